Source: an optimization exercise on an open RTL-to-GDS flow (aim: small area). Production flows keep margins and buffers that such runs may drop. At most, simulation tests tie the RTL to the original design; equivalence was not proved. Runs are listed by start time; runs that overlapped did not see each other's results, and the first one shown may already differ from the original design. Not every run is shown, and edits may drop behaviour that the tests do not exercise. The RTL of runs 3 to 6 was laid out without a check of its function. The flow treats the clock pin as an ideal source, which a real chip does not have. Power and IR drop assume default switching activity.

<file path="design/flow/design.v">
`timescale 1ns/100ps
module UART_echo(
	input wire CLK100MHZ,
	input wire SW0, SW1, SW2, 
	input wire RXD,
	output wire TXD
);
wire empty, full;
wire [4:0] depth;
wire isRX, isTX, reset;
assign reset = SW0;
assign isRX = SW1;
assign isTX = SW2;
wire [7:0] tx_data, rx_data;
wire done1, done2;
UART_Receiver U1 (.CLK100MHZ(CLK100MHZ), .reset(reset), .isRx(isRX), .RXD(RXD), .data(rx_data), .done(done1));
fifo_reg_array_sc U2 (.clk(CLK100MHZ), .reset(reset), .data_in(rx_data), .wen(done1), .ren(done2), .data_out(tx_data), .depth(depth), .empty(empty), .full(full));
UART_Trans #(8) M1 (.CLK100MHZ(CLK100MHZ), .reset(reset), .isTX(isTX&!empty), .data(tx_data), .TXD(TXD), .done(done2));
endmodule
module pulse_generator #(
	parameter CLEAR_IDLE = 0
) (
	input CLK100MHZ,
	input reset,
	input enable,
	output reg pulse
);
reg [9:0] counter;
parameter baudCount = 868;  
always @ (posedge CLK100MHZ, posedge reset) 
begin
	if (reset)
		begin
			pulse <= 0;
			counter <= 0;
		end
	else if (enable)	
		begin
			if (counter == baudCount - 1)
				begin
					pulse <= 1;
					counter <= 0;
				end
			else
				begin
					pulse <= 0;
					counter <= counter + 1;
				end
		end
	else if (CLEAR_IDLE)
		begin
			pulse <= 0;
			counter <= 0;
		end
end
endmodule
`timescale 1ns/100ps
module UART_Receiver #(
	parameter DATA_WIDTH = 8
)(
	input wire CLK100MHZ,
	input wire reset, 
	input wire isRx, 
	input wire RXD,
	output wire [DATA_WIDTH-1:0] data,
	output reg done
);
wire en;
reg [4:0] state;
reg pulse_enable;
reg [7:0] counter;
reg [4:0] i;
reg [DATA_WIDTH-1:0] D,Dout;
localparam
	Qini 	= 5'b00001,
	Qstart	= 5'b00010,
	Qrx		= 5'b00100,
	Qstop	= 5'b01000,
	Qdone 	= 5'b10000;
pulse_generator #(.CLEAR_IDLE(1)) Mp(.CLK100MHZ(CLK100MHZ), .reset(reset), .enable(pulse_enable), .pulse(en));
assign data = Dout;
always @ (posedge CLK100MHZ, posedge reset)
begin
	if (reset)
		begin
			state <= Qini;
			done <= 0;
			pulse_enable <= 0;
			D <= 0;
		end
	else if (isRx)
		case (state)
			Qini:
			begin
				if (RXD == 1'b0)
					begin
						state <= Qstart;
						pulse_enable <= 1;
						i <= 0;
						counter <= 0;
						D <= 0;
					end
			end
			Qstart:
			begin
				if (en)
					state <= Qrx;
			end
			Qrx:
			begin
				if (en)
					begin
						if (i == DATA_WIDTH-1)
							state <= Qstop;
						else 
							begin
								i <= i + 1;
								counter <= 0;
							end
					end
				else 
					begin
						counter <= counter + 1;
						if (counter == 217)
							begin
								D[i] <= RXD;
							end
					end
			end
			Qstop:
			begin
				if (en)
					begin
						state <= Qdone;
						done <= 1'b1;
						Dout <= D;
					end
			end
			Qdone:
			begin
				state<= Qini;
				done <= 1'b0;
				pulse_enable <= 1'b0;
			end
		endcase
end
endmodule
`timescale 1ns/100ps
module UART_Trans #(
	parameter DATA_WIDTH = 8
)(
	input wire CLK100MHZ,
	input wire reset, 
	input wire isTX, 
	input wire [DATA_WIDTH-1:0] data,
	output reg TXD,
	output reg done
);
wire en;
reg [4:0] i;
reg [DATA_WIDTH+1:0] dout;
reg [2:0] state;
localparam
	Qini 	= 3'b001,
	Qtrans	= 3'b010,
	Qend	= 3'b100;
pulse_generator Mp(.CLK100MHZ(CLK100MHZ), .reset(reset), .enable(isTX), .pulse(en));
always @ (posedge CLK100MHZ, posedge reset)
begin
	if (reset)
		begin
			state <= Qini;
			TXD <= 1;
			done <= 0;
		end
	else if (isTX) 
		begin		
			case(state)
				Qini:
				begin
					state <= Qtrans;
					i <= 0;
					dout <= {1'b1, data, 1'b0};  
				end
				Qtrans:
				begin
					if (en)
					begin
						if (i == DATA_WIDTH+2)
						begin
							i <= 0;
							state <= Qend;
							done <= 1'b1;
						end
						else
						begin
							TXD <= dout[i]; 
							i <= i + 1;
						end
					end
				end
				Qend:
				begin
					done <= 1'b0;
					state <= Qini;
				end
			endcase	
		end
end
endmodule
`timescale 1ns/100ps
module fifo_reg_array_sc (clk, reset, data_in, wen, ren, data_out, depth, empty, full);
parameter DATA_WIDTH = 8;
parameter ADDR_WIDTH = 4;
input clk, reset;
input wen, ren;  
input [DATA_WIDTH-1:0] data_in;
output [ADDR_WIDTH:0] depth;
output [DATA_WIDTH-1:0] data_out;
output empty, full;
reg [ADDR_WIDTH:0] rdptr, wrptr;  
wire [ADDR_WIDTH:0] depth;
wire wenq, renq; 
reg full, empty;
reg [DATA_WIDTH-1:0] Reg_Array [(2**ADDR_WIDTH)-1:0]; 
wire [ADDR_WIDTH:0] N_Plus_1_zeros = {(ADDR_WIDTH+1){1'b0}};
wire [ADDR_WIDTH-1:0] N_zeros = {(ADDR_WIDTH){1'b0}};
wire [ADDR_WIDTH:0] A_1_and_N_zeros = {1'b1, N_zeros}; 
assign depth = wrptr - rdptr;
always@(*)
begin
	empty  = 1'b0;
	full   = 1'b0;
	if (depth == N_Plus_1_zeros)
		empty  = 1'b1;
	if (depth ==  A_1_and_N_zeros) 
		full  = 1'b1;
end
assign wenq = (~full) & wen; 
assign renq = (~empty)& ren; 
assign data_out = Reg_Array[rdptr[ADDR_WIDTH-1:0]];  
always@(posedge clk, posedge reset)
begin
    if (reset)
		begin
			wrptr <= N_Plus_1_zeros;
			rdptr <= N_Plus_1_zeros;
		end
	else
		begin
			if (wenq) 
				begin
					Reg_Array[wrptr[ADDR_WIDTH-1:0]] <= data_in;   
					wrptr <= wrptr + 1;
				end
			if (renq)
					rdptr <= rdptr + 1;
		end
end
endmodule
</file>
<file path="design/flow/run.sh">
#!/bin/bash
# synth_recipe.tcl (not shown) runs the flow's synth.tcl, then flattens the netlist and writes it again
# the make line also repeats each setting of config.mk as NAME=value (left out here)
make -C /OpenROAD-flow-scripts/flow DESIGN_CONFIG=/design/flow/config.mk WORK_HOME=/design/flow/orfs CLKGATE_MAP_FILE= SYNTH_SCRIPT=/design/flow/synth_recipe.tcl finish
</file>
<file path="design/flow/config.mk">
export PLATFORM = sky130hd
export DESIGN_NAME = UART_echo
export DESIGN_NICKNAME = UART_echo
export VERILOG_FILES = /design/flow/design.v
export SDC_FILE = /design/flow/constraint.sdc
export NUM_CORES = 4
export LEC_CHECK = 0
export CAP_MARGIN = 20
export CORE_MARGIN = 2
export CORE_UTILIZATION = 40
export SLEW_MARGIN = 20
</file>
<file path="design/flow/constraint.sdc">
create_clock -name core_clock -period 10.0 [get_ports {CLK100MHZ}]
set_input_delay 2.0000 -clock core_clock [delete_from_list [all_inputs] [get_ports {CLK100MHZ}]]
set_output_delay 2.0000 -clock core_clock [all_outputs]
set_load 0.01 [all_outputs]
</file>
==> results.txt, run 1 <==
The sort of element at the start of the critical path was a flip-flop. For the via count, the log shows 5,888. For this run, the slowest stage of the critical path takes 1.02 ns.

The endpoint identified for the worst register-to-register timing path is U2.Reg_Array[2][2]. Data on the critical path is required at its endpoint by 10.12 ns. The worst-case reg-to-reg path depth is 7. Among all cell types in the netlist, the one instantiated most often is sky130_fd_sc_hd__edfxtp_1. Once detailed placement completed, the half-perimeter wirelength came to 13,300 um. The logs give 53 for the pin count of the biggest net entering global routing and 56 for the row count. Worst reg2reg path startpoint: U2.rdptr[3]. For the pin with the worst max-slew slack, the measured transition is 1.07 ns. Static timing analysis puts the maximum clock frequency at 230 MHz.

The worst hold path begins at U1.D[4]. The worst-case IR drop observed on VDD is 0.136 mV. The tools report the root cell of the clock tree as sky130_fd_sc_hd__clkbuf_16. For the total setup violations reported at the end of the flow, the log shows 0. Using the TritonRoute via totals, the vias-per-cell ratio works out to 5.56. The total global routing overflow was 0; the average detailed-routed wire length per instance was 19.2 um. Clock latency on the worst-skew pair, taken at its later pin, is 0.51 ns. Sorting the synthesized cells by how often they occur yields sky130_fd_sc_hd__edfxtp_1 (162), sky130_fd_sc_hd__nor2_1 (74), sky130_fd_sc_hd__dfrtp_1 (49), sky130_fd_sc_hd__nand2_1 (37), sky130_fd_sc_hd__o21ai_0 (36). The final worst clock skew came out at 0.0201 ns. The run gives 66 as the count of different cell masters after synthesis. The synthesized design spends more area on one cell type than any other, namely sky130_fd_sc_hd__edfxtp_1. The path class of the tightest hold or removal check is reg -> reg. After synthesis the netlist holds a flip-flop and latch count of 214.

The core region is 0.0233 mm2. Maximum level of the CTS H-tree: 1. For the total cell area at the placement stage, the log shows 0.00975 mm2.

After clock tree synthesis, the setup repair step added 0 buffers. Pin placement for this block handled 6 I/O pins. Synthesis produced a netlist with a net count of 745. The total routing usage reported by global routing was 17.0%; the fraction of final layout cells sized beyond drive strength 1 was 10.7%.

The congestion estimate from routability-driven global placement came to 0.824. The internal power contribution came out at 1.54 mW. At the end of the flow, the number of nets in the layout was 751.

The setup check on the worst reg-to-reg path leaves a slack of 5.65 ns. The routed design has 20,400 um of wire. Per report_power, the combinational group accounts for 5.7% of the total.

The finished layout holds 1,059 standard cells, fillers aside. The signal on the critical path passes through inv_1 > ha_1 > a21oi_1 > and3_1 > o41a_1 > nand3_1 > nor3_1. Clock-pin slew was measured on the worst setup and hold paths at 0.06 ns. The floorplan step defined a die boundary enclosing 0.0247 mm2. After clock tree synthesis, the repair step resized 0 gates. The final critical path takes up 43.5% of the cycle.

Counting along the longest clock path gives a buffer depth of 3. For this design the total switching power over the nets is 0.432 mW. Net switching is 21.8% of the power. TritonCTS built the clock tree.

Before antenna repair, the detailed router went through 6 iterations. The synthesized design devotes to its leading area cell type 51.8% of total area. The count of inserted antenna diode cells was 0; the leakage power total was 3.57 nW. The sequential share of power is 50.3%.

The critical path is of the reg -> reg type. The clock buffer count from CTS is 23, and the area growth from synthesis to final layout is 12.6%. For this configuration, the core starts out at a cell density of 40.3%. The Yosys step of the flow raised 6 warnings. Clock tree synthesis found a total of 214 sinks. The initial antenna violation count is 0. The synthesized area divided by synthesized cell count is 13.1 um2. On the critical path, the stage with the largest delay is an instance of sky130_fd_sc_hd__dfrtp_1.

Setup repair after global routing left no endpoint under its margin. Sequential cells were found to cover 65.8% of the synthesized design area. The clock period minus final worst setup slack is 4.35 ns.

Input and output buffers added on the ports amount to 5. Among all flip-flop cells after synthesis, the most frequent one is sky130_fd_sc_hd__edfxtp_1. The worst setup path is captured at a flip-flop. Chip height: 157 um. By area the synthesized netlist is led by sky130_fd_sc_hd__edfxtp_1 (52%), sky130_fd_sc_hd__dfrtp_1 (13%), sky130_fd_sc_hd__nor2_1 (3.0%), sky130_fd_sc_hd__ha_1 (2.9%), sky130_fd_sc_hd__xnor2_1 (2.2%).

Hold repair after CTS inserted 0 buffers. The iteration-0 DRC count of the detailed router came out at 578. The first global-routing pass estimated 32,700 um of wire.

Hold path endpoint: U1.Dout[4]. The flow ran to the end and the layout has no timing, DRC or antenna violations. The synthesized design contains 162 enable-type register cells. After synthesis, the share of flip-flops with an asynchronous set or reset is 24.3%. In the routed design, unresolved DRC markers number 0. The power density of the placed cells was 187 mW/mm2; the final-report max-slew violation count was 0. Measured along the x axis, the die boundary spans 157 um. The number of global-route vias before repair came out at 5,917. The antenna violation net count after detailed routing is 0.

Summing every instance area after synthesis gives 0.00938 mm2. Data arrives at the worst endpoint at 4.47 ns. For the worst slew margin relative to its limit, the log shows 27.9%.

For the finished layout cell area, the log shows 0.0106 mm2. The cell count after synthesis came out at 718. The worst hold path cell count was 0; the final total negative setup slack was 0 ns.

The number of failing hold endpoints at the final stage is 0, and the max-cap check violation count is 0. The post-placement cell count was 1,017; the largest driver fanout on the critical path was 32. The clock network accounts for 44.0% of the total power.
## critical path, delay by kind of cell, from the launching register on
family	cells	cell delay (ns)
flops	1	1.02
buf+inv	1	0.48
fa+ha+maj	1	0.47
compound gates	2	0.63
simple gates	3	1.35
## flip-flops by register name, indices dropped and copies added, names as in the netlist
register         cells
M1.Mp.counter       10
U2.wrptr             5
U1.D                 8
M1.i                 5
U1.Dout              8
U1.pulse_enable      1
U1.done              1
U2.rdptr             5
M1.Mp.pulse          1
U1.Mp.pulse          1
M1.state             3
U2.Reg_Array       128
M1.dout              8
U1.Mp.counter       10
U1.counter           8
M1.done              1
M1.TXD               1
U1.i                 5
U1.state             5
## through the flow
step | total power [mW] | worst slack [ns] | util, % | hold slack (ns)
2_1_floorplan | 1.09 | 5.48 | - | 0.419
3_3_place_gp | 1.11 | 5.78 | 41.9 | 0.430
3_5_place_dp | 1.12 | 5.59 | 41.9 | 0.434
4_1_cts | 1.99 | 5.57 | 45.3 | 0.447
5_1_grt | 2.05 | 5.26 | 45.4 | 0.471
6_report | 1.98 | 5.65 | 45.4 | 0.443
## layout by cell type, fill, tap and decap left out, drive strengths merged, types with 4 or more instances in the layout
master and n:
a21oi 24, a221oi 9, a222oi 10, a22oi 27
a311oi 6, a31oi 13, and3 7, buf 7
bufinv 4, clkbuf 26, clkdlybuf4s50 5, clkinv 10
dfrtp 49, edfxtp 162, ha 22, inv 22
mux2 7, mux2i 4, nand2 37, nand2b 11
nand3 36, nand4 6, nor2 74, nor2b 5
nor3 13, nor4 4, o21ai 37, o31ai 8
o41ai 4, or2 6, or3 5, xnor2 24
xor2 13
## layer usage
layer,part of all wire [%],vias up,global-route usage [%]
met5,0,-,0
met4,2.5,0,5.15
met3,6.7,36,2.75
li1,-,2741,-
met1,44,2905,23.9
met2,47,206,27.1
## power groups by stage
stage / Clock, mW / Sequential, mW / Combinational (mW)
global route: 0.922 / 0.997 / 0.129
global placement: 0 / 1.01 / 0.105
CTS: 0.885 / 0.993 / 0.112
floorplan: 0 / 0.999 / 0.0952
detailed placement: 0 / 1.01 / 0.112
finish: 0.870 / 0.993 / 0.113
## how the worst max path moves through the flow
| stage | from | slack (ns) | end | cells past startpoint |
|---|---|---|---|---|
| after floorplan | SW0 | 5.48 | U2.Reg_Array[1][0] | 3 |
| after global placement | SW0 | 5.78 | U2.Reg_Array[0][0] | 4 |
| after detailed placement | U2.rdptr[3] | 5.59 | U2.Reg_Array[0][0] | 6 |
| after CTS | U2.rdptr[3] | 5.57 | U2.Reg_Array[0][6] | 7 |
| after global routing | U2.rdptr[3] | 5.26 | U2.Reg_Array[3][0] | 7 |
| final | U2.rdptr[3] | 5.65 | U2.Reg_Array[2][2] | 7 |
## kinds of logic (layout without fill, tap and decap cells)
| logic type | count (synthesis) | count (layout) | share of synthesized area, % |
|---|---|---|---|
| flops | 214 | 214 | 65.8 |
| mux | 13 | 13 | 1.75 |
| simple gates | 224 | 224 | 12.1 |
| buf+inv | 53 | 75 | 2.20 |
| compound gates | 155 | 155 | 11.8 |
| fa+ha+maj | 22 | 22 | 2.93 |
| xor+xnor | 37 | 37 | 3.45 |
## area by class of cell
cell class              instances  area [um2]
clock buffers                  26         597
clock inverters                15         179
fillers                      2119       12700
inverters                      22        82.6
multi-input cells             451        3030
flip-flops and latches        214        6170
well taps                     319         399
repair buffers                 12         106
==> run 2, diff against run 1 <==
==> design/flow/design.v (replaced) <==
`timescale 1ns/100ps
module UART_echo(
	input wire CLK100MHZ,
	input wire SW0, SW1, SW2,
	input wire RXD,
	output wire TXD
);
wire clk = CLK100MHZ;
wire reset = SW0;
wire isRx = SW1;
localparam [3:0]
	R_INI   = 4'd0,
	R_START = 4'd1,
	R_RX0   = 4'd2,    
	R_STOP  = 4'd10,
	R_DONE  = 4'd11;
reg [3:0] rs;
reg [9:0] rc;        
reg [7:0] cnt;       
reg [7:0] D;
wire r_ini   = (rs == R_INI);
wire r_start = (rs == R_START);
wire r_rx    = (rs >= R_RX0) && (rs < R_STOP);
wire r_stop  = (rs == R_STOP);
wire r_done  = (rs == R_DONE);
wire [2:0] r_k = rs - R_RX0;
wire ren_p   = (rc == 10'd868);
always @(posedge clk, posedge reset)
	if (reset)
		rs <= R_INI;
	else if (isRx) begin
		if (r_ini) begin
			if (!RXD) rs <= R_START;
		end else if (r_done)
			rs <= R_INI;
		else if (ren_p)
			rs <= rs + 4'd1;
	end
always @(posedge clk)
	if (r_ini)
		rc <= 10'd0;
	else if (ren_p)
		rc <= 10'd1;
	else
		rc <= rc + 10'd1;
always @(posedge clk)
	if (isRx)
		cnt <= ren_p ? 8'd0 : cnt + 8'd1;
wire sample = isRx && r_rx && !ren_p && (cnt == 8'd217);
always @(posedge clk)
	if (isRx && r_start && ren_p)
		D <= 8'd0;
	else if (sample)
		D[r_k] <= RXD;
reg [4:0] wrptr, rdptr, w0;
reg [3:0] ph;
wire [4:0] depth = wrptr - rdptr;
wire empty = (depth == 5'd0);
wire full  = (depth == 5'd16);
localparam [3:0]
	T_INI = 4'd0,
	T_B0  = 4'd1,     
	T_END = 4'd12;
reg [3:0] ts;
wire t_end = (ts == T_END);
wire wenq = r_done && !full;
wire renq = t_end && !empty;
always @(posedge clk, posedge reset)
	if (reset) begin
		wrptr <= 5'd0;
		rdptr <= 5'd0;
		ph <= 4'd0;
	end else begin
		if (wenq) wrptr <= wrptr + 5'd1;
		if (renq) rdptr <= rdptr + 5'd1;
		ph <= ph + 4'd1;
	end
always @(posedge clk)
	if (isRx && r_stop && ren_p)
		w0 <= wrptr;
wire [4:0] nwr = wrptr - w0;
wire [3:0] off = ph - w0[3:0];
wire we = (r_done || r_ini || r_start) && ({1'b0, off} < nwr);
reg [15:0] ring [0:7];
integer b;
always @(posedge clk)
	for (b = 0; b < 8; b = b + 1)
		ring[b] <= {ring[b][14:0], we ? D[b] : ring[b][15]};
wire isTX = SW2 && !empty;
reg [9:0] tc;
wire ten = (tc == 10'd868);
always @(posedge clk, posedge reset)
	if (reset)
		tc <= 10'd0;
	else if (isTX)
		tc <= ten ? 10'd1 : tc + 10'd1;
always @(posedge clk, posedge reset)
	if (reset)
		ts <= T_INI;
	else if (isTX) begin
		if (ts == T_INI)
			ts <= T_B0;
		else if (t_end)
			ts <= T_INI;
		else if (ten)
			ts <= (ts == T_B0 + 4'd10) ? T_END : ts + 4'd1;
	end
wire [3:0] t_i = ts - T_B0;
wire [2:0] t_k = t_i - 4'd1;
wire t_data_next = (ts >= T_B0 + 4'd1) && (ts <= T_B0 + 4'd8);
wire t_data_now  = (ts >= T_B0 + 4'd2) && (ts <= T_B0 + 4'd9);
reg nextbit, databit;
reg [7:0] tap;
always @* for (b = 0; b < 8; b = b + 1) tap[b] = ring[b][15];
always @(posedge clk)
	if (t_data_next && ph == rdptr[3:0])
		nextbit <= tap[t_k];
always @(posedge clk)
	if (isTX && ten && t_data_next)
		databit <= nextbit;
assign TXD = (ts == T_B0 + 4'd1) ? 1'b0 : t_data_now ? databit : 1'b1;
endmodule
`timescale 1ns/100ps
`timescale 1ns/100ps
`timescale 1ns/100ps
==> results.txt, run 2 <==
The flow ran to the end and the layout has no timing, DRC or antenna violations. Counting instances in the post-synthesis netlist gives the leading cell types as sky130_fd_sc_hd__dfxtp_1 (146), sky130_fd_sc_hd__nor2_1 (43), sky130_fd_sc_hd__ha_1 (37), sky130_fd_sc_hd__dfrtp_1 (32), sky130_fd_sc_hd__nand3_1 (27). Summed over all cells, the static leakage comes to 3.17 nW. For this design the ratio of total power to cell area is 215 mW/mm2. The mapped netlist covers 0.00661 mm2. The congestion estimate from routability-driven global placement came to 0.822. The pin count of the biggest net entering global routing was 33; the maximum level of the CTS H-tree was 4.

Derived from the worst setup path, the maximum achievable clock frequency is 233 MHz. At the placement stage, the worst setup path has a slack of 5.67 ns. For this run, the register share of the synthesized area comes to 63.1%. The first routing iteration left 130 violations.

In this run the critical register-to-register path is captured at ring[7][0]. The worst vdd rail ir drop is 0.161 mV, and the ratio of final minimum period to clock period is 43.0%. The run gives 10,000 um as the total wirelength of the detailed-routed design.

The worst register-to-register path has a setup slack of 6.87 ns. For this design the top-level I/O count stands at 6. The critical path start-end classification is reg -> out.

The die is 133 um tall. The data arrival time of the critical path was 2.30 ns; the clock-pin transition on the worst setup and hold timing paths was 0.07 ns. The slowest stage of the critical path belongs to the cell sky130_fd_sc_hd__clkdlybuf4s50_1. The number of flops mapped to enable cells by yosys was 15.

The post-route netlist has 10.8% of its cells at a drive strength greater than 1. The starting density of the core came out at 40.4%. Setup repair after global routing left no endpoint under its margin. The clock period minus final worst setup slack is 4.30 ns, and the number of warnings reported in the yosys synthesis log is 2.

The run gives 3,570 as the number of global-route vias before repair. The worst setup path startpoint was ts[2]. The sort of element at the start of the critical path was a flip-flop. In the synthesized netlist the dominant register cell turns out to be sky130_fd_sc_hd__dfxtp_1. After synthesis, the netlist uses 61 different library cells.

The area growth from synthesis to final layout was 13.5%; the post-CTS repair timing setup buffer count was 0. The TritonCTS sink count is 193, and the row count is 47. The antenna violation net count after detailed routing came out at 0. For the number of buffers on the longest clock path, the log shows 2. For the number of filler cells placed in the layout, the log shows 1,523. The die is 133 um wide.

The startpoint identified for the worst register-to-register timing path is wrptr[0]. Share of flip-flops with an asynchronous set or reset after synthesis: 16.6%. The run gives 4 as the count of TritonRoute iterations in the first routing pass. The logs give 0 ns for the final total negative setup slack and 0.00750 mm2 for the finished layout cell area.

The worst hold path belongs to the class reg -> reg. The register with the most flip-flops in the layout has 128 of them. After floorplanning, the core was sized to cover 0.0163 mm2. The worst slew margin relative to its limit was 36.2%. The clock insertion delay at the later pin of the skew report is 0.43 ns, and the max-cap check violation count is 0. After synthesis, the largest area contributor takes up 44.2% of total cell area.

At the end of the flow, the number of nets in the layout was 596. The run gives 17,400 um as the global-route wire length before repair. Traced cell by cell, the critical path runs through inv_1 > ha_1 > a221oi_1 > nor3_1 > a21oi_1 > clkdlybuf4s50_1. In this run, synthesis produced a sequential element count of 193. The detailed placer's ending HPWL is 6680 um. After synthesis, the mean cell area works out to 12.4 um2. The post-detailed-route via-to-cell ratio is 4.71. Along the worst hold path, the cell count comes to 0. The routed layout has 3,697 vias. At the pin with the least slew margin, the transition time is 0.954 ns. The synthesized design spends more area on one cell type than any other, namely sky130_fd_sc_hd__dfxtp_1. The path with the worst hold slack has its endpoint at ring[6][10].

Hold buffer count at cts: 0. Data on the critical path is required at its endpoint by 8.00 ns. The clock arrives with 0.00762 ns of skew. The total global routing overflow was 0. TritonCTS built the clock tree. By area the synthesized netlist is led by sky130_fd_sc_hd__dfxtp_1 (44%), sky130_fd_sc_hd__dfrtp_1 (12%), sky130_fd_sc_hd__ha_1 (7.0%), sky130_fd_sc_hd__edfxtp_1 (6.8%), sky130_fd_sc_hd__xor2_1 (2.8%). The category of the worst setup path capture point was a primary output.

Across every metal layer, demand over resource in global routing totals 12.5%. Summing internal, switching and leakage power gives 1.62 mW. Counting every net in the synthesized netlist gives 577.

The launch instance of the worst min-delay path was ring[6][9]. The top cell types in the final layout, fill and taps aside, are sky130_fd_sc_hd__dfxtp_1 (146), sky130_fd_sc_hd__nor2_1 (43), sky130_fd_sc_hd__ha_1 (37). Setup violations remaining at the end of the flow were counted as 0.

The library cell used most frequently in the layout, excluding fill and tap cells, is sky130_fd_sc_hd__dfxtp_1. The setup slack after layout was 5.70 ns. Number of I/O port buffers: 5. The largest driver fanout on the critical path was 7; the total cell area at the placement stage was 0.00690 mm2. Count of inserted antenna diode cells: 0. Clock buffer count from CTS: 17.

The initial antenna violation count was 0. CTS placed an instance of sky130_fd_sc_hd__clkbuf_16 at the clock tree root. The instance count of the mapped netlist was 533.

The worst-case reg-to-reg path depth is 11. The final-report max-slew violation count was 0. The tools report the number of gates resized after CTS as 0. Dividing the detail-routed wire length by the instance count gives 12.8 um. In the post-synthesis netlist, the cell with the most instances is sky130_fd_sc_hd__dfxtp_1.

For this run, design rule violations remaining after detail routing come to 0. On the worst path, the slowest cell contributes a delay of 0.58 ns. The die covers 0.0176 mm2. The number of failing hold endpoints at the final stage is 0.
[run 2: cell types whose count changed in the layout (fill, tap and decap cells not counted), sizes merged, moves of 9 or more]
cell	change
a222oi	-10
o21ai	-18
ha	+15
inv	+15
dfrtp	-17
nor2	-31
nand2	-15
nand3	-9
a31oi	-10
a21oi	-9
edfxtp	-147
dfxtp	+146
a22oi	-25
[run 2: layout make-up]
| class | count | area [um2] | share of cell area [%] |
|---|---|---|---|
| multi-input combinational | 306 | 2290 | 30.5 |
| sequential | 193 | 4170 | 55.6 |
| timing repair buffer | 6 | 57.6 | 0.767 |
| tap | 220 | 275 | 3.67 |
| inverter | 28 | 105 | 1.40 |
| clock buffer | 18 | 439 | 5.85 |
| clock inverter | 14 | 161 | 2.15 |
[run 2: cell families (layout without fill, tap and decap cells)]
| family | Yosys count | count (layout) | synth area share [%] |
|---|---|---|---|
| buffers and inverters | 34 | 66 | 2.20 |
| adder cells (fa/ha/maj) | 39 | 39 | 7.61 |
| flip-flops | 193 | 193 | 63.1 |
| XOR/XNOR | 41 | 41 | 5.43 |
| AO/OA/AOI/OAI | 61 | 61 | 6.11 |
| AND/OR/NAND/NOR | 146 | 146 | 11.9 |
| multiplexers | 19 | 19 | 3.58 |
[run 2: how the worst max path moves through the flow]
stage,endpoint,slack [ns],cells after the start
global placement,D[0],5.76,7
CTS,TXD,5.67,6
detailed placement,D[0],5.67,7
global route,TXD,5.55,6
floorplan,D[0],6.80,6
finish,TXD,5.70,6
[run 2: power breakdown]
| part | switching (mW) | internal (mW) |
|---|---|---|
| Clock | 0.320 | 0.345 |
| Sequential | 0.0331 | 0.806 |
| Combinational | 0.0622 | 0.0495 |
| Total | 0.415 | 1.20 |
[run 2: worst max-delay path, delay by kind of cell (launching register included)]
kind	cells	cell delay (ns)
buffers and inverters	2	0.71
AND/OR/NAND/NOR	1	0.08
AO/OA/AOI/OAI	2	0.42
flip-flops	1	0.46
adder cells (fa/ha/maj)	1	0.20
[run 2: per-layer routing]
| metal | share of wire (%) | vias to the layer above | global-route usage [%] | wire, um |
|---|---|---|---|---|
| met4 | 2.2 | 0 | 5.97 | 221 |
| met2 | 44 | 36 | 18.8 | 4410 |
| met3 | 3.1 | 17 | 3.72 | 312 |
| met1 | 51 | 1772 | 16.5 | 5070 |
| met5 | 0 | - | 0 | 0 |
| li1 | - | 1872 | - | - |
[run 2: stage by stage]
step / cells / hold WS (ns) / utilization [%]
floorplan: 533 / 0.310 / -
CTS: 785 / 0.325 / 45.9
detailed placement: 753 / 0.312 / 42.2
finish: 785 / 0.326 / 45.9
global route: 785 / 0.332 / 45.9
global placement: 753 / 0.311 / 42.2
==> run 3, diff against run 2 <==
==> design/flow/design.v (replaced) <==
`timescale 1ns/100ps
module UART_echo(
	input wire CLK100MHZ,
	input wire SW0, SW1, SW2,
	input wire RXD,
	output reg TXD
);
wire clk = CLK100MHZ;
wire reset = SW0;
wire isRx = SW1;
localparam [9:0] BT_P = 10'd737;
function [9:0] bt_next(input [9:0] s, input p);
	bt_next = {s[8:3], s[2] ^ p, s[1:0], s[9] ^ s[6]};
endfunction
function bt_pulse(input [9:0] s);    
	bt_pulse = s[9] & s[6] & s[5] & !s[4] & !s[3] & s[2] & !s[1] & s[0];
endfunction
localparam [3:0]
	R_INI   = 4'd4,
	R_START = 4'd5,
	R_RX0   = 4'd6,
	R_RX6   = 4'd12,
	R_STOP  = 4'd14,
	R_DONE  = 4'd15;
reg [3:0] rs;
reg [9:0] rc;
reg [7:0] cnt;
reg [7:0] D;
wire r_ini   = (rs == R_INI);
wire r_start = (rs == R_START);
wire r_rx    = (rs >= R_RX0) && (rs < R_STOP);
wire r_stop  = (rs == R_STOP);
wire r_done  = (rs == R_DONE);
wire ren_p   = bt_pulse(rc);
wire r_adv   = isRx && (r_ini ? !RXD : (r_done || ren_p));
wire [4:0] rs_inc = {1'b0, rs} + 5'd1;
always @(posedge clk, posedge reset)
	if (reset)
		rs <= R_INI;
	else if (r_adv)
		rs <= rs_inc[3:0] | {1'b0, rs_inc[4], 2'b00};
always @(posedge clk)
	if (r_ini)
		rc <= BT_P;
	else
		rc <= bt_next(rc, ren_p);
always @(posedge clk)
	if (isRx)
		cnt <= ren_p ? 8'd0 : {cnt[6:0], cnt[7] ^ cnt[5] ^ cnt[4] ^ cnt[3] ^ (cnt[6:0] == 7'd0)};
wire sample = isRx && r_rx && !ren_p && (cnt == 8'd202);
wire shift = isRx && ren_p && (rs >= R_START) && (rs <= R_RX6);
always @(posedge clk)
	if (shift)
		D <= {1'b0, D[7:1]};
	else if (sample)
		D[7] <= RXD;
reg [4:0] wrptr, rdptr, w0;
reg [3:0] ph;
wire lo_eq = (wrptr[3:0] == rdptr[3:0]);
wire empty = lo_eq && (wrptr[4] == rdptr[4]);
wire full  = lo_eq && (wrptr[4] != rdptr[4]);
localparam [3:0]
	T_B9  = 4'd3,
	T_END = 4'd5,
	T_INI = 4'd6;
reg [3:0] ts;
wire t_end = (ts == T_END);
wire t_ini = (ts == T_INI);
wire wenq = r_done && !full;
wire renq = t_end && !empty;
always @(posedge clk, posedge reset)
	if (reset) begin
		wrptr <= 5'd0;
		rdptr <= 5'd0;
		ph <= 4'd0;
	end else begin
		if (wenq) wrptr <= wrptr + 5'd1;
		if (renq) rdptr <= rdptr + 5'd1;
		ph <= ph + 4'd1;
	end
always @(posedge clk)
	if (isRx && r_stop && ren_p)
		w0 <= wrptr;
wire [4:0] nwr = wrptr - w0;
wire [3:0] off = ph - w0[3:0];
wire we = (r_done || r_ini || r_start) && ({1'b0, off} < nwr);
reg [15:0] ring [0:7];
integer b;
always @(posedge clk)
	for (b = 0; b < 8; b = b + 1)
		ring[b] <= {ring[b][14:0], we ? D[b] : ring[b][15]};
wire isTX = SW2 && !empty;
reg [9:0] tc;
wire ten = bt_pulse(tc);
always @(posedge clk, posedge reset)
	if (reset)
		tc <= BT_P;
	else if (isTX)
		tc <= bt_next(tc, ten);
wire t_adv = isTX && (t_ini || t_end || ten);
wire [4:0] ts_inc = {1'b0, ts} + 5'd1;
always @(posedge clk, posedge reset)
	if (reset)
		ts <= T_INI;
	else if (t_adv)
		ts <= ts_inc[3:0] | {2'b00, ts_inc[4], ts_inc[4]};
reg nextbit;
reg [7:0] tap;
always @* for (b = 0; b < 8; b = b + 1) tap[b] = ring[b][15];
always @(posedge clk)
	if (t_ini)
		nextbit <= 1'b0;
	else if (ts == T_B9)
		nextbit <= 1'b1;
	else if (ts[3] && ph == rdptr[3:0])
		nextbit <= tap[ts[2:0]];
always @(posedge clk, posedge reset)
	if (reset)
		TXD <= 1'b1;
	else if (isTX && ten && !t_ini && !t_end)
		TXD <= nextbit;
endmodule
`timescale 1ns/100ps
`timescale 1ns/100ps
`timescale 1ns/100ps
--- a/design/flow/config.mk
+++ b/design/flow/config.mk
@@ -9,3 +9,4 @@
 export CORE_MARGIN = 2
 export CORE_UTILIZATION = 40
+export CTS_BUF_LIST = sky130_fd_sc_hd__clkbuf_8
 export SLEW_MARGIN = 20
==> results.txt, run 3 <==
In the final layout, the share of cells above drive strength 1 is 15.7%. For the iteration-0 DRC count of the detailed router, the log shows 108. Post-CTS repair timing setup buffer count: 0. For this design, the slowest cell found on the critical path is sky130_fd_sc_hd__a2111oi_2. The tools report the number of nets produced by synthesis as 433. The area growth from synthesis to final layout came out at 9.74%. The most used flip-flop cell after synthesis is sky130_fd_sc_hd__dfxtp_1. The floorplan step defined a core boundary enclosing 0.0145 mm2.

0 antenna diodes ended up in the layout. Synthesis instantiated 47 different standard cells from the library. Once placement finished, the instance area stood at 0.00619 mm2. After layout, the worst path uses 36.1% of the clock period. The post-detailed-route via-to-cell ratio is 4.50, and the worst vdd rail ir drop is 0.115 mV. The floorplan step defined a die boundary enclosing 0.0159 mm2. Measured along the x axis, the die boundary spans 126 um. Global routing used 10.9% of the available tracks. Setup repair after global routing left no endpoint under its margin.

Most common cell in the netlist: sky130_fd_sc_hd__dfxtp_1. The clock insertion delay at the later pin of the skew report is 0.44 ns, and the clock period minus final worst setup slack is 3.61 ns. The number of hold buffers added after CTS was 0.

After clock tree synthesis, the clock-pin slew on the worst setup and hold paths is 0.09 ns. Measured along the y axis, the die boundary spans 126 um. The first global-routing pass estimated 13,500 um of wire. Detailed routing inserted a total of 2,771 vias. Timing would allow up to 277 MHz. The register with the most flip-flops in the layout has 128 of them. Max-cap violations in this run came to 0. The multi-input combinational cells in the finished layout cover a total of 0.00159 mm2. STA puts the critical path data required time at 10.07 ns. The number of buffers on the longest clock path was 2.

Once detail routing completed, the nets flagged for antenna violations numbered 0. In the final design database the tool counted 450 nets. For this block, the routed nets add up to 7790 um of wire. The sequential cell area is 0.00424 mm2, and the average detailed-routed wire length per instance is 12.6 um. Once the floorplan was initialized, standard cells occupied 40.9% of the core. The post-route DRC violation count is 0, and the number of warnings reported in the yosys synthesis log is 2. By area the synthesized netlist is led by sky130_fd_sc_hd__dfxtp_1 (47%), sky130_fd_sc_hd__dfrtp_1 (10%), sky130_fd_sc_hd__edfxtp_1 (10%), sky130_fd_sc_hd__ha_1 (4.8%), sky130_fd_sc_hd__dfstp_2 (4.0%). Initial antenna violation count: 0. For the number of global-route vias before repair, the log shows 2,744. Yosys mapped a number of flops with a built-in enable equal to 20.

The sequential element share of the synthesized area is 71.3%, and the synthesis-stage register bit count is 193. The logs give 0 for the number of failing hold endpoints at the final stage and 193 for the TritonCTS sink count. For this design the ratio of total power to cell area is 258 mW/mm2. The run gives 0 as the number of gates resized after CTS.

Leaving out fill and tap cells, the most frequent cell in the layout is sky130_fd_sc_hd__dfxtp_1. The pin count of the biggest net entering global routing was 34; the number of filler cells placed in the layout was 1,314. Data on the critical path arrives at its endpoint at 3.68 ns.

On the final layout, the worst hold slack is 0.319 ns. The run gives 36.7% as the worst slew margin relative to its limit. The synthesized area divided by synthesized cell count came out at 14.8 um2.

The flow ran to the end and the layout has no timing, DRC or antenna violations. The floorplan has 44 rows. For the clock buffer count from CTS, the log shows 17.

The H-tree was split into 4 levels. The synthesized design devotes to its leading area cell type 47.1% of total area. STA classifies the critical path startpoint as an input pin. TritonCTS built the clock tree.

The placer congestion estimate came out at 0.740. The top cell types in the final layout, fill and taps aside, are sky130_fd_sc_hd__dfxtp_1 (140), sky130_fd_sc_hd__dfrtp_1 (24), sky130_fd_sc_hd__inv_1 (23), sky130_fd_sc_hd__ha_1 (23), sky130_fd_sc_hd__edfxtp_1 (20). The boundary pin count is 6. The delay of the slowest critical-path stage came out at 0.80 ns. Of all nets on the critical path, the largest fanout is 12. Of all cell types, the one taking the most synthesized area is sky130_fd_sc_hd__dfxtp_1.

Type of the tightest min-delay check: reg -> reg. Counting both buffers and inverters, the worst setup path holds a total of 2. Walking the worst path, the cells encountered are clkdlybuf4s50_1 > inv_1 > a2111oi_2. Among cell families on the critical path, the largest total delay comes from buffers and inverters.

The final total negative setup slack is 0 ns. CTS placed an instance of sky130_fd_sc_hd__clkbuf_8 at the clock tree root. After synthesis, the most frequently instantiated cells are sky130_fd_sc_hd__dfxtp_1 (140), sky130_fd_sc_hd__dfrtp_1 (24), sky130_fd_sc_hd__ha_1 (23), sky130_fd_sc_hd__edfxtp_1 (20), sky130_fd_sc_hd__inv_1 (19). Finished layout cell area: 0.00653 mm2. The worst setup path is of the in -> reg kind. After technology mapping, the gate count stands at 403. The transition time at the pin with the least slew margin was 0.941 ns.

The share of flip-flops with an asynchronous set or reset after synthesis came out at 17.1%. For the final worst clock skew, the log shows 0.0141 ns. The worst setup path is captured at a flip-flop.

In this run the tool buffered the top-level ports with 5 buffer cells. The logs give 0 for the total setup violations reported at the end of the flow and 0 for the total global routing overflow. For the detailed placer's ending HPWL, the log shows 4950 um. The count of TritonRoute iterations in the first routing pass was 4; the final-report max-slew violation count was 0.

The analysis attributes to cell leakage a power of 2.79 nW. Combined area of all synthesized cells: 0.00595 mm2.
## run 3: report_power, final
part           total (mW)  switching [mW]  internal [mW]
clock               0.429           0.252          0.177
combinational       0.226           0.104          0.122
sequential           1.03          0.0789          0.949
## run 3: worst paths after layout
| kind | start | slack, ns | endpoint | cells past startpoint |
|---|---|---|---|---|
| hold / removal | ring[0][2] | 0.32 | ring[0][3] | 0 |
| max in group asynchronous | SW0 | 7.71 | TXD | 3 |
| setup / recovery | SW1 | 6.39 | D[1] | 3 |
| min in group asynchronous | SW0 | 1.96 | wrptr[3] | 3 |
| setup reg to reg | wrptr[0] | 7.05 | ring[6][0] | 10 |
| hold reg to reg | ring[0][2] | 0.32 | ring[0][3] | 0 |
## run 3: cells by family (layout without fill, tap and decap cells)
logic type	Yosys count	count (layout)	synth area share, %
adders and majority gates	25	25	5.51
and+or+nand+nor	70	70	6.92
DFF	193	193	71.3
xor gates and xnor gates	33	33	4.86
buffers and inverters	27	56	2.06
AOI/OAI and AO/OA	28	28	3.30
muxes	27	27	6.02
## run 3: area by class of cell
cell class	count	area share [%]
flip-flops and latches	193	65.0
repair buffers	6	0.882
well taps	184	3.53
multi-input cells	183	24.4
clock inverters	13	1.36
inverters	19	1.09
clock buffers	18	3.80
## run 3: stage by stage
step	utilization, %	setup WS [ns]	power, mW	std cells
finish	44.9	6.39	1.68	616
detailed placement	42.6	5.88	1.27	585
floorplan	-	6.18	1.22	403
global route	44.9	6.23	1.78	616
CTS	44.9	6.39	1.71	616
global placement	42.6	5.98	1.26	585
## run 3: per-layer routing
layer | global-route usage [%] | up-vias | part of all wire, %
li1 | - | 1394 | -
met1 | 14.9 | 1345 | 52
met2 | 15.2 | 21 | 43
met3 | 4.16 | 11 | 3.0
met4 | 5.43 | 0 | 1.6
met5 | 0 | - | 0
==> run 4, diff against run 3 <==
--- a/design/flow/config.mk
+++ b/design/flow/config.mk
@@ -9,4 +9,3 @@
 export CORE_MARGIN = 2
 export CORE_UTILIZATION = 40
-export CTS_BUF_LIST = sky130_fd_sc_hd__clkbuf_8
 export SLEW_MARGIN = 20
==> results.txt, run 4 <==
Of the cells placed in the final design, the portion with a size suffix greater than 1 is 15.7%. The synthesized area divided by synthesized cell count works out to 14.8 um2. The flow ran to the end and the layout has no timing, DRC or antenna violations. For the number of warnings reported in the yosys synthesis log, the log shows 2. In this design, the largest share of critical-path delay is due to buffers and inverters. The total global routing overflow is 0, and the mux cell area share after synthesis is 6.02%. The run gives 13,500 um as the global-route wire length before repair. The average detailed-routed wire length per instance is 12.7 um. Of the total synthesized cell area, the portion taken by full adders, half adders and majority gates is 5.51%. TritonCTS built the clock tree. The width of the die was 126 um; the number of flip-flops in the largest register was 128.

Worst vdd rail ir drop: 0.132 mV. The initial antenna violation count came out at 0. In the synthesized netlist the dominant register cell turns out to be sky130_fd_sc_hd__dfxtp_1. The synthesis-stage register bit count works out to 193. The total wirelength of the detailed-routed design was 7800 um.

STA puts the critical path data required time at 10.04 ns. The tools report the data arrival time of the critical path as 3.67 ns. STA classifies the critical path startpoint as an input pin. Summed over its instances, the top area cell type makes up 47.1% of the synthesized netlist area. The tools report the sequential element share of the synthesized area as 71.3%. Dividing the detail-routed via count by the number of cells gives 4.52. The top cell types in the final layout, fill and taps aside, are sky130_fd_sc_hd__dfxtp_1 (140), sky130_fd_sc_hd__dfrtp_1 (24), sky130_fd_sc_hd__ha_1 (23). The synthesized netlist occupies a cell area of 0.00595 mm2. Of the total synthesized cell area, the portion taken by XOR and XNOR cells is 4.86%. For the antenna violation net count after detailed routing, the log shows 0.

The number of global-route vias before repair came out at 2,744. Setup violations remaining at the end of the flow were counted as 0. The most common cell in the synthesized netlist is sky130_fd_sc_hd__dfxtp_1. The run gives 1.85 mW as the total chip power. In the finished design, the share of the clock period the worst path needs comes to 36.3%. Type of the tightest min-delay check: reg -> reg. The critical path runs through a total of 3 cells. The run gives 36.6% as the worst slew margin relative to its limit. Delay of the slowest critical-path stage: 0.80 ns. The dominant cell type by area after synthesis was sky130_fd_sc_hd__dfxtp_1. The clock period minus final worst setup slack came out at 3.63 ns. Setup repair after global routing left no endpoint under its margin. Counting flops with a built-in enable in the synthesized netlist gives 20.

The compound-cell area share of the yosys netlist was 3.30%. Yosys mapped the design onto 47 distinct sky130hd cell types. The transition time at the pin with the least slew margin works out to 0.943 ns. The tools report the final-report max-slew violation count as 0. Counting along the longest clock path gives a buffer depth of 2. Yosys attributes the largest share of cell area to sky130_fd_sc_hd__dfxtp_1 (47%), sky130_fd_sc_hd__dfrtp_1 (10%), sky130_fd_sc_hd__edfxtp_1 (10%), sky130_fd_sc_hd__ha_1 (4.8%), sky130_fd_sc_hd__dfstp_2 (4.0%). Synthesis produced a netlist with a net count of 433. Most common cell after layout, fill and taps aside: sky130_fd_sc_hd__dfxtp_1. Routability-driven placement finished with a final weighted congestion of 0.740. The power density of the placed cells is 276 mW/mm2, and the number of gates resized after CTS is 0. Traced cell by cell, the critical path runs through clkdlybuf4s50_1 > inv_1 > a2111oi_2. The worst hold path cell count was 0.

The wire-length estimate of the detail-placed layout is 4950 um. Along the worst path, the maximum fanout reaches 12. The run gives 0 as the max-cap check violation count. Final total negative setup slack: 0 ns. In the synthesized netlist the async set-or-reset flop fraction comes to 17.1%.

The logs give 193 for the TritonCTS sink count and 0 for the hold buffer count at cts. The H-tree generated during clock tree synthesis spans 4 levels. The worst-case reg-to-reg path depth came out at 10.

The simple-gate area share of the yosys netlist is 6.92%. Clock insertion delay at the later pin of the skew report: 0.42 ns. The post-placement setup slack came out at 5.88 ns.

The number of buffer and inverter stages on the critical path is 2, and the post-route DRC violation count is 0. The area growth from synthesis to final layout works out to 13.0%. STA classifies the critical path endpoint as a flip-flop. The number of I/O port buffers is 5. The core area was 0.0145 mm2. The final-stage net count is 450. Summed over all cells, the static leakage comes to 2.86 nW. The row count was 44; the instance count of the mapped netlist was 403.

The root cell of the clock tree was sky130_fd_sc_hd__clkbuf_16. The logs give 10.9% for the total routing usage reported by global routing and 4 for the count of TritonRoute iterations in the first routing pass. The clock-pin transition on the worst setup and hold timing paths came out at 0.06 ns.

The critical path start-end classification is in -> reg. In this run the post-CTS setup repair buffer count came out at 0. Entering global routing, the biggest net connects 34 pins.

Ranked by instance count, the synthesized netlist is headed by sky130_fd_sc_hd__dfxtp_1 (140), sky130_fd_sc_hd__dfrtp_1 (24), sky130_fd_sc_hd__ha_1 (23), sky130_fd_sc_hd__edfxtp_1 (20), sky130_fd_sc_hd__inv_1 (19). For this configuration, the core starts out at a cell density of 40.9%. The clock buffer count from CTS was 17. The largest individual stage delay along the critical path comes from the cell sky130_fd_sc_hd__a2111oi_2.

The die covers 0.0159 mm2. Setup slack on the critical path of the routed design comes to 6.37 ns. For this run, the top clock speed supported by timing is 275 MHz. The chip height was 126 um. The run gives 0.0133 ns as the final worst clock skew.

The boundary pin count came out at 6. The run gives 0 as the number of failing hold endpoints at the final stage. Cells fill 46.2% of the core in the end.

The repair_antennas step left the layout with diodes totalling 0. The detailed router placed 2,786 vias in this run. The combinational family with the most area after synthesis is simple AND/OR/NAND/NOR gates.

The iteration-0 DRC count of the detailed router was 141.
-- run 4: cell count changes in the layout (fill, tap and decap cells not counted) --
cell,change
sky130_fd_sc_hd__clkbuf_8,-17
sky130_fd_sc_hd__clkbuf_16,+17
sky130_fd_sc_hd__inv_1,-4
sky130_fd_sc_hd__clkbuf_1,+4
-- run 4: per-stage QoR --
step | cells | instance area [um2] | hold WS [ns]
finish | 616 | 6720 | 0.320
global route | 616 | 6720 | 0.328
CTS | 616 | 6720 | 0.323
detailed placement | 585 | 6190 | 0.312
global placement | 585 | 6190 | 0.310
floorplan | 403 | 5950 | 0.310
-- run 4: worst paths after layout --
| kind | from | to | slack [ns] |
|---|---|---|---|
| max in group asynchronous | SW0 | TXD | 7.67 |
| max | SW1 | D[1] | 6.37 |
| min in group asynchronous | SW0 | wrptr[3] | 1.99 |
| min reg2reg | ring[0][2] | ring[0][3] | 0.32 |
| max reg2reg | wrptr[0] | ring[7][0] | 7.04 |
| min | ring[0][2] | ring[0][3] | 0.32 |
-- run 4: routing by layer --
layer	track usage [%]	part of all wire, %	vias to the layer above
met3	4.67	3.6	10
li1	-	-	1395
met5	0	0	-
met1	14.9	52	1351
met4	4.85	1.3	0
met2	15.2	43	30
-- run 4: layout make-up --
class,count,area [um2]
clock inverter,9,73.8
inverter,19,71.3
fill,1294,7820
clock buffer,22,454
sequential,193,4240
multi-input combinational,183,1590
tap,184,230
timing repair buffer,6,57.6
-- run 4: kinds of logic after synthesis --
| logic type | after synthesis |
|---|---|
| compound gates | 28 |
| flops | 193 |
| buf+inv | 27 |
| mux | 27 |
| xor+xnor | 33 |
| fa+ha+maj | 25 |
| simple gates | 70 |
-- run 4: power by group --
part | switching, mW | internal, mW | leakage (nW)
logic | 0.104 | 0.122 | 0.865
registers | 0.0789 | 0.950 | 1.74
clock network | 0.271 | 0.327 | 0.256
total | 0.454 | 1.40 | 2.86
==> run 5, diff against run 4 <==
--- a/design/flow/config.mk
+++ b/design/flow/config.mk
@@ -9,3 +9,7 @@
 export CORE_MARGIN = 2
 export CORE_UTILIZATION = 40
+export CTS_BUF_LIST = sky130_fd_sc_hd__clkbuf_8
+export CTS_CLUSTER_DIAMETER = 80
+export CTS_CLUSTER_SIZE = 25
+export HOLD_SLACK_MARGIN = 0
 export SLEW_MARGIN = 20
==> results.txt, run 5 <==
The number of gates resized after CTS was 0. After routing, the total negative slack on setup checks comes to 0 ns. Measured in cells, the most critical reg-to-reg path has a length of 10.

In this run the worst hold path is classified as reg -> reg. The synthesized netlist devotes 5.51% of its cell area to adder and majority cells. For this run, the detailed router's first-pass iteration total came to 4. The clock period minus final worst setup slack is 3.61 ns. In this run the post-CTS setup repair buffer count came out at 0.

The compound-cell area share of the yosys netlist is 3.30%. The area share of xor/xnor cells in the synthesized design was 4.86%. Number of flops mapped to enable cells by yosys: 20. The run gives 0.00653 mm2 as the finished layout cell area. Measured along the x axis, the die boundary spans 126 um. After detailed routing, the number of vias per cell comes to 4.50.

Registers take 0.00424 mm2. The number of I/O port buffers is 5. The tools report the worst reg2reg path startpoint as wrptr[0]. The run gives 2,771 as the via count. The initial antenna violation count is 0, and the number of failing hold endpoints at the final stage is 0.

The antenna violation net count after detailed routing was 0. Setup violations remaining at the end of the flow were counted as 0. met2 is the most crowded layer. Synthesis produced 403 cells.

Entering global routing, the biggest net connects 34 pins. The fraction of final layout cells sized beyond drive strength 1 is 15.7%. Between clock sinks in the finished design, the worst skew comes to 0.0141 ns. Sequential cells were found to cover 71.3% of the synthesized design area. Global routing used 15.2% of the available met2 tracks. The tools report the number of global-route vias before repair as 2,744. Global routing used 10.9% of the available tracks.

The iteration-0 DRC count of the detailed router is 108, and the setup slack after layout is 6.39 ns. For the leakage power total, the log shows 2.79 nW. STA classifies the critical path endpoint as a flip-flop. sky130_fd_sc_hd__dfxtp_1 takes more of the synthesized area than any other cell. The filler cells instantiated in the layout total 1,314. In this run the count of I/O pins placed on the die edge is 6. The run gives 7790 um as the total wirelength of the detailed-routed design. The number of antenna diodes in the final layout is 0. For the clock insertion delay at the later pin of the skew report, the log shows 0.44 ns.

Clock tree synthesis inserted a total of 17 buffers. The required time at the worst-slack endpoint is 10.07 ns. Of all flip-flops after synthesis, the portion carrying an async set or reset was 17.1%.

Detailed placement finished with a half-perimeter wire length of 4950 um. TritonCTS built the clock tree. After clock tree synthesis, the clock-pin slew on the worst setup and hold paths is 0.09 ns. The transition time at the pin with the least slew margin is 0.941 ns.

The worst setup path startpoint is SW1. The library cells used most frequently in the layout, excluding fill and tap cells, are sky130_fd_sc_hd__dfxtp_1 (140), sky130_fd_sc_hd__dfrtp_1 (24), sky130_fd_sc_hd__inv_1 (23), sky130_fd_sc_hd__ha_1 (23), sky130_fd_sc_hd__edfxtp_1 (20). Dividing the final minimum period by the clock period gives 36.1%.

In this run the critical register-to-register path is captured at ring[6][0]. Prior to clock tree synthesis, the placed netlist has a worst setup slack of 5.88 ns. Synthesized area divided by synthesized cell count: 14.8 um2. VDD sags by at most 0.115 mV.

Dividing the detail-routed wire length by the instance count gives 12.6 um. Root cell of the clock tree: sky130_fd_sc_hd__clkbuf_8. The tools report the total global routing overflow as 0. Across all register-to-register paths, the minimum setup slack is 7.05 ns. The post-route DRC violation count was 0. The most common cell in the netlist is sky130_fd_sc_hd__dfxtp_1.

The combinational family with the most area after synthesis was simple AND/OR/NAND/NOR gates. The number of nets produced by synthesis was 433; the chip height was 126 um. Of the post-synthesis cell area, the part taken by muxes is 6.02%. After clock tree synthesis, the flow added hold-fix buffers numbering 0.

The logs give 0 for the final-report max-slew violation count and 450 for the final-stage net count. In the synthesized netlist, the cells that appear most often are sky130_fd_sc_hd__dfxtp_1 (140), sky130_fd_sc_hd__dfrtp_1 (24), sky130_fd_sc_hd__ha_1 (23), sky130_fd_sc_hd__edfxtp_1 (20), sky130_fd_sc_hd__inv_1 (19). Max-cap violations in this run came to 0.

The routing usage on met1 came out at 14.9%. The die covers 0.0159 mm2. The proportion of netlist area held by the largest area contributor works out to 47.1%. By area the synthesized netlist is led by sky130_fd_sc_hd__dfxtp_1 (47%), sky130_fd_sc_hd__dfrtp_1 (10%), sky130_fd_sc_hd__edfxtp_1 (10%), sky130_fd_sc_hd__ha_1 (4.8%), sky130_fd_sc_hd__dfstp_2 (4.0%). The TritonCTS sink count is 193. By startpoint and endpoint, the worst setup path is classified as in -> reg. In the synthesized netlist the dominant register cell turns out to be sky130_fd_sc_hd__dfxtp_1.

After detailed placement, the total cell area comes to 0.00619 mm2. Largest driver fanout on the critical path: 12. The tools report the combined area of all synthesized cells as 0.00595 mm2. Based on the critical path, the design can be clocked at up to 277 MHz. The H-tree was split into 4 levels. Row generation in the floorplan step produced 44 rows. Capturing instance or port of the critical path: D[1]. The run gives 36.7% as the worst slew margin relative to its limit. STA puts the critical path data arrival time at 3.68 ns. Sort of element at the start of the critical path: an input pin. The first global-routing pass estimated 13,500 um of wire.

For this configuration, the core starts out at a cell density of 40.9%. The power density of the placed cells works out to 258 mW/mm2. During synthesis, Yosys emitted a total of 2 warnings. The run finished with no timing, DRC or antenna violations.

The congestion estimate from routability-driven global placement came to 0.740. The synthesized design contains 193 register bits. In this run the standard cell core region covers 0.0145 mm2. The register with the most flip-flops in the layout has 128 of them.

Routing usage on met3: 4.16%. The most common cell after layout, fill and taps aside was sky130_fd_sc_hd__dfxtp_1. From synthesis to final layout, the design area changed by 9.74%. The netlist uses 47 different library cells. For the number of buffers on the longest clock path, the log shows 2. The simple-gate area share of the yosys netlist is 6.92%, and the combined area of the multi-input logic cells is 0.00159 mm2. Setup repair after global routing left no endpoint under its margin.
[run 5: cell count changes in the layout (fill, tap and decap cells not counted)]
cell	change
sky130_fd_sc_hd__clkbuf_1	-4
sky130_fd_sc_hd__clkbuf_8	+17
sky130_fd_sc_hd__clkbuf_16	-17
sky130_fd_sc_hd__inv_1	+4
[run 5: per-stage QoR]
stage | hold WS, ns | total power [mW] | utilization (%) | instances
final | 0.319 | 1.68 | 44.9 | 616
after global routing | 0.333 | 1.78 | 44.9 | 616
after CTS | 0.323 | 1.71 | 44.9 | 616
after detailed placement | 0.312 | 1.27 | 42.6 | 585
after global placement | 0.310 | 1.26 | 42.6 | 585
after floorplan | 0.310 | 1.22 | - | 403
[run 5: logic make-up (layout without fill, tap and decap cells)]
group	Yosys count	in the layout
flip-flops	193	193
AND/OR/NAND/NOR	70	70
XOR/XNOR	33	33
AO/OA/AOI/OAI	28	28
multiplexers	27	27
buffers and inverters	27	56
adder cells (fa/ha/maj)	25	25
[run 5: worst min-delay path by stage]
stage	slack (ns)	cells after the start	endpoint	from
2_1_floorplan	0.31	0	ring[0][10]	ring[0][9]
3_3_place_gp	0.31	0	ring[0][2]	ring[0][1]
3_5_place_dp	0.31	0	ring[0][1]	ring[0][0]
4_1_cts	0.32	0	ring[3][11]	ring[3][10]
5_1_grt	0.33	0	ring[0][3]	ring[0][2]
6_report	0.32	0	ring[0][3]	ring[0][2]
[run 5: layer usage]
layer  part of all wire (%)  wire [um]  up-vias
met5                      0          0        -
met4                    1.6        123        0
met3                    3.0        235       11
met2                     43       3360       21
met1                     52       4060     1345
li1                       -          -     1394
[run 5: critical path, stage by stage]
cell	delay (ns)
sky130_fd_sc_hd__clkdlybuf4s50_1	0.77
sky130_fd_sc_hd__inv_1	0.10
sky130_fd_sc_hd__a2111oi_2	0.80
[run 5: power by group]
| group | switching [mW] | leakage [nW] | internal, mW |
|---|---|---|---|
| Sequential | 0.0789 | 1.74 | 0.949 |
| Clock | 0.252 | 0.185 | 0.177 |
| Combinational | 0.104 | 0.865 | 0.122 |
[run 5: layout make-up]
class / instances / share of cell area (%)
flip-flops and latches: 193 / 65.0
clock inverters: 13 / 1.36
multi-input cells: 183 / 24.4
clock buffers: 18 / 3.80
repair buffers: 6 / 0.882
well taps: 184 / 3.53
inverters: 19 / 1.09
==> run 6, diff against run 5 <==
--- a/design/flow/config.mk
+++ b/design/flow/config.mk
@@ -10,6 +10,6 @@
 export CORE_UTILIZATION = 40
 export CTS_BUF_LIST = sky130_fd_sc_hd__clkbuf_8
-export CTS_CLUSTER_DIAMETER = 80
-export CTS_CLUSTER_SIZE = 25
+export CTS_CLUSTER_DIAMETER = 200
+export CTS_CLUSTER_SIZE = 40
 export HOLD_SLACK_MARGIN = 0
 export SLEW_MARGIN = 20
==> results.txt, run 6 <==
The clock-pin transition on the worst setup and hold timing paths was 0.09 ns; the worst vdd rail ir drop was 0.115 mV. The most common cell after layout, fill and taps aside was sky130_fd_sc_hd__dfxtp_1. The run gives 0.00595 mm2 as the combined area of all synthesized cells. The share of synthesized area in the top cell type comes to 47.1%. The routing usage on met3 is 4.16%.

After clock tree synthesis, the setup repair step added 0 buffers. The clock passes through at most 2 buffers. The share of flip-flops with an asynchronous set or reset after synthesis works out to 17.1%. The chip height is 126 um. At the end of routability-driven placement, the weighted congestion stood at 0.740. For the leakage power total, the log shows 2.79 nW. Count of different cell masters after synthesis: 47. The synthesis-stage register bit count was 193.

The run gives 0.44 ns as the clock insertion delay at the later pin of the skew report. The average detailed-routed wire length per instance works out to 12.6 um. Setup repair after global routing left no endpoint under its margin. The starting density of the core came out at 40.9%.

TritonCTS built the clock tree. After routing the design area is 0.00653 mm2. The number of I/O port buffers came out at 5. Sorting the synthesized cells by how often they occur yields sky130_fd_sc_hd__dfxtp_1 (140), sky130_fd_sc_hd__dfrtp_1 (24), sky130_fd_sc_hd__ha_1 (23), sky130_fd_sc_hd__edfxtp_1 (20), sky130_fd_sc_hd__inv_1 (19). The instance count of the mapped netlist is 403, and the core area is 0.0145 mm2. The largest driver fanout on the critical path is 12, and the antenna violation net count after detailed routing is 0. The run gives 0 as the post-route DRC violation count. In the global route stage, met1 resource usage came out at 14.9%.

Among all cell types in the netlist, the one instantiated most often is sky130_fd_sc_hd__dfxtp_1. The sort of element at the start of the critical path was an input pin. The repair_antennas step left the layout with diodes totalling 0.

Before antenna repair, the detailed router went through 4 iterations. The total overflow left after global routing is 0. The transition time at the pin with the least slew margin came out at 0.941 ns. Setup violations remaining at the end of the flow were counted as 0. The row count was 44; the area growth from synthesis to final layout was 9.74%.

The tree is rooted in a sky130_fd_sc_hd__clkbuf_8. Prevailing post-synth register cell: sky130_fd_sc_hd__dfxtp_1. The worst setup path is captured at a flip-flop. Ranked by total cell area, the synthesized netlist is headed by sky130_fd_sc_hd__dfxtp_1 (47%), sky130_fd_sc_hd__dfrtp_1 (10%), sky130_fd_sc_hd__edfxtp_1 (10%), sky130_fd_sc_hd__ha_1 (4.8%), sky130_fd_sc_hd__dfstp_2 (4.0%). The ratio of final minimum period to clock period is 36.1%, and the number of gates resized after CTS is 0.

The initial antenna violation count is 0. For the total wirelength of the detailed-routed design, the log shows 7790 um. The worst setup path is of the in -> reg kind.

The final total negative setup slack came out at 0 ns. The logs give 2,744 for the number of global-route vias before repair and 13,500 um for the global-route wire length before repair. Width of the die: 126 um.

For the worst setup path, the data arrival time is 3.68 ns. The number of warnings reported in the yosys synthesis log is 2. When the netlist entered floorplanning its net count stood at 433.

The via count is 2,771. For this design the top-level I/O count stands at 6. In this run, the number of DRC markers left after iteration 0 of detailed routing was 108. Summed over all nets, the half-perimeter wirelength after detailed placement is 4950 um. The total chip power came out at 1.68 mW. The synthesized area divided by synthesized cell count came out at 14.8 um2. The final core area utilization is 44.9%, and the pin count of the biggest net entering global routing is 34. The logs give 0 for the hold buffer count at cts and 10.9% for the total routing usage reported by global routing. The power density of the placed cells works out to 258 mW/mm2. Buffers inserted during clock tree synthesis total 17.

The worst pin sits at a relative slew slack of 36.7%. The type of the tightest min-delay check is reg -> reg. In the layout the commonest cells are sky130_fd_sc_hd__dfxtp_1 (140), sky130_fd_sc_hd__dfrtp_1 (24), sky130_fd_sc_hd__inv_1 (23), sky130_fd_sc_hd__ha_1 (23), sky130_fd_sc_hd__edfxtp_1 (20). The tool flagged a number of max-cap violations equal to 0.

Of the cells placed in the final design, the portion with a size suffix greater than 1 is 15.7%. The global routing stage identified its most utilized layer as met2. The sequential element share of the synthesized area was 71.3%; the TritonCTS sink count was 193. The final-stage net count was 450. Using the TritonRoute via totals, the vias-per-cell ratio works out to 4.50. Yosys mapped a number of flops with a built-in enable equal to 20.

The flow ran to the end and the layout has no timing, DRC or antenna violations. The global-route track usage on met2 was 15.2%; the die footprint was 0.0159 mm2. The register with the most flip-flops in the layout has 128 of them. For this run, the top clock speed supported by timing is 277 MHz. For the maximum level of the CTS H-tree, the log shows 4. The biggest area contributor in the post-synthesis netlist is sky130_fd_sc_hd__dfxtp_1. The required time at the worst-slack endpoint was 10.07 ns; the clock period minus final worst setup slack was 3.61 ns.

The number of failing hold endpoints at the final stage is 0. The final-report max-slew violation count came out at 0. On the final layout, the worst clock skew is 0.0141 ns. Summing all placed instances gives a cell area of 0.00619 mm2.
run 6: cell counts in the layout (fill, tap and decap cells not counted):
No cell type changed its count.
run 6: critical path, stage by stage:
cell,delay (ns)
sky130_fd_sc_hd__clkdlybuf4s50_1,0.77
sky130_fd_sc_hd__inv_1,0.10
sky130_fd_sc_hd__a2111oi_2,0.80
run 6: through the flow:
stage                     hold WS [ns]  std cells  setup slack, ns
after floorplan                  0.310        403             6.18
after global placement           0.310        585             5.98
after detailed placement         0.312        585             5.88
after CTS                        0.323        616             6.39
after global routing             0.333        616             6.23
final                            0.319        616             6.39
run 6: per-layer routing:
metal / share of wire (%) / up-vias
met3: 3.0 / 11
met1: 52 / 1345
met5: 0 / -
met2: 43 / 21
met4: 1.6 / 0
li1: - / 1394
run 6: path summary, 6_finish.rpt:
path	slack [ns]	to	startpoint	cells past startpoint
max	6.39	D[1]	SW1	3
min	0.32	ring[0][3]	ring[0][2]	0
max reg2reg	7.05	ring[6][0]	wrptr[0]	10
min reg2reg	0.32	ring[0][3]	ring[0][2]	0
max in group asynchronous	7.71	TXD	SW0	3
min in group asynchronous	1.96	wrptr[3]	SW0	3
run 6: kinds of logic after synthesis:
logic type | synth area share, %
compound gates | 3.30
xor+xnor | 4.86
fa+ha+maj | 5.51
buf+inv | 2.06
flops | 71.3
mux | 6.02
simple gates | 6.92
run 6: area by class of cell:
class / instances / area, um2
multi-input combinational: 183 / 1590
inverter: 19 / 71.3
sequential: 193 / 4240
clock inverter: 13 / 88.8
clock buffer: 18 / 248
fill: 1314 / 8010
tap: 184 / 230
timing repair buffer: 6 / 57.6
run 6: power by group:
group | leakage (nW) | switching, mW | internal (mW)
clock | 0.185 | 0.252 | 0.177
combinational | 0.865 | 0.104 | 0.122
sequential | 1.74 | 0.0789 | 0.949
total | 2.79 | 0.435 | 1.25
==> run 7, diff against run 6 <==
--- a/design/flow/design.v
+++ b/design/flow/design.v
@@ -55,9 +55,8 @@
 	else if (sample)
 		D[7] <= RXD;
-reg [4:0] wrptr, rdptr, w0;
-reg [3:0] ph;
-wire lo_eq = (wrptr[3:0] == rdptr[3:0]);
-wire empty = lo_eq && (wrptr[4] == rdptr[4]);
-wire full  = lo_eq && (wrptr[4] != rdptr[4]);
+reg [4:0] depth, m;
+reg [3:0] j;
+wire empty = (depth == 5'd0);
+wire full  = depth[4];
 localparam [3:0]
 	T_B9  = 4'd3,
@@ -71,18 +70,14 @@
 always @(posedge clk, posedge reset)
 	if (reset) begin
-		wrptr <= 5'd0;
-		rdptr <= 5'd0;
-		ph <= 4'd0;
+		depth <= 5'd0;
+		j <= 4'd0;
 	end else begin
-		if (wenq) wrptr <= wrptr + 5'd1;
-		if (renq) rdptr <= rdptr + 5'd1;
-		ph <= ph + 4'd1;
+		depth <= depth + {4'd0, wenq} - {4'd0, renq};
+		j <= j + {3'd0, !renq};
 	end
+wire [4:0] m_base = (isRx && r_stop && ren_p) ? depth : m;
 always @(posedge clk)
-	if (isRx && r_stop && ren_p)
-		w0 <= wrptr;
-wire [4:0] nwr = wrptr - w0;
-wire [3:0] off = ph - w0[3:0];
-wire we = (r_done || r_ini || r_start) && ({1'b0, off} < nwr);
+	m <= m_base - {4'd0, renq && (m_base != 5'd0)};
+wire we = (r_done || r_ini || r_start) && ({1'b0, j} >= m);
 reg [15:0] ring [0:7];
 integer b;
@@ -113,5 +108,5 @@
 	else if (ts == T_B9)
 		nextbit <= 1'b1;
-	else if (ts[3] && ph == rdptr[3:0])
+	else if (ts[3] && j == 4'd0)
 		nextbit <= tap[ts[2:0]];
 always @(posedge clk, posedge reset)
--- a/design/flow/config.mk
+++ b/design/flow/config.mk
@@ -10,6 +10,3 @@
 export CORE_UTILIZATION = 40
 export CTS_BUF_LIST = sky130_fd_sc_hd__clkbuf_8
-export CTS_CLUSTER_DIAMETER = 200
-export CTS_CLUSTER_SIZE = 40
-export HOLD_SLACK_MARGIN = 0
 export SLEW_MARGIN = 20
==> results.txt, run 7 <==
The flow ran to the end and the layout has no timing, DRC or antenna violations. The combinational power share is 10.0%. The floorplan step defined a die boundary enclosing 0.0150 mm2.

Counting flops with an async set or reset pin after synthesis yields a share of 14.9%. Counting the buffers created by CTS gives 17. The tools report the sequential cell area as 0.00407 mm2. Data on the critical path is required at its endpoint by 10.34 ns. The final-report max-slew violation count was 0. The tools report the post-placement cell count as 566. In this run the top signal layer used is met4. Once the floorplan was initialized, standard cells occupied 40.7% of the core. Clock tree synthesis found a total of 188 sinks. The antenna violation net count after detailed routing was 0; the simple-gate area share of the yosys netlist was 8.29%. The commonest cells after synthesis are sky130_fd_sc_hd__dfxtp_1 (145), sky130_fd_sc_hd__ha_1 (23), sky130_fd_sc_hd__inv_1 (23), sky130_fd_sc_hd__dfrtp_1 (19), sky130_fd_sc_hd__mux2_1 (18). The global-route wire length before repair came out at 12,800 um. TritonCTS built the clock tree. The average detailed-routed wire length per instance was 12.1 um.

For the pin with the worst max-slew slack, the measured transition is 0.550 ns. The synthesized netlist devotes 2.80% of its cell area to XOR and XNOR gates. The sort of element at the start of the critical path is an input pin. Sequential elements use 72.2% of the synthesized area. The most critical setup path has its startpoint at SW1. The tools report the category of the worst setup path capture point as a flip-flop. At the end of routability-driven placement, the weighted congestion stood at 0.769.

In this run, flip-flops and latches consume 61.2% of the power. For this design the total switching power over the nets is 0.390 mW. In this run the critical register-to-register path is captured at depth[4]. Counting along the longest clock path gives a buffer depth of 2.

The pre-antenna-repair detailed-routing pass consisted of 4 iterations. Leaving out filler cells and counting taps, the final layout contains 598. The run gives 0.00145 mm2 as the combined area of the multi-input logic cells. The clock-pin transition on the worst setup and hold timing paths works out to 0.08 ns.

Setup repair after global routing left no endpoint under its margin. Dividing the detail-routed via count by the number of cells gives 4.40. The switching power share of the total is 24.8%, and the number of nets produced by synthesis is 414. Hold buffer count at cts: 0.

The run gives 105 as the iteration-0 DRC count of the detailed router. Setup slack on the worst reg-to-reg path comes out at 7.04 ns. The max-cap check violation count came out at 0.

By area the synthesized netlist is led by sky130_fd_sc_hd__dfxtp_1 (52%), sky130_fd_sc_hd__dfrtp_1 (8.4%), sky130_fd_sc_hd__edfxtp_1 (8.0%), sky130_fd_sc_hd__ha_1 (5.1%), sky130_fd_sc_hd__dfstp_2 (4.2%). The routed layout has 2,633 vias. Gates resized during post-CTS repair numbered 0. The chip height came out at 123 um.

The tools report the worst reg2reg path startpoint as depth[3]. The number of flops mapped to enable cells by yosys works out to 15. The run gives 0 as the initial antenna violation count.

The type of the tightest min-delay check was reg -> reg. The power density of the placed cells was 252 mW/mm2. The number of global-route vias before repair came out at 2,722. The critical path is of the in -> reg type. The boundary pin count is 6.

The tools report the clock insertion delay at the later pin of the skew report as 0.45 ns. After global routing the overflow that remains totals 0. The mapped netlist covers 0.00563 mm2.

The share of synthesized area in the top cell type comes to 51.6%. Synthesis inferred 188 register bits. The pin count of the biggest net entering global routing came out at 29. After layout, the design draws a total of 1.58 mW. Of all nets on the critical path, the largest fanout is 12. Derived from the worst setup path, the maximum achievable clock frequency is 257 MHz. The tools report the core area as 0.0138 mm2. The logs give 1,205 for the number of filler cells placed in the layout and 3030 um for the routed wire length on met2. After technology mapping, the gate count stands at 385.

Of the available clock period, the critical path in the final layout requires 39.0%. The clock period minus final worst setup slack was 3.90 ns. The path with the worst hold slack has its endpoint at ring[0][7]. The internal power contribution was 1.19 mW. The number of I/O port buffers works out to 5.

After legalization and detailed placement, the total HPWL measured 4700 um. The dominant cell type by area after synthesis was sky130_fd_sc_hd__dfxtp_1. For the final worst clock skew, the log shows 0.0137 ns. The library cells used most frequently in the layout, excluding fill and tap cells, are sky130_fd_sc_hd__dfxtp_1 (145), sky130_fd_sc_hd__inv_1 (25), sky130_fd_sc_hd__ha_1 (23). The row count was 43.

For this design the static power due to leakage is 2.65 nW. Among all cell types in the netlist, the one instantiated most often is sky130_fd_sc_hd__dfxtp_1. By area, the combinational part of the netlist is dominated by simple AND/OR/NAND/NOR gates.

The mux cell area share after synthesis was 5.58%. For the final routed database, the setup TNS stands at 0 ns. Once the clock tree was built, the setup fixing pass inserted 0 buffers.

Setup violations remaining at the end of the flow were counted as 0. After detailed routing, the wire length on met1 is 3800 um. The count of inserted antenna diode cells is 0, and the number of failing hold endpoints at the final stage is 0. The run gives 0 as the post-route DRC violation count.

For the worst slew margin relative to its limit, the log shows 63.2%. The clock tree synthesis step divided the H-tree into 4 levels. The data arrival time of the critical path was 4.23 ns; the synthesized area divided by synthesized cell count was 14.6 um2. The number of warnings reported in the yosys synthesis log was 2.

Global routing used 11.4% of the available tracks. In this run the horizontal extent of the chip is 123 um. Counting cells, the worst reg-to-reg path comes to 15.

The routed length on met3 is 280 um, and the arithmetic-cell share of the synthesized area counting full adders, half adders and majority gates is 5.47%. The most used flip-flop cell after synthesis is sky130_fd_sc_hd__dfxtp_1. The clock network burns 28.8% of the power. The startpoint identified for the worst hold timing path is ring[0][6]. Area growth from synthesis to final layout: 11.0%. For the count of different cell masters after synthesis, the log shows 54.

The root cell of the clock tree is sky130_fd_sc_hd__clkbuf_8. The total wirelength of the detailed-routed design came out at 7250 um. The run gives 434 as the final-stage net count.

The most common cell after layout, fill and taps aside is sky130_fd_sc_hd__dfxtp_1. The register with the most flip-flops in the layout has 128 of them. The run gives 0.122 mV as the worst vdd rail ir drop. Compound-cell area share of the yosys netlist: 3.56%. The fraction of final layout cells sized beyond drive strength 1 is 12.7%, and the worst hold path cell count is 0.
run 7: cell count changes after synthesis, sizes merged, moves of 4 or more:
cell	change
nor3	-5
inv	+4
xor2	-12
o21ai	-6
dfxtp	+5
dfrtp	-5
edfxtp	-5
nor2	+10
run 7: per-layer routing:
metal,GRT usage [%],vias to the layer above
li1,-,1337
met1,15.1,1257
met2,15.6,28
met3,4.93,11
met4,6.47,0
met5,0,-
run 7: critical path, stage by stage:
cell and delay, ns:
sky130_fd_sc_hd__clkdlybuf4s50_1 0.82, sky130_fd_sc_hd__nand3_4 0.24, sky130_fd_sc_hd__a311oi_1 0.32, sky130_fd_sc_hd__ha_1 0.26, sky130_fd_sc_hd__ha_1 0.21, sky130_fd_sc_hd__nand3_1 0.11
sky130_fd_sc_hd__xnor2_1 0.14, sky130_fd_sc_hd__nor2_1 0.09, sky130_fd_sc_hd__a21oi_1 0.05
run 7: worst max path at each step:
stage | to | slack (ns) | depth (start not counted)
2_1_floorplan | m[4] | 6.76 | 9
3_3_place_gp | m[4] | 5.75 | 9
3_5_place_dp | m[4] | 5.62 | 9
4_1_cts | m[4] | 6.12 | 9
5_1_grt | m[4] | 5.92 | 9
6_report | m[4] | 6.10 | 9
run 7: logic make-up (layout without fill, tap and decap cells):
family | Yosys count | after routing
xor gates and xnor gates | 18 | 18
AOI/OAI and AO/OA | 27 | 27
muxes | 26 | 26
DFF | 188 | 188
adders and majority gates | 24 | 24
buffers and inverters | 28 | 61
and+or+nand+nor | 74 | 74
run 7: stage by stage:
stage / setup WS [ns] / util [%] / area (um2) / hold WS [ns]
6_report: 6.10 / 45.2 / 6250 / 0.329
5_1_grt: 5.92 / 45.2 / 6250 / 0.332
4_1_cts: 6.12 / 45.2 / 6250 / 0.326
3_5_place_dp: 5.62 / 42.5 / 5880 / 0.312
3_3_place_gp: 5.75 / 42.5 / 5880 / 0.310
2_1_floorplan: 6.76 / - / 5630 / 0.310
run 7: layout make-up:
cell class,instances,share of cell area (%)
timing repair buffer,6,0.921
multi-input combinational,169,23.2
sequential,188,65.1
clock buffer,18,3.97
tap,180,3.61
clock inverter,14,1.88
inverter,23,1.38
run 7: power by group through the flow:
stage                     Combinational [mW]  Clock [mW]  Sequential (mW)
final                                  0.158       0.454            0.965
after global routing                   0.182       0.505            0.983
after CTS                              0.161       0.475            0.969
after detailed placement               0.160           0            0.982
after global placement                 0.155           0            0.980
after floorplan                        0.148           0            0.954
==> run 8, diff against run 7 <==
==> design/flow/flow/run.sh (new file) <==
#!/bin/bash
# The standard layout (bash standard.sh, standard synthesis included) with two
# changes passed to ORFS through its own variables:
#  - clock tree synthesis without dummy loads (ORFS's arguments otherwise);
#  - port buffers made with buf_1.
set -euo pipefail
export CTS_ARGS="-sink_clustering_enable -repair_clock_nets -dont_use_dummy_load -buf_list sky130_fd_sc_hd__clkbuf_8"
export BUFFER_PORTS_ARGS="-buffer_cell sky130_fd_sc_hd__buf_1"
bash standard.sh > standard_flow.log 2>&1
==> design/flow/standard.sh (new file) <==
#!/bin/bash
# synth_recipe.tcl (not shown) runs the flow's synth.tcl, then flattens the netlist and writes it again
# the make line also repeats each setting of config.mk as NAME=value (left out here)
make -C /OpenROAD-flow-scripts/flow DESIGN_CONFIG=/design/flow/config.mk WORK_HOME=/design/flow/orfs CLKGATE_MAP_FILE= SYNTH_SCRIPT=/design/flow/synth_recipe.tcl "${@:-finish}"
removed: design/flow/run.sh
==> results.txt, run 8 <==
The flow ran to the end and the layout has no timing, DRC or antenna violations. The most common cell in the netlist was sky130_fd_sc_hd__dfxtp_1. The completed layout was analyzed and its total power is 1.49 mW.

After synthesis, the share of flip-flops with an asynchronous set or reset is 14.9%. In the layout the commonest cells are sky130_fd_sc_hd__dfxtp_1 (145), sky130_fd_sc_hd__ha_1 (23), sky130_fd_sc_hd__inv_1 (22). The worst path meets setup with 6.38 ns of slack. For this run, the post-layout net count is 433. The cell sitting at the root of the clock tree is a sky130_fd_sc_hd__clkbuf_8.

For the sequential element share of the synthesized area, the log shows 72.2%. The antenna violation net count after detailed routing is 0. For this configuration, the core starts out at a cell density of 40.7%.

The final-report max-slew violation count is 0, and the detailed placer's ending HPWL is 4700 um. The number of clock buffers added by TritonCTS is 17. The worst vdd rail ir drop was 0.100 mV; the ratio of final minimum period to clock period was 36.2%. Initial antenna violation count: 0. TritonCTS built the clock tree. The final layout contains routed wiring with a total length of 7200 um. The die covers 0.0150 mm2. The slowest stage of the critical path is the sky130_fd_sc_hd__buf_1 cell. Clock-pin slew was measured on the worst setup and hold paths at 0.09 ns. The floorplan step set the die height to 123 um. Grouping stages by cell kind, the critical path spends the most delay in buffers and inverters.

For this design, the sink count on the clock tree is 188. The number of nets in the synthesized netlist is 414. In this run the core area contains 43 standard-cell rows. Averaged over all synthesized cells, the footprint is 14.6 um2.

The proportion of netlist area held by the largest area contributor works out to 51.6%. Timing would allow up to 276 MHz. By area the synthesized netlist is led by sky130_fd_sc_hd__dfxtp_1 (52%), sky130_fd_sc_hd__dfrtp_1 (8.4%), sky130_fd_sc_hd__edfxtp_1 (8.0%), sky130_fd_sc_hd__ha_1 (5.1%), sky130_fd_sc_hd__dfstp_2 (4.2%).

At the pin with the least slew margin, the transition time is 0.650 ns. For this run, the number of Yosys warnings is 2. Headroom to the max-slew limit came out at 56.7%. The number of global-route vias before repair was 2,666; the count of TritonRoute iterations in the first routing pass was 6. The category of the worst setup path capture point was a flip-flop.

Prevailing post-synth register cell: sky130_fd_sc_hd__dfxtp_1. The worst setup path is launched from an input pin. The leakage power total was 2.56 nW; the average detailed-routed wire length per instance was 12.4 um. At the worst endpoint, the required time is 10.32 ns. After global routing the overflow that remains totals 0. Clock insertion delay at the later pin of the skew report: 0.44 ns.

The repair_antennas step left the layout with diodes totalling 0. Routability-driven placement finished with a final weighted congestion of 0.769. For the combined area of all synthesized cells, the log shows 0.00563 mm2. The critical path start-end classification was in -> reg. The maximum level of the CTS H-tree was 4. The post-detailed-route via-to-cell ratio works out to 4.47. Summed over all instances, the cell type with the most area after synthesis is sky130_fd_sc_hd__dfxtp_1. Relative to the synthesized area, the layout overhead comes to 7.94%. After synthesis, the most frequently instantiated cells are sky130_fd_sc_hd__dfxtp_1 (145), sky130_fd_sc_hd__ha_1 (23), sky130_fd_sc_hd__inv_1 (23), sky130_fd_sc_hd__dfrtp_1 (19), sky130_fd_sc_hd__mux2_1 (18). After synthesis the netlist holds a flip-flop and latch count of 188.

The run gives 0 as the post-route DRC violation count. Counting flops with a built-in enable in the synthesized netlist gives 15. For the final routed database, the setup TNS stands at 0 ns. For this design the ratio of total power to cell area is 244 mW/mm2. The first global-routing pass estimated 12,500 um of wire. The fraction of final layout cells sized beyond drive strength 1 is 9.95%.

The library cell used most frequently in the layout, excluding fill and tap cells, is sky130_fd_sc_hd__dfxtp_1. The number of flip-flops in the largest register was 128; the count of different cell masters after synthesis was 54. Traced cell by cell, the critical path runs through buf_1 > nand3_4 > a311oi_1 > ha_1 > ha_1 > nand3_1 > xnor2_1 > nor2_1 > a21oi_1. The final route contains 2,600 vias. The final worst clock skew is 0.0334 ns.

Number of gates resized after CTS: 0. The boundary pin count came out at 6. The run gives 0 as the number of failing hold endpoints at the final stage.

The hold slack came out at 0.318 ns. The run gives 385 as the instance count of the mapped netlist. The number of buffers on the longest clock path is 2. Prior to clock tree synthesis, the placed netlist has a worst setup slack of 5.93 ns. The number of buffer and inverter stages on the critical path was 1; the pin count of the biggest net entering global routing was 29.

The delay of the slowest critical-path stage works out to 0.48 ns. Global routing used 11.1% of the available tracks. The data arrival time of the critical path is 3.94 ns, and the largest driver fanout on the critical path is 12.

The number of I/O port buffers is 5, and the iteration-0 DRC count of the detailed router is 126. Max-cap violations in this run came to 0. The floorplan step defined a core boundary enclosing 0.0138 mm2.

The hold buffer count at cts is 0. The smallest clock period supported by the final layout is computed as 3.62 ns. The post-CTS repair timing setup buffer count was 0.

The width of the die works out to 123 um. Setup repair after global routing left no endpoint under its margin. The type of the tightest min-delay check is reg -> reg. The total setup violations reported at the end of the flow is 0. The most common cell type on the critical path is sky130_fd_sc_hd__ha_1.
## run 8: cell counts after synthesis
No cell type changed its count.
## run 8: cell type report
cell class | instances | area [um2]
timing repair buffer | 5 | 18.8
sequential | 188 | 4070
tap | 180 | 225
multi-input combinational | 169 | 1450
clock buffer | 17 | 234
fill | 1229 | 7750
inverter | 23 | 86.3
## run 8: final timing paths
kind / from / endpoint / slack [ns] / depth (start not counted)
setup / recovery: SW1 / m[4] / 6.38 / 9
hold / removal: ring[2][2] / ring[2][3] / 0.32 / 0
setup reg to reg: depth[2] / depth[4] / 7.06 / 15
hold reg to reg: ring[2][2] / ring[2][3] / 0.32 / 0
max in group asynchronous: SW0 / j[3] / 7.96 / 2
min in group asynchronous: SW0 / tc[1] / 1.63 / 2
## run 8: worst register-to-register path: stages (launching register included)
cell and delay, ns:
sky130_fd_sc_hd__dfrtp_1 0.43, sky130_fd_sc_hd__inv_1 0.15, sky130_fd_sc_hd__ha_1 0.18, sky130_fd_sc_hd__or4b_1 0.49, sky130_fd_sc_hd__nand3_1 0.19, sky130_fd_sc_hd__inv_1 0.06
sky130_fd_sc_hd__ha_1 0.28, sky130_fd_sc_hd__inv_1 0.05, sky130_fd_sc_hd__ha_1 0.15, sky130_fd_sc_hd__inv_1 0.05, sky130_fd_sc_hd__fa_1 0.40, sky130_fd_sc_hd__inv_1 0.07
sky130_fd_sc_hd__a21oi_1 0.06, sky130_fd_sc_hd__nor2_1 0.09, sky130_fd_sc_hd__nor2_1 0.05, sky130_fd_sc_hd__xnor2_1 0.12
## run 8: logic make-up (layout without fill, tap and decap cells)
logic type / after synthesis / in the layout / synth area share [%]
AOI/OAI and AO/OA: 27 / 27 / 3.56
xor gates and xnor gates: 18 / 18 / 2.80
adders and majority gates: 24 / 24 / 5.47
buffers and inverters: 28 / 45 / 2.09
DFF: 188 / 188 / 72.2
muxes: 26 / 26 / 5.58
and+or+nand+nor: 74 / 74 / 8.29
## run 8: per-stage QoR
| step | utilization (%) | area, um2 | std cells |
|---|---|---|---|
| 4_1_cts | 43.9 | 6080 | 582 |
| 5_1_grt | 43.9 | 6080 | 582 |
| 6_report | 43.9 | 6080 | 582 |
| 3_3_place_gp | 42.2 | 5840 | 565 |
| 3_5_place_dp | 42.2 | 5840 | 565 |
| 2_1_floorplan | - | 5630 | 385 |
## run 8: per-layer routing
metal	part of all wire, %	vias to the layer above	track usage, %
li1	-	1316	-
met2	42	20	15.3
met5	0	-	0
met3	3.1	7	4.79
met4	1.3	0	4.96
met1	53	1257	15.1
## run 8: power breakdown
part	leakage (nW)	switching (mW)	internal [mW]
registers	1.67	0.0659	0.900
logic	0.761	0.0766	0.0817
clock network	0.122	0.210	0.151
total	2.56	0.352	1.13
==> run 9, diff against run 8 <==
--- a/design/flow/design.v
+++ b/design/flow/design.v
@@ -4,5 +4,5 @@
 	input wire SW0, SW1, SW2,
 	input wire RXD,
-	output reg TXD
+	output wire TXD
 );
 wire clk = CLK100MHZ;
@@ -60,7 +60,6 @@
 wire full  = depth[4];
 localparam [3:0]
-	T_B9  = 4'd3,
-	T_END = 4'd5,
-	T_INI = 4'd6;
+	T_END = 4'd4,
+	T_INI = 4'd5;
 reg [3:0] ts;
 wire t_end = (ts == T_END);
@@ -100,19 +99,15 @@
 	else if (t_adv)
 		ts <= ts_inc[3:0] | {2'b00, ts_inc[4], ts_inc[4]};
-reg nextbit;
+reg nextbit, databit;
 reg [7:0] tap;
-always @* for (b = 0; b < 8; b = b + 1) tap[b] = ring[b][15];
+always @* for (b = 0; b < 8; b = b + 1) tap[b] = ring[(b + 1) % 8][15];
+wire t_data_next = (ts >= 4'd7) && (ts != 4'd15);    
 always @(posedge clk)
-	if (t_ini)
-		nextbit <= 1'b0;
-	else if (ts == T_B9)
-		nextbit <= 1'b1;
-	else if (ts[3] && j == 4'd0)
+	if (t_data_next && j == 4'd0)
 		nextbit <= tap[ts[2:0]];
-always @(posedge clk, posedge reset)
-	if (reset)
-		TXD <= 1'b1;
-	else if (isTX && ten && !t_ini && !t_end)
-		TXD <= nextbit;
+always @(posedge clk)
+	if (isTX && ten && t_data_next)
+		databit <= nextbit;
+assign TXD = (ts == 4'd7) ? 1'b0 : (ts[3] ? databit : 1'b1);
 endmodule
 `timescale 1ns/100ps
==> results.txt, run 9 <==
The flow ran to the end and the layout has no timing, DRC or antenna violations. 6 I/O pins were placed. Final-stage net count: 435. The sort of element at the start of the critical path was an input pin. For this run, design rule violations remaining after detail routing come to 0. Across all hold checks on the routed design, the worst slack comes to 0.313 ns. In this run the worst setup path begins at SW1. The width of the die was 122 um. The most used flip-flop cell after synthesis is sky130_fd_sc_hd__dfxtp_1. STA puts the critical path data arrival time at 4.50 ns.

The average detailed-routed wire length per instance is 12.4 um. The tools report the category of the worst setup path capture point as a flip-flop. Sequential element share of the synthesized area: 72.9%. The library cells used most frequently in the layout, excluding fill and tap cells, are sky130_fd_sc_hd__dfxtp_1 (144), sky130_fd_sc_hd__ha_1 (23), sky130_fd_sc_hd__inv_1 (22). For the pin with the worst max-slew slack, the measured transition is 0.823 ns. The critical path is of the in -> reg type. The logs give 0.0149 mm2 for the die footprint and 10.9% for the total routing usage reported by global routing.

Counting flops and latches in the post-synthesis netlist gives 188. VDD sags by at most 0.0945 mV. The power density of the placed cells came out at 246 mW/mm2. The register-to-register setup slack is 6.95 ns, and the total wirelength of the detailed-routed design is 7260 um.

Fraction of final layout cells sized beyond drive strength 1: 13.9%. Hold repair after CTS inserted 0 buffers. The final core area utilization came out at 43.8%.

The repair_antennas step left the layout with diodes totalling 0. The worst slew margin relative to its limit was 44.9%; the worst hold path cell count was 0. The startpoint identified for the worst register-to-register timing path is depth[2].

The clock period minus final worst setup slack was 4.22 ns. The iteration-0 DRC count of the detailed router is 148. The most common cell in the netlist is sky130_fd_sc_hd__dfxtp_1. The first global-routing pass estimated 12,200 um of wire.

The largest driver fanout on the critical path works out to 15. Clock-pin slew was measured on the worst setup and hold paths at 0.08 ns. Synthesis handed over a netlist of 388 instances. During synthesis, Yosys emitted a total of 2 warnings. The detailed placer's ending HPWL was 4790 um; the leakage power total was 2.48 nW.

For the combined area of all synthesized cells, the log shows 0.00559 mm2. The number of filler cells placed in the layout was 1,284. The number of flops mapped to enable cells by yosys came out at 17. The share of flip-flops with an asynchronous set or reset after synthesis works out to 14.4%. TritonCTS built the clock tree.

The register with the most flip-flops in the layout has 128 of them. Measured in cells, the most critical reg-to-reg path has a length of 15. The maximum level of the CTS H-tree is 4, and the highest achievable clock rate is 237 MHz.

The cell sitting at the root of the clock tree is a sky130_fd_sc_hd__clkbuf_8. Buffers inserted during clock tree synthesis total 17. The tools report the number of buffers on the longest clock path as 2. Setup repair after global routing left no endpoint under its margin. The final total negative setup slack was 0 ns; the proportion of netlist area held by the largest area contributor was 51.6%. For this run the aggregate overflow at the end of global routing stands at 0. The biggest area contributor in the post-synthesis netlist is sky130_fd_sc_hd__dfxtp_1. Ratio of final minimum period to clock period: 42.2%. At the later pin of the worst-skew pair, clock insertion delay measures 0.43 ns. The run gives 43 as the row count. The routed layout has 2,643 vias. The chip height is 122 um. After detailed routing, the number of vias per cell comes to 4.53. The initial antenna violation count was 0.

Sorting the synthesized cells by how often they occur yields sky130_fd_sc_hd__dfxtp_1 (144), sky130_fd_sc_hd__ha_1 (23), sky130_fd_sc_hd__inv_1 (23), sky130_fd_sc_hd__mux2_2 (20), sky130_fd_sc_hd__dfrtp_1 (19). The run gives 0 as the number of failing hold endpoints at the final stage. The max-cap check violation count is 0.

The tools report the launch instance of the worst min-delay path as ring[0][5]. Required time at the worst-slack endpoint: 10.27 ns. When the netlist entered floorplanning its net count stood at 417. Core area: 0.0138 mm2. The synthesized area divided by synthesized cell count is 14.4 um2. The number of different library cells used by synthesis comes to 47. The post-CTS repair timing setup buffer count is 0.

Clock skew on the completed layout was measured at 0.0212 ns. The number of I/O port buffers came out at 5. The count of TritonRoute iterations in the first routing pass is 4, and the number of global-route vias before repair is 2,580. The starting density of the core came out at 40.6%. By area the synthesized netlist is led by sky130_fd_sc_hd__dfxtp_1 (52%), sky130_fd_sc_hd__edfxtp_1 (9.1%), sky130_fd_sc_hd__dfrtp_1 (8.5%), sky130_fd_sc_hd__ha_1 (5.1%), sky130_fd_sc_hd__mux2_2 (4.0%). Final-report max-slew violation count: 0. The most common cell after layout, fill and taps aside was sky130_fd_sc_hd__dfxtp_1. The TritonCTS sink count came out at 188. Entering global routing, the biggest net connects 28 pins.

The tools report the finished layout cell area as 0.00604 mm2. Total cell area at the placement stage: 0.00580 mm2. The area growth from synthesis to layout is 7.97%.

The logs give 0 for the number of gates resized after CTS and 0 for the total setup violations reported at the end of the flow. The type of the tightest min-delay check is reg -> reg. In this run the remaining antenna-violating nets after routing total 0. Routability-driven placement finished with a final weighted congestion of 0.756.
==> run 9: cells by family after synthesis <==
logic type / Yosys count / synth area share, %
AO/OA/AOI/OAI: 29 / 3.45
XOR/XNOR: 17 / 2.66
adder cells (fa/ha/maj): 24 / 5.50
buffers and inverters: 29 / 2.13
flip-flops: 188 / 72.9
multiplexers: 24 / 5.19
AND/OR/NAND/NOR: 77 / 8.12
==> run 9: cell type report <==
cell class                      instances  area, um2  share of cell area, %
Clock buffer                           17        234                   3.88
Inverter                               23       86.3                   1.43
Multi-Input combinational cell        171       1390                   23.1
Sequential cell                       188       4080                   67.6
Tap cell                              180        225                   3.73
Timing Repair Buffer                    5       18.8                  0.311
==> run 9: path summary, 6_finish.rpt <==
check                              to
hold / removal             ring[0][6]
setup / recovery                 m[4]
max in group asynchronous       tc[6]
setup reg to reg             depth[4]
hold reg to reg            ring[0][6]
min in group asynchronous        j[1]
==> run 9: worst max-delay path, cell delays in order <==
cell	delay [ns]
sky130_fd_sc_hd__buf_1	0.43
sky130_fd_sc_hd__nand2b_1	0.18
sky130_fd_sc_hd__nor4_4	0.63
sky130_fd_sc_hd__nor2_2	0.06
sky130_fd_sc_hd__a311oi_2	0.28
sky130_fd_sc_hd__ha_1	0.28
sky130_fd_sc_hd__ha_1	0.24
sky130_fd_sc_hd__nand3_1	0.11
sky130_fd_sc_hd__xnor2_1	0.13
sky130_fd_sc_hd__nor2_1	0.09
sky130_fd_sc_hd__a21oi_1	0.05
==> run 9: power by group <==
| part | total, mW | internal [mW] | switching (mW) | leakage, nW |
|---|---|---|---|---|
| clock | 0.359 | 0.150 | 0.208 | 0.122 |
| sequential | 0.967 | 0.907 | 0.0607 | 1.67 |
| combinational | 0.161 | 0.0795 | 0.0817 | 0.688 |
| total | 1.49 | 1.14 | 0.351 | 2.48 |
==> run 9: layer usage <==
layer	wire (um)	track usage, %	vias up
li1	-	-	1325
met1	3770	14.6	1284
met2	3120	14.8	30
met3	284	4.60	4
met4	83	6.32	0
met5	0	0	-
==> run 9: per-stage QoR <==
step / power (mW) / std cells / setup WS [ns]
after global routing: 1.57 / 584 / 5.46
after global placement: 1.14 / 567 / 5.56
after CTS: 1.51 / 584 / 5.81
after floorplan: 1.10 / 388 / 6.36
after detailed placement: 1.15 / 567 / 5.33
final: 1.49 / 584 / 5.78
==> run 10, diff against run 9 <==
==> design/flow/flow/run.sh (replaced) <==
#!/bin/bash
# The standard layout (bash standard.sh, standard synthesis included) with
# changes passed to ORFS through its own variables and step hooks:
#  - clock tree synthesis without dummy loads (ORFS's arguments otherwise);
#  - port buffers made with buf_1;
#  - after floorplan, combinational cells downsized (flow/downsize.tcl);
#  - after CTS, clock buffers downsized where slew allows (flow/clk_downsize.tcl).
set -euo pipefail
here=$(pwd)
export CTS_ARGS="-sink_clustering_enable -repair_clock_nets -dont_use_dummy_load -buf_list sky130_fd_sc_hd__clkbuf_8"
export BUFFER_PORTS_ARGS="-buffer_cell sky130_fd_sc_hd__buf_1"
export POST_FLOORPLAN_TCL="$here/flow/downsize.tcl"
export POST_CTS_TCL="$here/flow/clk_downsize.tcl"
bash standard.sh > standard_flow.log 2>&1
==> design/flow/flow/clk_downsize.tcl (new file) <==
proc clk_sink_slew_max { inst } {
  set worst 0.0
  foreach opin [get_pins -of_objects $inst -filter "direction == output"] {
    set net [get_nets -of_objects $opin]
    foreach p [get_pins -of_objects $net -filter "direction == input"] {
      set s [get_property $p slew_max]
      if { $s > $worst } { set worst $s }
    }
  }
  return $worst
}
set clk_limit 0.110
estimate_parasitics -placement
set swapped 0
foreach inst [get_cells clkbuf_*] {
  if { [get_property $inst ref_name] != "sky130_fd_sc_hd__clkbuf_8" } { continue }
  set name [get_name $inst]
  replace_cell $name sky130_fd_sc_hd__clkbuf_4
  estimate_parasitics -placement
  if { [clk_sink_slew_max $inst] > $clk_limit } {
    replace_cell $name sky130_fd_sc_hd__clkbuf_8
    estimate_parasitics -placement
  } else {
    incr swapped
  }
}
puts "clk_downsize: $swapped clock buffers now clkbuf_4"
==> design/flow/flow/downsize.tcl (new file) <==
# POST_FLOORPLAN hook: the design has several ns of setup slack, so give every
# combinational cell the smallest-area cell of its family (same function and
# pins). Later steps (repair_design, repair_timing) size up what needs it.
# Flip-flops, clock cells and physical cells are left alone.
set ds_dont_use [split $::env(DONT_USE_CELLS)]
set ds_count 0
set ds_saved 0.0
foreach inst [get_cells *] {
  set ref [get_property $inst ref_name]
  if { ![regexp {^(sky130_fd_sc_hd__([a-z0-9]+))_([0-9]+)$} $ref -> base fam drv] } { continue }
  if { [regexp {^(df|dl|sdf|edf|clk|tap|fill|decap|conb|diode|lpflow|probe)} $fam] } { continue }
  set cur [lindex [get_lib_cells */$ref] 0]
  set best $ref
  set best_area [get_property $cur area]
  foreach c [get_lib_cells */${base}_*] {
    set cname [get_name $c]
    if { ![regexp "^${base}_\[0-9\]+\$" $cname] } { continue }
    if { [lsearch -exact $ds_dont_use $cname] >= 0 } { continue }
    set a [get_property $c area]
    if { $a < $best_area } {
      set best $cname
      set best_area $a
    }
  }
  if { $best ne $ref } {
    set ds_saved [expr { $ds_saved + [get_property $cur area] - $best_area }]
    replace_cell [get_name $inst] $best
    incr ds_count
  }
}
puts "downsize: $ds_count cells resized, [format %.1f $ds_saved] um2 less"
==> results.txt, run 10 <==
Of the total power, the share spent switching nets is 23.6%. Power density of the placed cells: 243 mW/mm2. Timing would allow up to 240 MHz. The sequential cell area is 0.00408 mm2, and the count of different cell masters after synthesis is 47. For this run, the post-layout net count is 435. The tools report the max-cap check violation count as 0. Counting flops with a built-in enable in the synthesized netlist gives 17. The setup path with the least slack is of type in -> reg. In this run, synthesis produced a sequential element count of 188. The clock period minus final worst setup slack works out to 4.17 ns. Fill cells in the final layout number 1,275. Type of the tightest min-delay check: reg -> reg. After detailed routing, no signal wire sits above met4. The number of I/O port buffers is 5, and the instance count of the mapped netlist is 388. Setup violations remaining at the end of the flow were counted as 0.

The initial antenna violation count is 0. Along the worst path, the maximum fanout reaches 15. From synthesis to final layout, the design area changed by 6.87%. For the routed wire length on met2, the log shows 3090 um. The register with the most flip-flops in the layout has 128 of them.

sky130_fd_sc_hd__dfxtp_1 takes more of the synthesized area than any other cell. After detailed routing, the number of remaining DRC violations is 0. The first global-routing pass estimated 12,500 um of wire. The total wirelength of the detailed-routed design is 7250 um.

The most common cell after layout, fill and taps aside was sky130_fd_sc_hd__dfxtp_1. Counting flops with an async set or reset pin after synthesis yields a share of 14.4%. By instance count, the leading cell after synthesis is sky130_fd_sc_hd__dfxtp_1. The run finished with no timing, DRC or antenna violations. In the finished design, the share of the clock period the worst path needs comes to 41.7%.

The met1 wire length was 3790 um; the hold slack was 0.306 ns. Total global routing overflow: 0. The internal power contribution was 1.11 mW; the clock-pin transition on the worst setup and hold timing paths was 0.10 ns. After Yosys synthesis, XOR and XNOR cells account for 2.66% of the synthesized area.

For the final worst clock skew, the log shows 0.0288 ns. Routability-driven placement finished with a final weighted congestion of 0.746. Prior to clock tree synthesis, the placed netlist has a worst setup slack of 5.07 ns.

The tools report the combined area of all synthesized cells as 0.00559 mm2. From bottom edge to top edge, the die measures 122 um. For this configuration, the core starts out at a cell density of 40.6%. The simple-gate area share of the yosys netlist came out at 8.12%.

The tools report the die footprint as 0.0149 mm2. The post-route netlist has 12.9% of its cells at a drive strength greater than 1. Detailed routing placed a total of 255 um of wire on met3. 0 antenna diodes ended up in the layout. IR analysis of the VDD net gives a maximum drop of 0.0917 mV. At the worst endpoint, the arrival time is 4.47 ns.

Combinational cells account for 10.6% of the total power. The final-report max-slew violation count is 0, and the antenna violation net count after detailed routing is 0. The proportion of netlist area held by the largest area contributor was 51.6%. Of the post-synthesis cell area, the part taken by muxes is 5.19%. The prevailing post-synth register cell is sky130_fd_sc_hd__dfxtp_1.

The total routing usage reported by global routing is 11.1%. The transition time at the pin with the least slew margin works out to 0.848 ns. Iteration-0 DRC count of the detailed router: 133. During synthesis, Yosys emitted a total of 2 warnings.

TritonCTS built the clock tree. The via count was 2,611. After floorplanning, the core was sized to cover 0.0138 mm2. The run gives 66.7% as the sequential share of power. The run gives 2.46 nW as the leakage power total. After routing, the total negative slack on setup checks comes to 0 ns. Summing the areas of all compound-gate instances in the mapped netlist gives 3.45% of the synthesized area.

The pin count of the biggest net entering global routing is 28. Counting every sink on the clock net gives 188. Per report_power, the clock group accounts for 22.6% of the total. The setup slack after layout is 5.83 ns, and the total net switching power is 0.342 mW. By area, the combinational part of the netlist is dominated by simple AND/OR/NAND/NOR gates.

Setup repair after global routing left no endpoint under its margin. Row generation in the floorplan step produced 43 rows. In the layout the commonest cells are sky130_fd_sc_hd__dfxtp_1 (144), sky130_fd_sc_hd__ha_1 (23), sky130_fd_sc_hd__inv_1 (22). For this run, the register share of the synthesized area comes to 72.9%.

The worst setup path is captured at a flip-flop. At the worst endpoint, the required time is 10.29 ns. The detailed placer's ending HPWL came out at 4730 um.

Dividing the detail-routed wire length by the instance count gives 12.4 um. When the netlist entered floorplanning its net count stood at 417. The completed layout was analyzed and its total power is 1.45 mW. The synthesized area divided by synthesized cell count came out at 14.4 um2. Measured against its own limit, the worst slew margin works out to 43.2%. Using the TritonRoute via totals, the vias-per-cell ratio works out to 4.47.

By count the netlist is led by sky130_fd_sc_hd__dfxtp_1 (144), sky130_fd_sc_hd__ha_1 (23), sky130_fd_sc_hd__inv_1 (23), sky130_fd_sc_hd__mux2_2 (20), sky130_fd_sc_hd__dfrtp_1 (19). The clock insertion delay at the later pin of the skew report is 0.43 ns. The number of global-route vias before repair is 2,654, and the boundary pin count is 6. Summing all multi-input logic gate instances after layout gives 0.00137 mm2.

The pre-antenna-repair detailed-routing pass consisted of 4 iterations. The arithmetic-cell share of the synthesized area counting full adders, half adders and majority gates came out at 5.50%. The width of the die is 122 um. By area the synthesized netlist is led by sky130_fd_sc_hd__dfxtp_1 (52%), sky130_fd_sc_hd__edfxtp_1 (9.1%), sky130_fd_sc_hd__dfrtp_1 (8.5%), sky130_fd_sc_hd__ha_1 (5.1%), sky130_fd_sc_hd__mux2_2 (4.0%). STA classifies the critical path startpoint as an input pin. Number of failing hold endpoints at the final stage: 0.
-- run 10: cell counts after synthesis --
No cell type changed its count.
-- run 10: final cells by class --
class / instances / share of cell area, %
multi-input combinational: 171 / 22.9
clock buffer: 17 / 3.29
tap: 180 / 3.77
sequential: 188 / 68.3
inverter: 23 / 1.44
timing repair buffer: 5 / 0.314
-- run 10: kinds of logic (layout without fill, tap and decap cells) --
kind of cell	after synthesis	count (layout)
compound gates	29	29
xor+xnor	17	17
simple gates	77	77
mux	24	24
fa+ha+maj	24	24
buf+inv	29	45
flops	188	188
-- run 10: worst paths after layout --
| kind | to | depth (start not counted) | slack [ns] | start |
|---|---|---|---|---|
| min reg2reg | ring[5][1] | 0 | 0.31 | ring[5][0] |
| max | m[4] | 11 | 5.83 | SW1 |
| max reg2reg | depth[4] | 15 | 6.94 | depth[2] |
| min | ring[5][1] | 0 | 0.31 | ring[5][0] |
| min in group asynchronous | tc[8] | 2 | 1.60 | SW0 |
| max in group asynchronous | ts[3] | 2 | 7.99 | SW0 |
-- run 10: metal layers --
| metal | GRT usage, % | vias to the layer above |
|---|---|---|
| li1 | - | 1328 |
| met5 | 0 | - |
| met4 | 4.96 | 0 |
| met3 | 4.51 | 8 |
| met1 | 14.8 | 1252 |
| met2 | 15.8 | 23 |
-- run 10: power by group through the flow --
stage	Sequential [mW]	Combinational (mW)	Clock, mW
final	0.968	0.154	0.328
after global routing	0.985	0.178	0.374
after floorplan	0.957	0.142	0
after global placement	0.984	0.150	0
after detailed placement	0.985	0.153	0
-- run 10: critical path, cell delays in order --
cell and delay, ns:
sky130_fd_sc_hd__buf_1 0.43, sky130_fd_sc_hd__nand2b_1 0.18, sky130_fd_sc_hd__nor4_4 0.57, sky130_fd_sc_hd__nor2_1 0.10, sky130_fd_sc_hd__a311oi_1 0.29, sky130_fd_sc_hd__ha_1 0.28
sky130_fd_sc_hd__ha_1 0.24, sky130_fd_sc_hd__nand3_1 0.11, sky130_fd_sc_hd__xnor2_1 0.13, sky130_fd_sc_hd__nor2_1 0.09, sky130_fd_sc_hd__a21oi_1 0.05
-- run 10: stage by stage --
stage / utilization, % / instances / instance area (um2)
2_1_floorplan: - / 388 / 5590
6_report: 43.4 / 584 / 5980
5_1_grt: 43.4 / 584 / 5980
3_5_place_dp: 41.9 / 567 / 5770
3_3_place_gp: 41.9 / 567 / 5770
==> run 11, diff against run 10 <==
--- a/design/flow/flow/clk_downsize.tcl
+++ b/design/flow/flow/clk_downsize.tcl
@@ -10,5 +10,5 @@
   return $worst
 }
-set clk_limit 0.110
+set clk_limit 0.120
 estimate_parasitics -placement
 set swapped 0
==> results.txt, run 11 <==
The flow ran to the end and the layout has no timing, DRC or antenna violations. The clock-pin transition on the worst setup and hold timing paths is 0.11 ns, and the share of flip-flops with an asynchronous set or reset after synthesis is 14.4%. The post-detailed-route via-to-cell ratio works out to 4.48. Sorting the synthesized cells by area gives the leading types as sky130_fd_sc_hd__dfxtp_1 (52%), sky130_fd_sc_hd__edfxtp_1 (9.1%), sky130_fd_sc_hd__dfrtp_1 (8.5%), sky130_fd_sc_hd__ha_1 (5.1%), sky130_fd_sc_hd__mux2_2 (4.0%).

The synthesized area divided by synthesized cell count is 14.4 um2, and the required time at the worst-slack endpoint is 10.28 ns. TritonCTS built the clock tree. Before antenna repair, the detailed router went through 4 iterations. Counting I/O delays and the setup requirement, the final critical path takes 4.19 ns. The area share of xor/xnor cells in the synthesized design came out at 2.66%.

The initial antenna violation count was 0. The fraction of final layout cells sized beyond drive strength 1 was 12.9%; the total net switching power was 0.340 mW. The count of nets left with antenna violations once routing finished came out at 0.

The total wirelength of the detailed-routed design is 7260 um. 0 antenna diodes ended up in the layout. Entering global routing, the biggest net connects 28 pins. Among all flip-flop cells after synthesis, the most frequent one is sky130_fd_sc_hd__dfxtp_1. After global routing the overflow that remains totals 0.

For this run, the total global-route usage over all layers was measured as 11.1%. Setup violations remaining at the end of the flow were counted as 0. After detailed routing, the number of remaining DRC violations is 0. Static timing analysis puts the maximum clock frequency at 239 MHz. For this block, the initial DRC count from the detailed router was 150. The logs give 4730 um for the detailed placer's ending HPWL and 2 for the number of warnings reported in the yosys synthesis log. The biggest area contributor in the post-synthesis netlist is sky130_fd_sc_hd__dfxtp_1. The synthesized netlist devotes 3.45% of its cell area to compound gates. The internal portion of the total power is 1.09 mW. The min-delay analysis places its worst path in the category reg -> reg. From bottom edge to top edge, the die measures 122 um.

The delay of the slowest critical-path stage came out at 0.57 ns. The average detailed-routed wire length per instance came out at 12.4 um. Of the available clock period, the critical path in the final layout requires 41.9%. The finished layout holds 584 standard cells, fillers aside. The portion of synthesized area spent on multiplexers is 5.19%. Counting every instance in the synthesized netlist gives 388. The sequential share of power came out at 67.6%. In the layout the commonest cells are sky130_fd_sc_hd__dfxtp_1 (144), sky130_fd_sc_hd__ha_1 (23), sky130_fd_sc_hd__inv_1 (22). VDD sags by at most 0.0917 mV. Ranked by instance count, the synthesized netlist is headed by sky130_fd_sc_hd__dfxtp_1 (144), sky130_fd_sc_hd__ha_1 (23), sky130_fd_sc_hd__inv_1 (23), sky130_fd_sc_hd__mux2_2 (20), sky130_fd_sc_hd__dfrtp_1 (19). Counting every sink on the clock net gives 188.

The number of flops mapped to enable cells by yosys works out to 17. The register with the most flip-flops in the layout has 128 of them. The number of failing hold endpoints at the final stage is 0. The category of the worst setup path capture point was a flip-flop. The die is 122 um wide. Leakage power total: 2.45 nW. The synthesized design devotes to its leading area cell type 51.6% of total area.

The detailed router placed 2,615 vias in this run. By startpoint and endpoint, the worst setup path is classified as in -> reg. At the worst endpoint, the arrival time is 4.47 ns. The most common cell in the netlist is sky130_fd_sc_hd__dfxtp_1. The cell area that synthesis handed to floorplanning was 0.00559 mm2.

The library cell contributing the largest single delay on the critical path was sky130_fd_sc_hd__nor4_4. Row generation in the floorplan step produced 43 rows. The final-report max-slew violation count was 0; the sequential element share of the synthesized area was 72.9%. For the pin with the worst max-slew slack, the measured transition is 0.848 ns.

The boundary pin count was 6; the share of total power in the clock network was 21.6%. Net switching is 23.7% of the power. After synthesis the netlist holds a flip-flop and latch count of 188.

Clock insertion delay at the later pin of the skew report: 0.43 ns. In this run the tool buffered the top-level ports with 5 buffer cells. Walking the worst path, the cells encountered are buf_1 > nand2b_1 > nor4_4 > nor2_1 > a311oi_1 > ha_1 > ha_1 > nand3_1 > xnor2_1 > nor2_1 > a21oi_1.

Summed over all failing endpoints, the final setup total negative slack is 0 ns. The sort of element at the start of the critical path was an input pin. Simple-gate area share of the yosys netlist: 8.12%.

In this run the power density over the cells is 241 mW/mm2. Final-stage net count: 435. The combinational power share is 10.8%, and the core area is 0.0138 mm2. The tools report the placer congestion estimate as 0.746. When the netlist entered floorplanning its net count stood at 417. The max-cap check violation count is 0, and the die footprint is 0.0149 mm2. Arithmetic-cell share of the synthesized area counting full adders, half adders and majority gates: 5.50%. The tools report the post-placement cell count as 567. Of all nets on the critical path, the largest fanout is 15. The area growth from synthesis to final layout works out to 6.42%. In this run, distinct cell masters in the synthesized netlist total 47. The starting density of the core was 40.6%.

Most common cell after layout, fill and taps aside: sky130_fd_sc_hd__dfxtp_1. Setup repair after global routing left no endpoint under its margin. In this run the tightest slew margin relative to its limit is 43.2%. The global-route wire length before repair came out at 12,500 um. Combinational family with the most area after synthesis: simple AND/OR/NAND/NOR gates. For the number of global-route vias before repair, the log shows 2,652. The final worst clock skew is 0.0297 ns.
==> run 11: critical path, delay by kind of cell <==
kind / cells / cell delay (ns)
adders and majority gates: 2 / 0.52
xor gates and xnor gates: 1 / 0.13
buffers and inverters: 1 / 0.43
and+or+nand+nor: 5 / 1.05
AOI/OAI and AO/OA: 2 / 0.34
==> run 11: cell families (layout without fill, tap and decap cells) <==
kind of cell               count (synthesis)  count (layout)
adders and majority gates                 24              24
xor gates and xnor gates                  17              17
muxes                                     24              24
AOI/OAI and AO/OA                         29              29
buffers and inverters                     29              45
and+or+nand+nor                           77              77
DFF                                      188             188
==> run 11: through the flow <==
stage | util (%) | setup WS (ns) | cell area [um2] | hold slack, ns | power (mW)
final | 43.2 | 5.81 | 5950 | 0.305 | 1.43
after global routing | 43.2 | 5.43 | 5950 | 0.307 | 1.52
after detailed placement | 41.9 | 5.07 | 5770 | 0.312 | 1.14
after global placement | 41.9 | 5.27 | 5770 | 0.310 | 1.13
after floorplan | - | 6.36 | 5590 | 0.310 | 1.10
==> run 11: final timing paths <==
kind | startpoint | depth (start not counted) | endpoint | slack [ns]
min in group asynchronous | SW0 | 2 | ts[1] | 1.60
worst max-delay path | SW1 | 11 | m[4] | 5.81
worst min-delay path | ring[4][3] | 0 | ring[4][4] | 0.30
worst max register to register | depth[2] | 15 | depth[4] | 6.94
max in group asynchronous | SW0 | 2 | ts[2] | 7.99
worst min register to register | ring[4][3] | 0 | ring[4][4] | 0.30
==> run 11: per-layer routing <==
| layer | global-route usage (%) | up-vias | share of wire, % |
|---|---|---|---|
| li1 | - | 1329 | - |
| met1 | 14.8 | 1255 | 53 |
| met2 | 15.8 | 23 | 42 |
| met3 | 4.51 | 8 | 3.5 |
| met4 | 4.96 | 0 | 1.5 |
| met5 | 0 | - | 0 |
==> run 11: power by group through the flow <==
stage | registers, mW | clock network (mW) | logic (mW)
after floorplan | 0.957 | 0 | 0.142
after global placement | 0.984 | 0 | 0.150
after detailed placement | 0.985 | 0 | 0.153
after global routing | 0.985 | 0.355 | 0.178
final | 0.968 | 0.310 | 0.154
==> run 11: final cells by class <==
type	instances	area, um2
Sequential cell	188	4080
Multi-Input combinational cell	171	1370
Tap cell	180	225
Clock buffer	17	171
Fill cell	1283	7820
Inverter	23	86.3
Timing Repair Buffer	5	18.8
==> run 12, diff against run 11 <==
--- a/design/flow/config.mk
+++ b/design/flow/config.mk
@@ -8,5 +8,5 @@
 export CAP_MARGIN = 20
 export CORE_MARGIN = 2
-export CORE_UTILIZATION = 40
+export CORE_UTILIZATION = 25
 export CTS_BUF_LIST = sky130_fd_sc_hd__clkbuf_8
 export SLEW_MARGIN = 20
==> results.txt, run 12 <==
For this block, the initial DRC count from the detailed router was 159. STA classifies the critical path endpoint as a flip-flop. The analysis attributes to cell leakage a power of 2.45 nW. After clock tree synthesis, the clock-pin slew on the worst setup and hold paths is 0.12 ns. Dividing total power by cell area gives a power density of 236 mW/mm2.

The synthesized design contains 17 enable-type register cells. Sequential cells were found to cover 72.9% of the synthesized design area. Global routing used 7.02% of the available tracks. The logs give 417 for the number of nets produced by synthesis and 0 for the initial antenna violation count.

Routability-driven placement finished with a final weighted congestion of 0.666. After Yosys synthesis, XOR and XNOR cells account for 2.66% of the synthesized area. The total cell area at the placement stage was 0.00589 mm2. For the number of global-route vias before repair, the log shows 2,725.

In this run the most used layer during global routing was met2. In the routed layout, each cell is associated on average with a via count of 3.87. For this run, the number of standard cells in the final layout without fillers is 684. Internal power comes to 1.09 mW. Cells fill 27.7% of the core in the end.

The number of placed instances, taps included, is 667. In the synthesized netlist the async set-or-reset flop fraction comes to 14.4%. 0 antenna diodes ended up in the layout. The ratio of final minimum period to clock period was 42.0%; the width of the die was 154 um.

Leaving out fill and tap cells, the most frequent cell in the layout is sky130_fd_sc_hd__dfxtp_1. Entering global routing, the biggest net connects 28 pins. The post-route DRC violation count is 0.

The register with the most flip-flops in the layout has 128 of them. Summed over all nets, the switching power comes to 0.343 mW. For this run, the number of Yosys warnings is 2. Global routing finished with a remaining overflow of 0. The tools report the via count as 2,647. In this run the most critical hold path is launched from ring[7][14]. The tools report the clock insertion delay at the later pin of the skew report as 0.44 ns. The die covers 0.0236 mm2. The worst reg2reg path startpoint is depth[2]. The critical path start-end classification is in -> reg.

The simple-gate area share of the yosys netlist was 8.12%; the row count was 54. For this run, the leading register cell type out of synthesis is sky130_fd_sc_hd__dfxtp_1. Setup violations remaining at the end of the flow were counted as 0. Leaving out fill and tap cells, the most frequent cells in the layout are sky130_fd_sc_hd__dfxtp_1 (144), sky130_fd_sc_hd__ha_1 (23), sky130_fd_sc_hd__inv_1 (22). The sort of element at the start of the critical path is an input pin. The combinational power share was 10.8%. The tools report the terminus of the critical flop-to-flop path as depth[4]. The logs give 6.88 ns for the register-to-register setup slack and 188 for the TritonCTS sink count. For the routing usage on met3, the log shows 2.96%. The dominant cell type by area after synthesis is sky130_fd_sc_hd__dfxtp_1.

The tools report the hold path endpoint as ring[7][15]. The tools report the final worst clock skew as 0.0364 ns. In this run the tool buffered the top-level ports with 5 buffer cells.

The area growth from synthesis to final layout is 8.46%, and the worst-case reg-to-reg path depth is 15. The arithmetic-cell share of the synthesized area counting full adders, half adders and majority gates was 5.50%; the finished layout cell area was 0.00606 mm2. Static timing analysis puts the maximum clock frequency at 238 MHz. Final total negative setup slack: 0 ns.

By area the synthesized netlist is led by sky130_fd_sc_hd__dfxtp_1 (52%), sky130_fd_sc_hd__edfxtp_1 (9.1%), sky130_fd_sc_hd__dfrtp_1 (8.5%), sky130_fd_sc_hd__ha_1 (5.1%), sky130_fd_sc_hd__mux2_2 (4.0%). In the global route stage, met2 resource usage came out at 10.0%. The worst pin sits at a relative slew slack of 35.6%. 6 I/O pins were placed. Yosys instantiated no cell more often than sky130_fd_sc_hd__dfxtp_1. Counting flops and latches in the post-synthesis netlist gives 188. The tools report the data arrival time of the critical path as 4.49 ns.

Measured against the total synthesized area, the mux share comes to 5.19%. The flow ran to the end and the layout has no timing, DRC or antenna violations. Max-cap check violation count: 0. For the share of total power in the clock network, the log shows 21.6%. The count of TritonRoute iterations in the first routing pass is 4, and the worst vdd rail ir drop is 0.0762 mV. The net count of the finished layout is 435.

The final-report max-slew violation count is 0. The switching power share of the total works out to 24.0%. For met1 alone, demand over resource in global routing was 8.92%. Setup repair after global routing left no endpoint under its margin.

STA puts the critical path data required time at 10.29 ns. Along the worst hold path, the cell count comes to 0. Summing the areas of all compound-gate instances in the mapped netlist gives 3.45% of the synthesized area. In the synthesized netlist, the cells that appear most often are sky130_fd_sc_hd__dfxtp_1 (144), sky130_fd_sc_hd__ha_1 (23), sky130_fd_sc_hd__inv_1 (23), sky130_fd_sc_hd__mux2_2 (20), sky130_fd_sc_hd__dfrtp_1 (19). The run gives 0.00559 mm2 as the combined area of all synthesized cells.

In this run the worst hold path is classified as reg -> reg. By area, the combinational part of the netlist is dominated by simple AND/OR/NAND/NOR gates. The global-route wire length before repair was 12,800 um; the chip height was 154 um. TritonCTS built the clock tree.

The run gives 4970 um as the detailed placer's ending HPWL. The cell count after synthesis came out at 388. The core region is 0.0219 mm2. The total wirelength of the detailed-routed design was 7500 um; the starting density of the core was 25.5%.

The number of failing hold endpoints at the final stage is 0, and the fraction of final layout cells sized beyond drive strength 1 is 12.6%. The detail route stage leaves a number of antenna-violating nets equal to 0. The number of different library cells used by synthesis comes to 47.

In this run the worst path has a maximum fanout of 15. The clock period minus final worst setup slack works out to 4.20 ns. The top cell type by area accounts for 51.6% of the synthesized area. The transition time at the pin with the least slew margin was 0.958 ns; the sequential share of power was 67.6%. The average detailed-routed wire length per instance is 11.0 um, and the synthesized area divided by synthesized cell count is 14.4 um2.
## run 12: cells by family after synthesis
family | Yosys count
DFF | 188
and+or+nand+nor | 77
AOI/OAI and AO/OA | 29
buffers and inverters | 29
muxes | 24
adders and majority gates | 24
xor gates and xnor gates | 17
## run 12: critical path, stage by stage
cell and delay (ns):
sky130_fd_sc_hd__buf_1 0.44, sky130_fd_sc_hd__nand2b_1 0.18, sky130_fd_sc_hd__nor4_4 0.57, sky130_fd_sc_hd__nor2_1 0.10
sky130_fd_sc_hd__a311oi_1 0.30, sky130_fd_sc_hd__ha_1 0.28, sky130_fd_sc_hd__ha_1 0.24, sky130_fd_sc_hd__nand3_1 0.11
sky130_fd_sc_hd__xnor2_1 0.13, sky130_fd_sc_hd__nor2_1 0.08, sky130_fd_sc_hd__a21oi_1 0.04
## run 12: through the flow
step	hold WS [ns]	total power, mW	setup slack [ns]
finish	0.308	1.43	5.80
global route	0.305	1.52	5.56
global placement	0.311	1.13	5.32
floorplan	0.310	1.10	6.36
detailed placement	0.312	1.14	5.08
## run 12: routing by layer
metal | share of wire, % | vias to the layer above
met5 | 0 | -
met4 | 1.9 | 0
met3 | 4.7 | 11
met2 | 43 | 42
met1 | 50 | 1271
li1 | - | 1323
## run 12: cell type report
type                            count  area, um2
Multi-Input combinational cell    171       1370
Clock buffer                       17        165
Tap cell                          280        350
Inverter                           23       86.3
Fill cell                        2245      15800
Sequential cell                   188       4080
Timing Repair Buffer                5       18.8
## run 12: worst max path at each step
stage          startpoint  endpoint  slack [ns]  depth (start not counted)
2_1_floorplan         SW1      m[4]        6.36                         11
3_3_place_gp          SW1      m[4]        5.32                         11
3_5_place_dp          SW1      m[4]        5.08                         11
5_1_grt               SW1      m[4]        5.56                         11
6_report              SW1      m[4]        5.80                         11
## run 12: power groups by stage
stage	Sequential (mW)	Combinational (mW)	Clock, mW
finish	0.968	0.154	0.309
global route	0.987	0.179	0.358
detailed placement	0.985	0.154	0
global placement	0.982	0.148	0
floorplan	0.957	0.142	0
==> run 13, diff against run 12 <==
--- a/design/flow/config.mk
+++ b/design/flow/config.mk
@@ -8,5 +8,5 @@
 export CAP_MARGIN = 20
 export CORE_MARGIN = 2
-export CORE_UTILIZATION = 25
+export CORE_UTILIZATION = 55
 export CTS_BUF_LIST = sky130_fd_sc_hd__clkbuf_8
 export SLEW_MARGIN = 20
==> results.txt, run 13 <==
The run gives 4.47 ns as the data arrival time of the critical path. The leakage power total was 2.45 nW. Ranked by instance count, the synthesized netlist is headed by sky130_fd_sc_hd__dfxtp_1 (144), sky130_fd_sc_hd__ha_1 (23), sky130_fd_sc_hd__inv_1 (23), sky130_fd_sc_hd__mux2_2 (20), sky130_fd_sc_hd__dfrtp_1 (19). The flow ran to the end and the layout has no timing, DRC or antenna violations. The ratio of final minimum period to clock period was 42.2%. Max-cap check violation count: 0. The library cells used most frequently in the layout, excluding fill and tap cells, are sky130_fd_sc_hd__dfxtp_1 (144), sky130_fd_sc_hd__ha_1 (23), sky130_fd_sc_hd__inv_1 (22). The dominant cell type by area after synthesis is sky130_fd_sc_hd__dfxtp_1. The first global-routing pass estimated 12,300 um of wire.

The finished layout holds 537 standard cells, fillers aside. The worst vdd rail ir drop was 0.168 mV; the routing usage on met1 was 20.7%. Once the floorplan was initialized, standard cells occupied 56.9% of the core. The Yosys step of the flow raised 2 warnings.

After synthesis the netlist holds a flip-flop and latch count of 188. The average detailed-routed wire length per instance is 13.2 um. In this run the remaining antenna-violating nets after routing total 0. Sort of element at the start of the critical path: an input pin.

The iteration-0 DRC count of the detailed router was 105; the number of I/O port buffers was 5. Power spread over the standard cell area amounts to 243 mW/mm2. The routed layout has 2,629 vias. The run gives 0 as the initial antenna violation count. The tools report the routing usage on met3 as 5.36%. The tightest min-delay check is of the reg -> reg type. The pre-antenna-repair detailed-routing pass consisted of 4 iterations. STA puts the critical path data required time at 10.25 ns.

Headroom to the max-slew limit came out at 44.5%. Setup repair after global routing left no endpoint under its margin. Summed over all nets, the half-perimeter wirelength after detailed placement is 4630 um. The highest achievable clock rate came out at 237 MHz. Compared with the post-synthesis result, the final layout area differs by 5.37%. The number of different library cells used by synthesis comes to 47.

Entering global routing, the biggest net connects 28 pins. The die footprint was 0.0110 mm2; the clock period minus final worst setup slack was 4.22 ns. The post-route DRC violation count was 0; the final-report max-slew violation count was 0. For this block, the routed nets add up to 7080 um of wire. Post-detailed-route via-to-cell ratio: 4.90. For this run, global-route usage on met2 was measured as 20.4%. The share of synthesized area in the top cell type comes to 51.6%. Averaged over all synthesized cells, the footprint is 14.4 um2. The die is 105 um wide. The worst register-to-register path has a depth of 10. The register with the most flip-flops in the layout has 128 of them.

Of the cells placed in the final design, the portion with a size suffix greater than 1 is 12.9%. The TritonCTS sink count was 188; the post-placement cell count was 520. At the end of routability-driven placement, the weighted congestion stood at 0.760. Setup violations remaining at the end of the flow were counted as 0. The worst setup path is captured at a flip-flop. The floorplan has 36 rows. Among all cell types in the netlist, the one instantiated most often is sky130_fd_sc_hd__dfxtp_1.

The final worst clock skew is 0.0308 ns, and the sequential element share of the synthesized area is 72.9%. The die is 105 um tall. TritonCTS built the clock tree. In the post-synthesis netlist, the biggest area contributors are sky130_fd_sc_hd__dfxtp_1 (52%), sky130_fd_sc_hd__edfxtp_1 (9.1%), sky130_fd_sc_hd__dfrtp_1 (8.5%), sky130_fd_sc_hd__ha_1 (5.1%), sky130_fd_sc_hd__mux2_2 (4.0%).

Synthesis produced a netlist with a net count of 417. The synthesized netlist occupies a cell area of 0.00559 mm2. The number of global-route vias before repair was 2,543.

Global routing used 14.7% of the available tracks across all layers. The most common cell after layout, fill and taps aside was sky130_fd_sc_hd__dfxtp_1. The instance count of the mapped netlist came out at 388. After routing, the total negative slack on setup checks comes to 0 ns.

The largest driver fanout on the critical path was 15. For the pin with the worst max-slew slack, the measured transition is 0.829 ns. For this run, the share of the core covered by cells in the final layout is 60.0%. Overall power consumption after layout is estimated at 1.43 mW. For the final-stage net count, the log shows 435. The clock insertion delay at the later pin of the skew report is 0.42 ns.

The critical path start-end classification was in -> reg. Along the worst hold path, the cell count comes to 0. The synthesized design contains 17 enable-type register cells. After floorplanning, the core was sized to cover 0.00982 mm2. The boundary pin count is 6, and the share of flip-flops with an asynchronous set or reset after synthesis is 14.4%. Prevailing post-synth register cell: sky130_fd_sc_hd__dfxtp_1.

Global routing finished with a remaining overflow of 0. The repair_antennas step left the layout with diodes totalling 0. The most congested layer reported by global routing is met1. The tools report the number of failing hold endpoints at the final stage as 0. The clock-pin transition on the worst setup and hold timing paths is 0.10 ns.
[run 13: cell counts after synthesis]
No cell type changed its count.
[run 13: power by group]
part	leakage [nW]	switching, mW	internal, mW
registers	1.67	0.0618	0.906
logic	0.685	0.0791	0.0763
clock network	0.0963	0.199	0.109
[run 13: layout make-up]
| cell class | count | area [um2] |
|---|---|---|
| Multi-Input combinational cell | 171 | 1370 |
| Fill cell | 825 | 3930 |
| Clock buffer | 17 | 171 |
| Timing Repair Buffer | 5 | 18.8 |
| Sequential cell | 188 | 4080 |
| Tap cell | 133 | 166 |
| Inverter | 23 | 86.3 |
[run 13: stage by stage]
| step | hold WS (ns) | instance area (um2) | setup slack, ns |
|---|---|---|---|
| 2_1_floorplan | 0.310 | 5590 | 6.36 |
| 3_3_place_gp | 0.310 | 5710 | 5.28 |
| 3_5_place_dp | 0.312 | 5710 | 5.06 |
| 5_1_grt | 0.321 | 5890 | 5.48 |
| 6_report | 0.314 | 5890 | 5.78 |
[run 13: logic make-up after synthesis]
logic type / after synthesis / share of synthesized area (%)
muxes: 24 / 5.19
buffers and inverters: 29 / 2.13
DFF: 188 / 72.9
adders and majority gates: 24 / 5.50
and+or+nand+nor: 77 / 8.12
xor gates and xnor gates: 17 / 2.66
AOI/OAI and AO/OA: 29 / 3.45
[run 13: metal layers]
layer / vias to the layer above / wire length [um] / part of all wire, %
li1: 1324 / - / -
met1: 1276 / 3690 / 52
met2: 20 / 3100 / 44
met3: 9 / 200 / 2.8
met4: 0 / 94 / 1.3
met5: - / 0 / 0
[run 13: path summary, 6_finish.rpt]
path	start	end	slack [ns]
hold / removal	ring[0][7]	ring[0][8]	0.31
setup reg to reg	rc[4]	m[4]	6.97
setup / recovery	SW1	m[4]	5.78
min in group asynchronous	SW0	depth[4]	1.62
max in group asynchronous	SW0	rs[2]	7.99
hold reg to reg	ring[0][7]	ring[0][8]	0.31
[run 13: critical path, stage by stage]
cell and delay [ns]:
sky130_fd_sc_hd__buf_1 0.44, sky130_fd_sc_hd__nand2b_1 0.18, sky130_fd_sc_hd__nor4_4 0.58, sky130_fd_sc_hd__nor2_1 0.08
sky130_fd_sc_hd__a311oi_1 0.29, sky130_fd_sc_hd__ha_1 0.27, sky130_fd_sc_hd__ha_1 0.25, sky130_fd_sc_hd__nand3_1 0.12
sky130_fd_sc_hd__xnor2_1 0.13, sky130_fd_sc_hd__nor2_1 0.08, sky130_fd_sc_hd__a21oi_1 0.04

-- separate check: timing with driven ports --
How much do the figures lean on ideal ports? The routed layouts below were timed once more, with nothing changed but the port constraints.
Step 1 sets driving cells, clkbuf_16 on the clock port and buf_2 on the other inputs (assumed; they add their load-dependent delay and slew).
Step 2 adds t to the input delays and takes it off the output delays; t is the mean of the earliest and latest rising clock arrival at the registers after step 1. Input paths then give back, and output paths get back, about the clock's delay inside the block.
a / b / c = no drivers / after step 1 / after step 2; a / b = the first two.
run	t (ns)	slack for setup (ns)	hold slack, ns	worst register clock-pin slew, ns
run 1	0.546	5.650 / 5.650 / 5.650	0.443 / 0.443 / 0.443	0.07 / 0.07
run 2	0.465	5.700 / 5.660 / 5.633	0.326 / 0.326 / 0.326	0.07 / 0.07
run 3	0.471	6.390 / 6.402 / 5.931	0.319 / 0.319 / 0.319	0.09 / 0.09
run 4	0.453	6.369 / 6.387 / 5.935	0.320 / 0.320 / 0.320	0.07 / 0.07
run 5	0.471	6.390 / 6.402 / 5.931	0.319 / 0.319 / 0.319	0.09 / 0.09
run 6	0.471	6.390 / 6.402 / 5.931	0.319 / 0.319 / 0.319	0.09 / 0.09
run 7	0.477	6.103 / 6.116 / 5.638	0.329 / 0.329 / 0.329	0.09 / 0.09
run 8	0.456	6.378 / 6.388 / 5.933	0.318 / 0.318 / 0.318	0.09 / 0.09
run 9	0.458	5.777 / 5.787 / 5.329	0.313 / 0.313 / 0.313	0.09 / 0.09
run 10	0.448	5.827 / 5.835 / 5.388	0.306 / 0.306 / 0.306	0.10 / 0.10
run 11	0.445	5.813 / 5.822 / 5.377	0.305 / 0.305 / 0.305	0.11 / 0.11
run 12	0.455	5.798 / 5.808 / 5.354	0.308 / 0.308 / 0.308	0.12 / 0.12
run 13	0.440	5.779 / 5.787 / 5.348	0.314 / 0.314 / 0.314	0.11 / 0.11
After both steps setup and hold are still met in every run listed. For run 7, which loses most, drivers alone change the setup slack by +0.013 ns; drivers and shift together by -0.465 ns.
